What follows belongs to an exercise in optimizing a design on an open flow for small area; a production flow would make more cautious choices.
Only simulation tests tie the RTL to the original design; equivalence was not proved.
Runs are listed by start time; runs that overlapped did not see each other's results, and the first one shown may already differ from the original design.
Some runs may be left out. An edit can pass the tests and still lose a function that they never use.
The clock cells of runs 7 to 9 and 11 to 15 come from the design's own scripts or RTL, not from TritonCTS.
The clock input has no modelled driver; a real chip could not lean on it and would need a root buffer or a full tree.
Power figures rest on the tool's default switching activity, not on a simulated workload.

===== config.mk =====
export PLATFORM = sky130hd
export DESIGN_NAME = Passthrough
export DESIGN_NICKNAME = Passthrough
export VERILOG_FILES = /design/flow/design.v
export SDC_FILE = /design/flow/constraint.sdc
export NUM_CORES = 4
export LEC_CHECK = 0
export CAP_MARGIN = 20
export CORE_MARGIN = 2
export CORE_UTILIZATION = 40
export SLEW_MARGIN = 20

===== constraint.sdc =====
create_clock -name core_clock -period 10.0 [get_ports {CLK}]
set_input_delay 2.0000 -clock core_clock [delete_from_list [all_inputs] [get_ports {CLK}]]
set_output_delay 2.0000 -clock core_clock [all_outputs]
set_load 0.01 [all_outputs]

===== design.v =====
`timescale 1ns / 1ps
module Transmitter(
	input wire clk,
	input wire rst,
	input wire en,
	input wire [7:0] data_tx,
	output reg rdy,
	output reg dout
	);
reg [2:0] index;
reg [1:0] state;
reg [8:0] counter;
always @(posedge clk)
begin
	if (rst) begin
		state <= 2'd0;
		counter <= 9'd0;
		rdy <= 1;
		dout <= 1;
	end else begin
		case (state)
			2'd0: begin
				counter <= 9'd0;
				rdy <= 1;
				dout <= 1;
				index <= 3'd0;
				if (en) begin
					state <= 2'd1;
				end else begin
					state <= 2'd0;
				end
			end
			2'd1: begin
				rdy <= 0;
				dout <= 0;
				index <= 3'd0;
				if (counter < 278) begin
					counter <= counter + 9'd1;
					state <= 2'd1;
				end else begin
					counter <= 0;
					state <= 2'd2;
				end
			end
			2'd2: begin
				rdy <= 0;
				if (counter == 0) begin
					dout <= data_tx[index];
				end else begin
					dout <= dout;
				end
				if (counter < 278) begin
					counter <= counter + 9'd1;
					index <= index;
					state <= 2'd2;
				end else begin
					if (index < 7) begin
						index <= index + 3'd1;
						counter <= 0;
						state <= 2'd2;
					end else begin
						index <= 0;
						counter <= 0;
						state <= 2'd3;
					end
				end
			end
			2'd3: begin
				rdy <= 0;
				dout <= 1;
				index <= 0;
				if (counter < 278) begin
					counter <= counter + 9'd1;
					state <= 2'd3;
				end else begin
					counter <= 0;
					state <= 2'd0;
				end
			end
		endcase
	end
end
endmodule
`timescale 1ns / 1ps
module Passthrough(
	input wire CLK,
	input wire rst,  
	output wire TX,
	output wire C4,  
	output wire C5,  
	input wire C6,  
	output wire C8,  
	output reg LED1,
	output wire C15
);
reg [7:0] bs_send_char;
reg bs_send_char_en;
reg bs_send_char_valid;
reg [7:0] usb_send_char;
reg usb_send_char_en;
reg usb_send_char_valid;
wire [7:0] data1;
wire data1_trigger;
wire [7:0] data2;
wire data2_trigger;
wire t_usb_rdy;
wire t_bs_rdy;
reg target_reset;
reg [2:0] state;  
reg [3:0] num_bytes;  
reg [12:0] resp_time;  
reg [12:0] max_resp;  
reg [7:0] max_char;  
reg [16:0] timeout;  
reg [16:0] grace_timeout;  
reg [7:0] current_char;
reg debug;
Transmitter t_usb(
	.clk(CLK),
	.rst(rst),
	.rdy(t_usb_rdy),
	.en(usb_send_char_en),
	.data_tx(usb_send_char),
	.dout(TX)
	);
Transmitter t_bs(
	.clk(CLK),
	.rst(rst),
	.rdy(t_bs_rdy),
	.en(bs_send_char_en),
	.data_tx(bs_send_char),
	.dout(C4)
	);
assign C8 = target_reset;
assign C5 = debug;
assign C15 = t_bs_rdy;
always @(posedge CLK) begin
  if (rst) begin
    state <= 3'd0;
    bs_send_char <= 8'd32;
    timeout <= 17'd0;
    num_bytes <= 4'd0;
    resp_time <= 13'd0;
    max_resp <= 13'd0;
    max_char <= 8'd0;
    grace_timeout <= 17'd0;
    usb_send_char <= 8'd0;
    LED1 <= 0;
    debug <= 0;
    current_char <= 8'd32;
    bs_send_char_en <= 0;
    usb_send_char_en <= 0;
    target_reset <= 1;
  end else begin
	bs_send_char_en <= 0;  
	usb_send_char_en <= 0;
	target_reset <= 1;
    bs_send_char <= bs_send_char;
	 current_char <= current_char;
    case (state)
        3'd0: begin
            timeout <= timeout + 17'd1;
            state <= 3'd0;
            if (timeout == 17'd110000) begin
                state <= 3'd1;
					 num_bytes <= 4'd0;
                resp_time <= 13'd0;
                if (current_char == 8'd126) begin
                    current_char <= 8'd32;
                    max_resp <= 0;
                    usb_send_char_en <=1;
                end else begin
                    current_char <= current_char +8'd1;
                end
            end
        end
        3'd1: begin
				if (num_bytes == 8'd0) begin
					bs_send_char <= 8'd72;  
				end else if (num_bytes == 8'd1) begin
					bs_send_char <= 8'd52;  
				end else if (num_bytes == 8'd2) begin
					bs_send_char <= 8'd114;  
				end else if (num_bytes == 8'd3) begin
					bs_send_char <= 8'd100;  
				end else if (num_bytes == 8'd4) begin
					bs_send_char <= 8'd99;  
				end else if (num_bytes == 8'd5) begin
					bs_send_char <= 8'd48;  
				end else if (num_bytes == 8'd6) begin
					bs_send_char <= 8'd114;  
				end else if (num_bytes == 8'd7) begin
					bs_send_char <= 8'd51;  
				end else begin
					bs_send_char <= current_char;
				end
            bs_send_char_en <= 1;
            num_bytes <= num_bytes + 5'd1;
            state <= 3'd4;
				grace_timeout <= 16'd0;
        end
		  3'd4: begin
				if (grace_timeout == 16'd1000) begin
					state <= 3'd2;
				end else begin
					grace_timeout <= grace_timeout + 16'd1;
				end
		  end
        3'd2: begin
            state <= state;
            if (t_bs_rdy && !(num_bytes == 4'd0)) begin
                state <= 3'd1;
                num_bytes <= num_bytes;
            end else if (t_bs_rdy) begin
                num_bytes <= 4'd0;
                state <= 3'd3;    
                resp_time <= 13'd0; 
					 debug <= 1;
            end
        end
        3'd3: begin
            state <= state;
            bs_send_char <= bs_send_char;
            resp_time <= resp_time +13'd1;
            if (~C6) begin
					debug <= 0;
                if (resp_time > max_resp) begin
                    LED1 <= 1;
                    max_char <= current_char;
                    max_resp <= resp_time;
                end
                resp_time <=13'd0;
                num_bytes <= 4'd0;
                timeout <= 17'd0;
					 timeout <= timeout + 64 * max_char;
                usb_send_char <= max_char;
                state <= 3'd0;
                target_reset <= 0;
            end
        end
    endcase 
  end
end
endmodule

===== run.sh =====
#!/bin/bash
# synth_recipe.tcl (not shown) runs the flow's synth.tcl, then flattens the netlist and writes it again
# the make line also repeats each setting of config.mk as NAME=value (left out here)
make -C /OpenROAD-flow-scripts/flow DESIGN_CONFIG=/design/flow/config.mk WORK_HOME=/design/flow/orfs CLKGATE_MAP_FILE= SYNTH_SCRIPT=/design/flow/synth_recipe.tcl finish

==> results.sh, run 1 <==
export IMPL_clock_fmax_mhz=278
export IMPL_cts_resized=0
export IMPL_fp_dieH_um=138
export IMPL_grt_util_all_layers_pct=16.7
export IMPL_grt_pass1_vias=5491
export IMPL_grt_max_degree=79
export IMPL_multi_input_area_mm2=0.00414
export IMPL_hold_path_startpoint="usb_send_char_en"
export IMPL_clk_pin_slew_ns=0.06
export IMPL_cts_tree="built"
export IMPL_routed_wl_um=15700
export IMPL_pwr_share_clk_pct=52.5
export IMPL_yosysWarnings=2
export IMPL_first_pass_iters=4
export IMPL_hold_depth=2
export IMPL_r2r_slack_ns=6.55
export IMPL_clock_path_buffers=2
export IMPL_tns_ns=0
export IMPL_hp_class="flip-flop to flip-flop"
export IMPL_final_max_slew_viol_count=0
export IMPL_ys_seq_area_share_pct=38.3
export IMPL_start_util_pct=40.5
export IMPL_power_density_mw_per_mm2=147
export IMPL_max_slew_worst_pin_slew_ns=0.980
export IMPL_cts_hold_buf=0
export IMPL_htreeDepth=4
export IMPL_grt_overflow=0
export IMPL_numCtsBuffers=17
export IMPL_ys_async_sr_fraction_pct=0
export IMPL_ios=9
export IMPL_synthCells=851
export IMPL_holdPathEnd="t_usb.state[0]"
export IMPL_drive_gt1_share_pct=6.18
export IMPL_rows=49
export IMPL_root_buffer="clkbuf_16"
export IMPL_post_cts_setup_buffers=0
export IMPL_portBuffers=8
export IMPL_synth_top_area_cell="dfxtp_1"
export IMPL_drv_cap=0
export IMPL_p_leak_nw=2.94
export IMPL_n_fill_cell=1738
export IMPL_peakVddDrop_v=0.000117
export IMPL_drc=0
export IMPL_synth_top_area_share_pct=35.8
export IMPL_hold_viol=0
export IMPL_clk_latency_ns=0.42
export IMPL_critPathCaptureType="flip-flop"
export IMPL_rsz0062_at_grt="false"
export IMPL_synth_cell_types=73
export IMPL_crit_arrival_ns=3.87
export IMPL_r2r_end="max_resp[1]"
export IMPL_synth_seq_cells=135
export IMPL_synth_area_mm2=0.00722
export IMPL_seqPwrFrac_pct=46.2
export IMPL_drt_iter0_drc=249
export IMPL_fin_worst_skew_ns=0.0102
export IMPL_post_route_min_period_ns=3.60
export IMPL_setup_ws_ns=6.40
export IMPL_crit_required_ns=10.27
export IMPL_synth_edf_count=6
export IMPL_start_kind="input port"
export IMPL_grt_pass1_wl_um=26600
export IMPL_path_class="input port to flip-flop"
export IMPL_combPwrFrac_pct=1.3
export IMPL_synth_net_count=901
export IMPL_num_vias=5958
export IMPL_layout_nets=896
export IMPL_internal_power_w=0.000941
export IMPL_relSlewSlack_pct=34.2
export IMPL_ff_latch_area_mm2=0.00276
export IMPL_diodes=0
export IMPL_reg2reg_from="timeout[6]"
export IMPL_p_switching_w=0.000243
export IMPL_ys_flop_type="dfxtp_1"
export IMPL_finalCritPeriodShare_pct=36.0
export IMPL_ant_nets=0
export IMPL_crit_fanout=15
export IMPL_clock_sinks=135
export IMPL_hpwl_um=10900
export IMPL_startpoint="C6"
export IMPL_setup_viol=0
export IMPL_sw_frac_of_total_pct=20.5
export IMPL_status="no timing/DRC/antenna violations"
export IMPL_wl_per_cell_um=14.4
export IMPL_place_ws_ns=5.96
export IMPL_netlist_top_cells_area="dfxtp_1 (36%), ha_1 (8.0%), nor2_1 (5.5%), a21oi_1 (4.7%), xor2_1 (4.2%)"
export IMPL_die_w_um=138
export IMPL_ff2ff_path_depth=6
export IMPL_via_per_inst=5.48
export IMPL_syn_avg_cell_area_um2=8.48
export IMPL_place_gp_congestion=0.829
export IMPL_antenna_found_initial=0
export IMPL_core_mm2=0.0178
export IMPL_syn_to_final_growth_pct=11.3
export IMPL_die_area_mm2=0.0191
-- how the worst max path moves through the flow --
stage / end / cells past startpoint
after floorplan: timeout[12] / 6
after global placement: timeout[15] / 7
after detailed placement: timeout[15] / 7
after CTS: timeout[15] / 7
after global routing: timeout[15] / 7
final: timeout[15] / 7
-- stage by stage --
step / util [%] / total power (W) / hold slack [ns] / std cells / area, um^2
4_1_cts: 45.0 / 0.00120 / 0.442 / 1087 / 8030
6_report: 45.0 / 0.00118 / 0.436 / 1087 / 8030
3_5_place_dp: 41.7 / 0.000574 / 0.430 / 1056 / 7450
5_1_grt: 45.0 / 0.00123 / 0.479 / 1087 / 8030
2_1_floorplan: - / 0.000569 / 0.410 / 851 / 7220
3_3_place_gp: 41.7 / 0.000574 / 0.426 / 1056 / 7450
-- cell usage after synthesis (all sizes together) (5+ instances only) --
master	number
dfxtp	129
nor2	107
a21oi	68
nand2	68
o21ai	50
ha	46
inv	41
xor2	35
nand3	32
clkbuf	24
nor3	23
nand4	21
and3	19
xnor2	18
o2111ai	15
buf	12
a211oi	11
mux2i	11
or3	9
nor4	8
edfxtp	6
o21a	6
a21o	5
and2	5
nand2b	5
-- power by group through the flow --
stage	registers [W]	logic [W]	clock network (W)
6_report	0.000547	0.0000155	0.000622
5_1_grt	0.000547	0.0000178	0.000663
4_1_cts	0.000546	0.0000159	0.000639
3_5_place_dp	0.000558	0.0000159	0
3_3_place_gp	0.000558	0.0000158	0
2_1_floorplan	0.000558	0.0000118	0
-- worst max-delay path, stage by stage --
cell and delay (ns):
clkdlybuf4s50_1 0.51, and3b_1 0.25, o21a_1 0.43, o311ai_0 0.24, a211oi_1 0.25, xnor2_1 0.15
nor2_1 0.05
-- cell usage in the layout, fill, tap and decap left out, types with 4 or more instances in the layout --
master,netlist,final
a211oi_1,11,11
a21o_1,5,5
a21oi_1,68,68
a41oi_1,4,4
and2_1,5,5
and3_1,19,19
buf_4,2,4
clkbuf_1,23,4
clkbuf_16,0,18
clkdlybuf4s50_1,0,7
dfxtp_1,129,129
edfxtp_1,6,6
ha_1,46,46
inv_1,41,41
mux2i_1,11,11
mux4_2,4,4
nand2_1,68,68
nand2b_1,5,5
nand3_1,32,32
nand4_1,21,21
nor2_1,106,106
nor2b_1,4,4
nor3_1,23,23
nor3b_1,4,4
nor4_1,6,6
o2111ai_1,15,15
o21a_1,6,6
o21ai_0,38,38
o21ai_1,9,9
o22ai_1,4,4
or3_1,8,8
xnor2_1,18,18
xor2_1,35,35
-- layer usage --
layer | up-vias | wire length, um | share of wire (%) | GRT usage [%]
met2 | 70 | 7020 | 45 | 26.4
met3 | 11 | 442 | 2.8 | 3.57
met4 | 0 | 131 | 0.84 | 4.73
met1 | 2818 | 8080 | 52 | 23.1
li1 | 3059 | - | - | -
met5 | - | 0 | 0 | 0
-- final cells by class --
cell class	count	share of cell area, %
tap	229	3.57
sequential	135	34.4
inverter	41	1.92
timing repair buffer	12	1.31
clock buffer	24	6.14
multi-input combinational	639	51.5
clock inverter	7	1.17
-- cell families after synthesis --
logic type | synth area share (%)
flip-flops | 38.3
AND/OR/NAND/NOR | 22.3
XOR/XNOR | 6.43
adder cells (fa/ha/maj) | 8.25
AO/OA/AOI/OAI | 17.0
buffers and inverters | 4.49
multiplexers | 3.24
-- sequential cells by signal (all words and copies together), names as in the netlist, 9 cells and up --
| name | cells |
|---|---|
| t_usb.counter | 9 |
| max_resp | 13 |
| timeout | 17 |
| grace_timeout | 17 |
| resp_time | 13 |
| t_bs.counter | 9 |
==> run 2: changes to the inputs <==
==> design.v (replaced) <==
`timescale 1ns / 1ps
module Passthrough(
	input wire CLK,
	input wire rst,  
	output wire TX,
	output wire C4,
	output wire C5,
	input wire C6,
	output wire C8,
	output wire LED1,
	output wire C15
);
localparam [1:0] P_WAIT = 2'd0, P_WAITF = 2'd1, P_SEND = 2'd2, P_RESP = 2'd3;
reg [1:0] ph;
reg [16:0] cnt;
reg [6:0] cc;      
reg [6:0] mc;      
reg u;             
reg [12:0] mr;     
reg c4_q, c15_q;
wire [8:0] tmr = cnt[8:0];
wire [3:0] bi = cnt[12:9];
wire [3:0] by = cnt[16:13];
wire [16:0] inc = cnt + 17'd1;
wire tovf = &tmr;
wire is_send = (ph == P_SEND);
wire is_gap = (bi == 4'd9);
wire [6:0] oldmax = u ? 7'd126 : mc;
wire cc_last = (cc == 7'd126);
wire gt = cnt[12:0] > mr;
reg [6:0] pre;
always @(*) begin
	case (by[2:0])
		3'd0: pre = 7'h48;  
		3'd1: pre = 7'h34;  
		3'd2: pre = 7'h72;  
		3'd3: pre = 7'h64;  
		3'd4: pre = 7'h63;  
		3'd5: pre = 7'h30;  
		3'd6: pre = 7'h72;  
		default: pre = 7'h33;  
	endcase
end
wire [7:0] bs_data = {1'b0, by[3] ? cc : pre};
wire [7:0] usb_data = {1'b0, mc};
wire bs_frame = (bi == 4'd15) ? 1'b0 : (bi[3] ? 1'b1 : bs_data[bi[2:0]]);
wire usb_low = (cc == 7'd32) & (((bi == 4'd15) & (by == 4'd15)) |
                                (~bi[3] & (by == 4'd0) & ~usb_data[bi[2:0]]));
assign TX = ~(is_send & usb_low);
assign C4 = c4_q;
assign C15 = c15_q;
assign C5 = (ph == P_RESP);
assign C8 = (ph != P_WAITF);
assign LED1 = u | mc[6] | mc[5];
always @(posedge CLK) begin
	if (rst) begin
		ph <= P_WAIT;
		cnt <= 17'd21071;
		cc <= 7'd32;
		mc <= 7'd0;
		u <= 1'b0;
		mr <= 13'd0;
		c4_q <= 1'b1;
		c15_q <= 1'b1;
	end else begin
		c4_q <= ~is_send | bs_frame;
		c15_q <= ~is_send | is_gap;
		cnt <= inc;
		case (ph)
			P_WAIT: begin
				if (&cnt) begin
					ph <= P_SEND;
					cnt <= {4'd15, 4'd9, 9'd510};
					cc <= cc_last ? 7'd32 : cc + 7'd1;
					if (cc_last)
						mr <= 13'd0;
				end
			end
			P_WAITF: begin
				ph <= P_WAIT;
			end
			P_SEND: begin
				if (is_gap & (by == 4'd15) & ~tmr[1] & tmr[0]) begin
					ph <= P_RESP;
					cnt <= 17'd0;
				end else if (tovf) begin
					cnt[8:0] <= (bi == 4'd8) ? 9'd508 : 9'd233;
					if (is_gap)
						cnt[12:9] <= 4'd15;
				end
			end
			P_RESP: begin
				if (~C6) begin
					ph <= P_WAITF;
					cnt <= {4'd0, oldmax, 6'd0};
					if (gt)
						mr <= cnt[12:0];
					mc <= (gt & ~cc_last) ? cc : oldmax;
					u <= gt & cc_last;
				end
			end
		endcase
	end
end
endmodule
==> run 2 against run 1 <==
Still clean on timing, DRC and antenna. Critical path depth fell by 2. Clock skew up 0.0049 ns. Routed wire length shrank 51%. Core utilization is 0.52 points lower. Critical endpoint is now TX. Largest cell class unchanged. Largest power group is now sequential cells.
==> results.sh, run 2 <==
export IMPL_synth_net_count=392
export IMPL_peakVddDrop_v=0.0000741
export IMPL_ys_async_sr_fraction_pct=0
export IMPL_synth_top_area_cell="dfxtp_1"
export IMPL_layout_nets=392
export IMPL_drv_cap=0
export IMPL_mostFrequentLayoutCells="dfxtp_1 (49), nor2_1 (31), inv_1 (29), nand2_1 (29), o21ai_0 (26)"
export IMPL_final_max_slew_viol_count=0
export IMPL_final_util_pct=44.5
export IMPL_post_cts_setup_buffers=0
export IMPL_portBuffers=8
export IMPL_synth_area_mm2=0.00302
export IMPL_core_mm2=0.00729
export IMPL_synth_edf_count=0
export IMPL_hp_class="flip-flop to flip-flop"
export IMPL_relSlewSlack_pct=58.1
export IMPL_grt_pass1_wl_um=12800
export IMPL_root_buffer="clkbuf_8"
export IMPL_grt_max_degree=32
export IMPL_fin_cells=468
export IMPL_grt_pass1_vias=2537
export IMPL_top_register="cnt"
export IMPL_clk_latency_ns=0.32
export IMPL_cts_resized=0
export IMPL_power_density_mw_per_mm2=112
export IMPL_tns_ns=0
export IMPL_dp_cells=461
export IMPL_use_met1_pct=27.0
export IMPL_syn_to_final_growth_pct=7.50
export IMPL_ios=9
export IMPL_p_leak_nw=1.22
export IMPL_place_ws_ns=5.83
export IMPL_grt_busiest_layer="met2"
export IMPL_start_util_pct=41.4
export IMPL_finalCritPeriodShare_pct=45.3
export IMPL_cts_tree="built"
export IMPL_hpwl_um=5610
export IMPL_layout_commonest_cell="dfxtp_1"
export IMPL_synth_common_cells="dfxtp_1 (49), nor2_1 (31), inv_1 (29), nand2_1 (29), o21ai_0 (26)"
export IMPL_ys_seq_area_share_pct=32.5
export IMPL_hold_viol=0
export IMPL_fin_worst_skew_ns=0.0151
export IMPL_routed_wl_um=7620
export IMPL_rsz0062_at_grt="false"
export IMPL_crit_fanout=16
export IMPL_rows=31
export IMPL_synth_most_common_cell="dfxtp_1"
export IMPL_fp_dieH_um=90.9
export IMPL_p_total_w=0.000364
export IMPL_r2r_slack_ns=7.21
export IMPL_critPathCaptureType="primary output"
export IMPL_clock_fmax_mhz=221
export IMPL_first_pass_iters=5
export IMPL_diodes=0
export IMPL_antenna_found_initial=0
export IMPL_drt_iter0_drc=171
export IMPL_largestRegisters="cnt x17, mr x13"
export IMPL_setup_viol=0
export IMPL_clock_path_buffers=2
export IMPL_status="no timing/DRC/antenna violations"
export IMPL_via_per_inst=5.65
export IMPL_numCtsBuffers=5
export IMPL_die_area_mm2=0.00826
export IMPL_yosysWarnings=1
export IMPL_synth_seq_cells=49
export IMPL_start_kind="flip-flop"
export IMPL_max_slew_worst_pin_slew_ns=0.623
export IMPL_crit_arrival_ns=2.53
export IMPL_wl_per_cell_um=16.3
export IMPL_drc=0
export IMPL_crit_required_ns=8.00
export IMPL_synth_cell_types=64
export IMPL_path_class="flip-flop to primary output"
export IMPL_post_route_min_period_ns=4.53
export IMPL_clock_sinks=49
export IMPL_htreeDepth=2
export IMPL_grt_use_met3_pct=3.01
export IMPL_place_gp_congestion=0.916
export IMPL_ant_nets=0
export IMPL_globalRouteMet2Util_pct=30.3
export IMPL_grt_util_all_layers_pct=19.3
export IMPL_synth_top_area_share_pct=32.5
export IMPL_setup_ws_ns=5.47
export IMPL_syn_avg_cell_area_um2=8.18
export IMPL_clk_pin_slew_ns=0.10
export IMPL_largest_register_ffs=17
export IMPL_cts_hold_buf=0
export IMPL_num_vias=2643
export IMPL_drive_gt1_share_pct=6.50
export IMPL_grt_overflow=0
export IMPL_netlist_top_cells_area="dfxtp_1 (32%), ha_1 (8.3%), o21ai_0 (4.3%), nor2_1 (3.9%), a22o_1 (3.8%)"
export IMPL_die_w_um=90.9
export IMPL_synthCells=369
export IMPL_ys_flop_type="dfxtp_1"
==> run 2: per-stage QoR <==
step | cell area (um^2) | hold WS [ns]
after floorplan | 3020 | 0.449
after global placement | 3160 | 0.462
after detailed placement | 3160 | 0.465
after CTS | 3250 | 0.493
after global routing | 3250 | 0.503
final | 3250 | 0.486
==> run 2: cell type report <==
cell class / count / area, um^2
well taps: 99 / 124
inverters: 29 / 109
fillers: 780 / 4050
repair buffers: 10 / 95.1
clock buffers: 6 / 82.6
multi-input cells: 274 / 1850
flip-flops and latches: 49 / 981
clock inverters: 1 / 7.51
==> run 2: critical path: stages, from the launching register on <==
cell	delay, ns
dfxtp_1	0.74
mux4_2	0.57
o21ai_0	0.16
nand3_1	0.09
a21o_1	0.19
clkdlybuf4s50_1	0.47
==> run 2: where the power goes <==
group	internal, W	switching, W	total [W]
registers	0.000199	0.00000838	0.000208
clock network	0.0000549	0.0000712	0.000126
logic	0.0000138	0.0000166	0.0000305
total	0.000268	0.0000962	0.000364
==> run 2: worst paths after layout <==
kind	from	to	depth (start not counted)
max	cnt[9]	TX	5
min	mr[6]	mr[6]	1
max reg2reg	cnt[9]	mr[11]	10
min reg2reg	mr[6]	mr[6]	1
==> run 2: layer usage <==
layer / routed length (um) / vias up
li1: - / 1331
met1: 3750 / 1253
met2: 3440 / 48
met3: 292 / 11
met4: 140 / 0
met5: 0 / -
==> run 2: logic make-up (layout without fill, tap and decap cells) <==
family | Yosys count | after routing | synth area share [%]
flip-flops | 49 | 49 | 32.5
XOR/XNOR | 13 | 13 | 3.77
AND/OR/NAND/NOR | 133 | 133 | 23.3
AO/OA/AOI/OAI | 103 | 103 | 23.7
multiplexers | 5 | 5 | 2.11
adder cells (fa/ha/maj) | 20 | 20 | 8.29
buffers and inverters | 46 | 46 | 6.34
==> run 3: changes to the inputs <==
==> flow/run.sh (new file) <==
#!/bin/bash
# Own flow: the standard layout, except that synthesis maps the logic with
# an area-oriented ABC script (flow/abc_area.script). Everything else in
# synthesis (flip-flop mapping, flattening, renaming) is the standard script's.
set -euo pipefail
here=$(pwd)
script=$here/flow/abc_area.script
# ORFS's synth.tcl with only the ABC call changed
sed "s#log_cmd abc {\*}\$abc_args#log_cmd abc -script $script {*}[lrange \$abc_args 2 end]#" \
  "$FLOW_HOME/scripts/synth.tcl" > "$here/synth_area.tcl"
grep -q "abc -script $script" "$here/synth_area.tcl"
# The standard flow's synthesis script, sourcing the changed synth.tcl
sed "s#\$::env(SCRIPTS_DIR)/synth.tcl#$here/synth_area.tcl#" synth_recipe.tcl > "$here/synth_recipe_area.tcl"
grep -q "synth_area.tcl" "$here/synth_recipe_area.tcl"
bash standard.sh SYNTH_SCRIPT="$here/synth_recipe_area.tcl" finish > "$here/flow.log" 2>&1
==> flow/abc_area.script (new file) <==
strash
&get -n
&deepsyn -T 20
&dch
&nf -a
&put
==> standard.sh (new file) <==
#!/bin/bash
# synth_recipe.tcl (not shown) runs the flow's synth.tcl, then flattens the netlist and writes it again
# the make line also repeats each setting of config.mk as NAME=value (left out here)
make -C /OpenROAD-flow-scripts/flow DESIGN_CONFIG=/design/flow/config.mk WORK_HOME=/design/flow/orfs CLKGATE_MAP_FILE= SYNTH_SCRIPT=/design/flow/synth_recipe.tcl "${@:-finish}"
removed: run.sh
==> run 3 against run 2 <==
Synthesized cell count is 13% lower. Synthesized area decreased by 13%. Non-clock buffer count shrank 2. Sequential share of layout area up 3.7 points. Global-route usage up 0.59 points. Critical path type unchanged. Flip-flop and latch count stayed put. Maximum frequency rose by 3.3%.
==> results.sh, run 3 <==
export IMPL_synth_seq_cells=49
export IMPL_dp_cells=406
export IMPL_combPwrFrac_pct=6.8
export IMPL_hpwl_um=5240
export IMPL_rsz0062_at_grt="false"
export IMPL_setup_ws_ns=5.61
export IMPL_hold_viol=0
export IMPL_die_area_mm2=0.00725
export IMPL_synth_top_family_by_area="compound AO/OA/AOI/OAI gates"
export IMPL_ys_async_sr_fraction_pct=0
export IMPL_clock_fmax_mhz=228
export IMPL_synth_net_count=344
export IMPL_muxShareOfSynthArea_pct=0.380
export IMPL_yosysWarnings=1
export IMPL_grt_max_degree=16
export IMPL_layout_nets=359
export IMPL_post_route_min_period_ns=4.39
export IMPL_internal_power_w=0.000257
export IMPL_wl_met3_um=279
export IMPL_wl_met1_um=3320
export IMPL_synthAdderAreaFrac_pct=9.51
export IMPL_grt_pass1_wl_um=11500
export IMPL_tns_ns=0
export IMPL_synth_cell_types=38
export IMPL_netlist_top_cells_area="dfxtp_1 (37%), ha_1 (9.5%), nand2_1 (5.0%), a22o_1 (4.7%), nor2_1 (4.3%)"
export IMPL_syn_to_final_growth_pct=9.93
export IMPL_core_mm2=0.00635
export IMPL_ys_seq_area_share_pct=37.3
export IMPL_relSlewSlack_pct=32.1
export IMPL_wl_met2_um=3190
export IMPL_place_gp_congestion=0.977
export IMPL_path_class="flip-flop to primary output"
export IMPL_ys_flop_type="dfxtp_1"
export IMPL_grt_pass1_vias=2267
export IMPL_rows=29
export IMPL_synth_edf_count=0
export IMPL_start_kind="flip-flop"
export IMPL_p_leak_nw=1.05
export IMPL_drc=0
export IMPL_fin_worst_skew_ns=0.0129
export IMPL_die_w_um=85.1
export IMPL_synth_most_common_cell="dfxtp_1"
export IMPL_cts_hold_buf=0
export IMPL_ant_nets=0
export IMPL_hp_class="flip-flop to flip-flop"
export IMPL_drive_gt1_share_pct=2.08
export IMPL_synth_top_area_share_pct=37.3
export IMPL_max_slew_worst_pin_slew_ns=1.00
export IMPL_num_vias=2416
export IMPL_ff2ff_path_depth=12
export IMPL_via_per_inst=5.85
export IMPL_cts_tree="built"
export IMPL_startpoint="cnt[9]"
export IMPL_pwr_share_clk_pct=33.7
export IMPL_cts_resized=0
export IMPL_r2r_slack_ns=6.53
export IMPL_numCtsBuffers=5
export IMPL_synthCells=321
export IMPL_portBuffers=8
export IMPL_grt_util_all_layers_pct=19.9
export IMPL_mostFrequentLayoutCells="dfxtp_1 (49), nand2_1 (35), nor2_1 (30)"
export IMPL_largest_register_ffs=17
export IMPL_largestRegisters="cnt x17, mr x13"
export IMPL_clock_path_buffers=2
export IMPL_root_buffer="clkbuf_8"
export IMPL_grt_overflow=0
export IMPL_r2r_end="mr[4]"
export IMPL_finalCritPeriodShare_pct=43.9
export IMPL_sw_frac_of_total_pct=25.4
export IMPL_ios=9
export IMPL_clk_latency_ns=0.31
export IMPL_peakVddDrop_v=0.0000808
export IMPL_crit_required_ns=8.00
export IMPL_top_register="cnt"
export IMPL_post_cts_setup_buffers=0
export IMPL_critPathCaptureType="primary output"
export IMPL_diodes=0
export IMPL_start_util_pct=41.5
export IMPL_wl_per_cell_um=16.8
export IMPL_synth_top_area_cell="dfxtp_1"
export IMPL_crit_fanout=14
export IMPL_synth_area_mm2=0.00263
export IMPL_syn_avg_cell_area_um2=8.20
export IMPL_highest_layer="met4"
export IMPL_synth_common_cells="dfxtp_1 (49), nand2_1 (35), nor2_1 (30), clkinv_1 (28), o21ai_0 (22)"
export IMPL_setup_viol=0
export IMPL_drv_cap=0
export IMPL_crit_arrival_ns=2.39
export IMPL_synthXorXnorAreaFrac_pct=2.33
export IMPL_antenna_found_initial=0
export IMPL_fp_dieH_um=85.1
export IMPL_clock_sinks=49
export IMPL_synth_compound_area_share_pct=24.0
export IMPL_reg2reg_from="cnt[1]"
export IMPL_fin_cells=413
export IMPL_drt_iter0_drc=138
export IMPL_clk_pin_slew_ns=0.08
export IMPL_power_density_mw_per_mm2=119
export IMPL_first_pass_iters=4
export IMPL_synthSimpleGateAreaFrac_pct=22.5
export IMPL_htreeDepth=2
export IMPL_p_switching_w=0.0000875
export IMPL_crit_path_end="TX"
export IMPL_routed_wl_um=6920
export IMPL_seqPwrFrac_pct=59.6
export IMPL_final_max_slew_viol_count=0
export IMPL_place_ws_ns=5.35
export IMPL_status="no timing/DRC/antenna violations"
export IMPL_layout_commonest_cell="dfxtp_1"
[run 3: cell count changes after synthesis, moves of 5 or more]
| cell | delta |
|---|---|
| xnor2_1 | -8 |
| clkinv_1 | +28 |
| a21oi_1 | +5 |
| a211oi_1 | -5 |
| inv_1 | -29 |
| o221a_1 | +5 |
| nand2b_1 | -5 |
| nand2_1 | +6 |
| nand4_1 | +8 |
| buf_2 | -6 |
| and2_1 | -8 |
| clkbuf_1 | -8 |
[run 3: cell families (layout without fill, tap and decap cells)]
kind of cell               after synthesis  in the layout
muxes                                    1              1
AOI/OAI and AO/OA                       93             93
buffers and inverters                   28             43
DFF                                     49             49
adders and majority gates               20             20
xor gates and xnor gates                 7              7
and+or+nand+nor                        123            123
[run 3: metal layers]
| layer | vias to the layer above | track usage (%) |
|---|---|---|
| met5 | - | 0 |
| met1 | 1124 | 27.1 |
| met3 | 13 | 4.28 |
| met4 | 0 | 5.05 |
| met2 | 68 | 32.2 |
| li1 | 1211 | - |
[run 3: layout make-up]
class	instances	area, um^2
Clock buffer	5	68.8
Tap cell	77	96.3
Timing Repair Buffer	8	80.1
Clock inverter	2	16.3
Inverter	28	105
Multi-Input combinational cell	244	1550
Fill cell	619	3460
Sequential cell	49	981
[run 3: worst min-delay path by stage]
stage	slack (ns)	endpoint	startpoint	cells after the start
CTS	0.50	mr[12]	mr[12]	1
global placement	0.47	mr[12]	mr[12]	1
detailed placement	0.47	mr[8]	mr[8]	1
floorplan	0.45	mr[0]	mr[0]	1
global route	0.51	mr[12]	mr[12]	1
finish	0.50	mr[7]	mr[7]	1
[run 3: critical path, cell delays in order, from the launching register on]
cell and delay [ns]:
dfxtp_1 0.60, nor2b_1 0.39, a22oi_1 0.15, nand2_1 0.10, a211oi_1 0.07, o211ai_1 0.21
clkdlybuf4s50_1 0.57
[run 3: power groups by stage]
stage          Sequential [W]  Combinational, W  Clock, W
2_1_floorplan        0.000207         0.0000173         0
3_3_place_gp         0.000210         0.0000222         0
3_5_place_dp         0.000210         0.0000231         0
4_1_cts              0.000205         0.0000233  0.000118
5_1_grt              0.000206         0.0000265  0.000127
6_report             0.000205         0.0000233  0.000116
[run 3: metrics by stage]
stage / utilization, % / cell area [um^2] / power (W) / hold WS, ns
detailed placement: 44.2 / 2810 / 0.000233 / 0.474
finish: 45.6 / 2890 / 0.000345 / 0.496
global route: 45.6 / 2890 / 0.000360 / 0.512
floorplan: - / 2630 / 0.000224 / 0.454
global placement: 44.2 / 2810 / 0.000232 / 0.471
CTS: 45.6 / 2890 / 0.000347 / 0.499
==> run 4: changes to the inputs <==
--- a/flow/run.sh
+++ b/flow/run.sh
@@ -12,4 +12,4 @@
 # The standard flow's synthesis script, sourcing the changed synth.tcl
 sed "s#\$::env(SCRIPTS_DIR)/synth.tcl#$here/synth_area.tcl#" synth_recipe.tcl > "$here/synth_recipe_area.tcl"
 grep -q "synth_area.tcl" "$here/synth_recipe_area.tcl"
-bash standard.sh SYNTH_SCRIPT="$here/synth_recipe_area.tcl" finish > "$here/flow.log" 2>&1
+bash standard.sh SYNTH_SCRIPT="$here/synth_recipe_area.tcl" ADDER_MAP_FILE= finish > "$here/flow.log" 2>&1
==> flow/abc_area.script (replaced) <==
strash
&get -n
&deepsyn -T 20
&dch -f
&nf -a -R 1000
&put
--- a/config.mk
+++ b/config.mk
@@ -7,5 +7,8 @@
 export LEC_CHECK = 0
 export CAP_MARGIN = 20
 export CORE_MARGIN = 2
-export CORE_UTILIZATION = 40
+export CORE_UTILIZATION = 60
+export CTS_BUF_LIST = sky130_fd_sc_hd__clkbuf_8
+export CTS_CLUSTER_DIAMETER = 300
+export CTS_CLUSTER_SIZE = 60
 export SLEW_MARGIN = 20
==> run 4 against run 3 <==
Clock skew down 0.0079 ns. Critical path type unchanged. Setup slack worse by 0.24 ns. Via count down 9.4%. Sequential power about the same. Global-route usage up 10 points. Die area down 41%. Non-clock buffer count up 2. Core utilization up 23 points. Still clean on timing, DRC and antenna. Combinational power down 7%. Clock power down 6%. First-iteration DRC count unchanged. Highest routed layer unchanged. Routed wire length down 15%.
==> results.sh, run 4 <==
export IMPL_peakVddDrop_v=0.0000805
export IMPL_mostFrequentLayoutCells="dfxtp_1 (49), nor2_1 (37), nor3_1 (25)"
export IMPL_fp_dieH_um=65.2
export IMPL_grt_max_degree=21
export IMPL_clock_path_buffers=2
export IMPL_yosysWarnings=1
export IMPL_synth_area_mm2=0.00224
export IMPL_top_register="cnt"
export IMPL_path_cells="clkinv_1 -> or3_1 -> o221ai_1 -> nor3_1 -> a21oi_1 -> o2111ai_1 -> clkdlybuf4s50_1"
export IMPL_power_density_mw_per_mm2=135
export IMPL_critPathCaptureType="primary output"
export IMPL_tns_ns=0
export IMPL_synthCells=279
export IMPL_design_area_mm2=0.00248
export IMPL_clock_sinks=49
export IMPL_syn_avg_cell_area_um2=8.05
export IMPL_clock_fmax_mhz=216
export IMPL_clk_pin_slew_ns=0.08
export IMPL_cp_slowest_stage_delay_ns=0.62
export IMPL_post_cts_setup_buffers=0
export IMPL_netlist_top_cells_area="dfxtp_1 (44%), nor2_1 (6.2%), nor3_1 (5.6%), a22o_1 (5.5%), o21ai_0 (4.0%)"
export IMPL_die_w_um=65.2
export IMPL_grt_busiest_layer="met2"
export IMPL_grt_use_met3_pct=5.65
export IMPL_synth_cell_types=38
export IMPL_cts_resized=0
export IMPL_grt_pass1_vias=2055
export IMPL_cts_tree="built"
export IMPL_hold_viol=0
export IMPL_use_met1_pct=40.2
export IMPL_rows=22
export IMPL_ant_nets=0
export IMPL_drt_iter0_drc=138
export IMPL_ys_flop_type="dfxtp_1"
export IMPL_p_leak_nw=0.881
export IMPL_grt_pass1_wl_um=9860
export IMPL_fin_cells=345
export IMPL_ff2ff_path_depth=13
export IMPL_cts_hold_buf=0
export IMPL_synth_edf_count=0
export IMPL_hp_class="flip-flop to flip-flop"
export IMPL_slowest_stage="dfxtp_1"
export IMPL_synth_most_common_cell="dfxtp_1"
export IMPL_post_route_min_period_ns=4.63
export IMPL_layout_nets=299
export IMPL_n_fill_cell=320
export IMPL_syn_to_final_growth_pct=10.6
export IMPL_hold_path_startpoint="mr[6]"
export IMPL_numCtsBuffers=5
export IMPL_crit_arrival_ns=2.63
export IMPL_placed_area_mm2=0.00240
export IMPL_setup_viol=0
export IMPL_antenna_found_initial=0
export IMPL_start_kind="flip-flop"
export IMPL_die_area_mm2=0.00425
export IMPL_htreeDepth=2
export IMPL_final_max_slew_viol_count=0
export IMPL_ys_async_sr_fraction_pct=0
export IMPL_grt_util_all_layers_pct=30.1
export IMPL_largest_register_ffs=17
export IMPL_grt_overflow=0
export IMPL_portBuffers=8
export IMPL_diodes=0
export IMPL_crit_family="buffers and inverters"
export IMPL_crit_fanout=11
export IMPL_drc=0
export IMPL_status="no timing/DRC/antenna violations"
export IMPL_root_buffer="clkbuf_8"
export IMPL_hold_depth=1
export IMPL_start_util_pct=61.8
export IMPL_holdPathEnd="mr[6]"
export IMPL_reg2reg_from="cnt[1]"
export IMPL_drv_cap=0
export IMPL_largestRegisters="cnt x17, mr x13"
export IMPL_ys_seq_area_share_pct=43.7
export IMPL_globalRouteMet2Util_pct=49.0
export IMPL_wl_per_cell_um=17.0
export IMPL_ios=9
export IMPL_synth_top_area_cell="dfxtp_1"
export IMPL_num_vias=2188
export IMPL_synth_top_area_share_pct=43.7
export IMPL_core_mm2=0.00363
export IMPL_synth_net_count=282
export IMPL_p_total_w=0.000334
export IMPL_dp_cells=337
export IMPL_routed_wl_um=5850
export IMPL_hpwl_um=4290
export IMPL_rsz0062_at_grt="false"
export IMPL_place_gp_congestion=0.948
export IMPL_relSlewSlack_pct=28.9
export IMPL_via_per_inst=6.34
export IMPL_synth_common_cells="dfxtp_1 (49), nor2_1 (37), nor3_1 (25), nand2_1 (23), clkinv_1 (19)"
export IMPL_clk_latency_ns=0.30
export IMPL_max_slew_worst_pin_slew_ns=1.06
export IMPL_drive_gt1_share_pct=3.03
export IMPL_r2r_end="u"
export IMPL_place_ws_ns=5.45
export IMPL_crit_required_ns=8.00
export IMPL_layout_commonest_cell="dfxtp_1"
export IMPL_critPathBufInv=2
export IMPL_setup_ws_ns=5.37
export IMPL_finalCritPeriodShare_pct=46.3
export IMPL_first_pass_iters=5
export IMPL_fin_worst_skew_ns=0.00503
export IMPL_synth_seq_cells=49
export IMPL_path_class="flip-flop to primary output"
export IMPL_r2r_slack_ns=6.17
run 4: cell types whose count changed in the layout (fill, tap and decap cells not counted), sizes merged, moves of 5 or more:
cell	previous run	this run
a21oi	21	14
nand2	35	23
nor2	30	37
o22ai	0	9
xor2	5	0
clkinv	29	21
ha	20	0
nand4	12	3
nor3	7	25
run 4: final cells by class:
class,count,area [um^2],share of cell area [%]
multi-input cells,211,1190,48.0
repair buffers,10,95.1,3.83
flip-flops and latches,49,981,39.5
well taps,48,60.1,2.42
clock inverters,3,13.8,0.554
inverters,19,71.3,2.87
clock buffers,5,68.8,2.77
run 4: worst max path at each step:
| stage | start | to | slack [ns] | cells past startpoint |
|---|---|---|---|---|
| after floorplan | cnt[10] | TX | 6.59 | 6 |
| after global placement | rst | mr[0] | 5.57 | 5 |
| after detailed placement | rst | mr[0] | 5.45 | 5 |
| after CTS | cnt[10] | TX | 5.41 | 7 |
| after global routing | cnt[10] | TX | 5.28 | 7 |
| final | cnt[10] | TX | 5.37 | 7 |
run 4: cell families after synthesis:
kind of cell	after synthesis	share of synthesized area, %
and+or+nand+nor	121	25.5
AOI/OAI and AO/OA	83	24.9
DFF	49	43.7
buffers and inverters	19	3.18
xor gates and xnor gates	6	2.34
adders and majority gates	1	0.446
run 4: metal layers:
metal  part of all wire [%]  vias to the layer above
li1                       -                     1071
met1                     46                     1034
met2                     46                       70
met3                    5.7                       13
met4                    2.3                        0
met5                      0                        -
run 4: where the power goes:
group / internal [W] / leakage [nW] / switching (W) / total [W]
clock: 0.0000475 / 0.0491 / 0.0000610 / 0.000109
sequential: 0.000199 / 0.397 / 0.00000493 / 0.000204
combinational: 0.00000808 / 0.434 / 0.0000135 / 0.0000216
run 4: stage by stage:
step	utilization [%]	hold WS, ns
floorplan	-	0.450
global placement	66.0	0.458
detailed placement	66.0	0.472
CTS	68.3	0.494
global route	68.3	0.510
finish	68.3	0.489
==> run 5: changes to the inputs <==
--- a/flow/run.sh
+++ b/flow/run.sh
@@ -12,4 +12,4 @@
 # The standard flow's synthesis script, sourcing the changed synth.tcl
 sed "s#\$::env(SCRIPTS_DIR)/synth.tcl#$here/synth_area.tcl#" synth_recipe.tcl > "$here/synth_recipe_area.tcl"
 grep -q "synth_area.tcl" "$here/synth_recipe_area.tcl"
-bash standard.sh SYNTH_SCRIPT="$here/synth_recipe_area.tcl" ADDER_MAP_FILE= finish > "$here/flow.log" 2>&1
+bash standard.sh SYNTH_SCRIPT="$here/synth_recipe_area.tcl" ADDER_MAP_FILE= BUFFER_PORTS_ARGS="-inputs -outputs -buffer_cell sky130_fd_sc_hd__buf_1" CTS_ARGS="-repair_clock_nets -buf_list sky130_fd_sc_hd__clkbuf_8 -root_buf sky130_fd_sc_hd__clkbuf_8 -dont_use_dummy_load" finish > "$here/flow.log" 2>&1
==> run 5 against run 4 <==
Maximum frequency grew 13%. Global-route usage shrank 0.90 points. Cell count shrank 0.87%. Synthesized cell count is the same. Synthesized area is the same. Still clean. Core utilization shrank 1.8 points. Sequential share of layout area grew 1.0 points. Via count shrank 0.87%. Design area shrank 2.6%.
==> results.sh, run 5 <==
export IMPL_path_class="flip-flop to primary output"
export IMPL_final_util_pct=66.6
export IMPL_die_w_um=65.2
export IMPL_finalCritPeriodShare_pct=41.0
export IMPL_placed_area_mm2=0.00235
export IMPL_hpwl_um=4380
export IMPL_grt_pass1_vias=1915
export IMPL_antenna_found_initial=0
export IMPL_crit_fanout=11
export IMPL_wl_per_cell_um=17.1
export IMPL_holdPathEnd="mr[0]"
export IMPL_crit_arrival_ns=2.10
export IMPL_drive_gt1_share_pct=2.38
export IMPL_grt_pass1_wl_um=9520
export IMPL_crit_required_ns=8.00
export IMPL_cts_tree="built"
export IMPL_rows=22
export IMPL_fin_worst_skew_ns=0.0102
export IMPL_synth_seq_cells=49
export IMPL_ys_seq_area_share_pct=43.7
export IMPL_p_leak_nw=0.844
export IMPL_critPathCaptureType="primary output"
export IMPL_relSlewSlack_pct=26.1
export IMPL_synth_edf_count=0
export IMPL_final_max_slew_viol_count=0
export IMPL_tns_ns=0
export IMPL_fin_cells=342
export IMPL_status="no timing/DRC/antenna violations"
export IMPL_post_route_min_period_ns=4.10
export IMPL_start_kind="flip-flop"
export IMPL_r2r_slack_ns=6.20
export IMPL_drv_cap=0
export IMPL_cts_hold_buf=0
export IMPL_ant_nets=0
export IMPL_first_pass_iters=5
export IMPL_syn_to_final_growth_pct=7.75
export IMPL_die_area_mm2=0.00425
export IMPL_rsz0062_at_grt="false"
export IMPL_place_gp_congestion=0.926
export IMPL_synthCells=279
export IMPL_drc=0
export IMPL_max_slew_worst_pin_slew_ns=1.11
export IMPL_ios=9
export IMPL_ys_async_sr_fraction_pct=0
export IMPL_cts_resized=0
export IMPL_synth_cell_types=38
export IMPL_htreeDepth=2
export IMPL_startpoint="cnt[10]"
export IMPL_synth_top_area_share_pct=43.7
export IMPL_root_buffer="clkbuf_8"
export IMPL_hp_class="flip-flop to flip-flop"
export IMPL_dp_cells=337
export IMPL_yosysWarnings=1
export IMPL_grt_max_degree=21
export IMPL_top_register="cnt"
export IMPL_r2r_end="u"
export IMPL_netlist_top_cells_area="dfxtp_1 (44%), nor2_1 (6.2%), nor3_1 (5.6%), a22o_1 (5.5%), o21ai_0 (4.0%)"
export IMPL_clk_pin_slew_ns=0.09
export IMPL_post_cts_setup_buffers=0
export IMPL_hold_depth=1
export IMPL_peakVddDrop_v=0.0000993
export IMPL_clk_latency_ns=0.30
export IMPL_layout_commonest_cell="dfxtp_1"
export IMPL_grt_util_all_layers_pct=29.2
export IMPL_numCtsBuffers=5
export IMPL_syn_avg_cell_area_um2=8.05
export IMPL_diodes=0
export IMPL_reg2reg_from="cnt[1]"
export IMPL_ff2ff_path_depth=13
export IMPL_synth_top_area_cell="dfxtp_1"
export IMPL_fp_dieH_um=65.2
export IMPL_synth_net_count=282
export IMPL_clock_fmax_mhz=244
export IMPL_grt_overflow=0
export IMPL_ys_flop_type="dfxtp_1"
export IMPL_synth_area_mm2=0.00224
export IMPL_design_area_mm2=0.00242
export IMPL_clock_path_buffers=2
export IMPL_layout_nets=299
export IMPL_drt_iter0_drc=192
export IMPL_clock_sinks=49
export IMPL_power_density_mw_per_mm2=136
export IMPL_via_per_inst=6.34
export IMPL_largest_register_ffs=17
export IMPL_fin_hold_ws_ns=0.491
export IMPL_hold_path_startpoint="mr[0]"
export IMPL_core_mm2=0.00363
export IMPL_routed_wl_um=5840
export IMPL_start_util_pct=61.8
export IMPL_synth_common_cells="dfxtp_1 (49), nor2_1 (37), nor3_1 (25), nand2_1 (23), clkinv_1 (19)"
export IMPL_largestRegisters="cnt x17, mr x13"
export IMPL_hold_viol=0
export IMPL_mostFrequentLayoutCells="dfxtp_1 (49), nor2_1 (37), nor3_1 (25)"
export IMPL_num_vias=2169
export IMPL_setup_viol=0
export IMPL_synth_most_common_cell="dfxtp_1"
export IMPL_portBuffers=8
## run 5: cell counts after synthesis
Identical to the previous run, type by type.
## run 5: through the flow
stage	worst slack (ns)	total power (W)
after floorplan	6.59	0.000222
after global placement	5.82	0.000229
final	5.90	0.000330
after global routing	5.75	0.000342
after detailed placement	5.84	0.000229
after CTS	5.94	0.000331
## run 5: worst max-delay path by stage
stage,end
after floorplan,TX
after global placement,mr[4]
after detailed placement,mr[4]
after CTS,TX
after global routing,TX
final,TX
## run 5: cell type report
class / instances / area [um^2]
inverters: 19 / 71.3
multi-input cells: 211 / 1190
fillers: 341 / 1210
repair buffers: 10 / 45.0
clock buffers: 5 / 68.8
flip-flops and latches: 49 / 981
well taps: 48 / 60.1
## run 5: layer usage
layer  GRT usage [%]  wire (um)
met5               0          0
met2            46.8       2650
met3            5.65        472
met1            41.5       2630
met4            5.47         89
## run 5: where the power goes
part           internal [W]  switching [W]  leakage (nW)  total [W]
combinational    0.00000755      0.0000132         0.412  0.0000208
clock             0.0000452      0.0000599        0.0359   0.000105
sequential         0.000199     0.00000509         0.397   0.000204
## run 5: critical path: stages, from the launching register on
cell	delay, ns
dfxtp_1	0.55
clkinv_1	0.29
or3_1	0.40
o221ai_1	0.08
nor3_1	0.06
a21oi_1	0.14
o2111ai_1	0.14
buf_1	0.16
## run 5: kinds of logic after synthesis
kind of cell             synth area share, %
flip-flops                              43.7
AND/OR/NAND/NOR                         25.5
adder cells (fa/ha/maj)                0.446
AO/OA/AOI/OAI                           24.9
buffers and inverters                   3.18
XOR/XNOR                                2.34
==> run 6: changes to the inputs <==
--- a/flow/run.sh
+++ b/flow/run.sh
@@ -12,4 +12,4 @@
 # The standard flow's synthesis script, sourcing the changed synth.tcl
 sed "s#\$::env(SCRIPTS_DIR)/synth.tcl#$here/synth_area.tcl#" synth_recipe.tcl > "$here/synth_recipe_area.tcl"
 grep -q "synth_area.tcl" "$here/synth_recipe_area.tcl"
-bash standard.sh SYNTH_SCRIPT="$here/synth_recipe_area.tcl" ADDER_MAP_FILE= BUFFER_PORTS_ARGS="-inputs -outputs -buffer_cell sky130_fd_sc_hd__buf_1" CTS_ARGS="-repair_clock_nets -buf_list sky130_fd_sc_hd__clkbuf_8 -root_buf sky130_fd_sc_hd__clkbuf_8 -dont_use_dummy_load" finish > "$here/flow.log" 2>&1
+bash standard.sh SYNTH_SCRIPT="$here/synth_recipe_area.tcl" ADDER_MAP_FILE= BUFFER_PORTS_ARGS="-inputs -outputs -buffer_cell sky130_fd_sc_hd__buf_1" CTS_ARGS="-sink_clustering_enable -repair_clock_nets -sink_clustering_size 60 -sink_clustering_max_diameter 300 -buf_list sky130_fd_sc_hd__clkbuf_16 -root_buf sky130_fd_sc_hd__clkbuf_16 -dont_use_dummy_load" finish > "$here/flow.log" 2>&1
==> run 6 against run 5 <==
Die area unchanged. Count of clock-buffer cells in the layout unchanged. Via count up 0.41%.
==> results.sh, run 6 <==
export IMPL_netlist_top_cells_area="dfxtp_1 (44%), nor2_1 (6.2%), nor3_1 (5.6%), a22o_1 (5.5%), o21ai_0 (4.0%)"
export IMPL_combPwrFrac_pct=5.5
export IMPL_max_slew_worst_pin_slew_ns=1.09
export IMPL_path_cells="clkinv_1 -> or3_1 -> o221ai_1 -> nor3_1 -> a21oi_1 -> o2111ai_1 -> buf_1"
export IMPL_synth_area_mm2=0.00224
export IMPL_start_kind="flip-flop"
export IMPL_die_area_mm2=0.00425
export IMPL_post_route_min_period_ns=4.06
export IMPL_ys_flop_type="dfxtp_1"
export IMPL_crit_required_ns=8.00
export IMPL_tns_ns=0
export IMPL_rows=22
export IMPL_cts_tree="built"
export IMPL_antenna_found_initial=0
export IMPL_grt_max_degree=21
export IMPL_ys_seq_area_share_pct=43.7
export IMPL_portBuffers=8
export IMPL_grt_util_all_layers_pct=29.3
export IMPL_ys_async_sr_fraction_pct=0
export IMPL_fp_dieH_um=65.2
export IMPL_die_w_um=65.2
export IMPL_diodes=0
export IMPL_rsz0062_at_grt="false"
export IMPL_fin_cells=342
export IMPL_synth_top_area_share_pct=43.7
export IMPL_hpwl_um=4380
export IMPL_clock_path_buffers=2
export IMPL_seqPwrFrac_pct=53.9
export IMPL_cp_slowest_stage_delay_ns=0.53
export IMPL_synth_top_area_cell="dfxtp_1"
export IMPL_synth_cell_types=38
export IMPL_yosysWarnings=1
export IMPL_drt_iter0_drc=209
export IMPL_htreeDepth=2
export IMPL_internal_power_w=0.000295
export IMPL_routed_wl_um=5830
export IMPL_final_util_pct=68.1
export IMPL_post_cts_setup_buffers=0
export IMPL_synth_edf_count=0
export IMPL_crit_fanout=11
export IMPL_status="no timing/DRC/antenna violations"
export IMPL_syn_avg_cell_area_um2=8.05
export IMPL_critPathCaptureType="primary output"
export IMPL_grt_pass1_wl_um=9540
export IMPL_ios=9
export IMPL_critPathBufInv=2
export IMPL_reg2reg_from="cnt[1]"
export IMPL_clk_pin_slew_ns=0.06
export IMPL_top_register="cnt"
export IMPL_drive_gt1_share_pct=2.38
export IMPL_hold_viol=0
export IMPL_startpoint="cnt[10]"
export IMPL_place_gp_congestion=0.926
export IMPL_hold_path_startpoint="mr[0]"
export IMPL_relSlewSlack_pct=26.8
export IMPL_first_pass_iters=5
export IMPL_setup_viol=0
export IMPL_ant_nets=0
export IMPL_synth_common_cells="dfxtp_1 (49), nor2_1 (37), nor3_1 (25), nand2_1 (23), clkinv_1 (19)"
export IMPL_largest_register_ffs=17
export IMPL_largestRegisters="cnt x17, mr x13"
export IMPL_layout_nets=299
export IMPL_crit_arrival_ns=2.06
export IMPL_hold_depth=1
export IMPL_crit_cells=7
export IMPL_mostFrequentLayoutCells="dfxtp_1 (49), nor2_1 (37), nor3_1 (25)"
export IMPL_p_switching_w=0.0000835
export IMPL_layout_commonest_cell="dfxtp_1"
export IMPL_core_mm2=0.00363
export IMPL_grt_pass1_vias=1969
export IMPL_cts_resized=0
export IMPL_sw_frac_of_total_pct=22.1
export IMPL_cts_hold_buf=0
export IMPL_numCtsBuffers=5
export IMPL_clock_fmax_mhz=247
export IMPL_hp_class="flip-flop to flip-flop"
export IMPL_fin_worst_skew_ns=0.00711
export IMPL_power_density_mw_per_mm2=153
export IMPL_placed_area_mm2=0.00235
export IMPL_root_buffer="clkbuf_16"
export IMPL_path_class="flip-flop to primary output"
export IMPL_n_fill_cell=333
export IMPL_pwr_share_clk_pct=40.6
export IMPL_design_area_mm2=0.00247
export IMPL_clk_latency_ns=0.29
export IMPL_crit_family="flip-flops"
export IMPL_slowest_stage="dfxtp_1"
export IMPL_clock_sinks=49
export IMPL_setup_ws_ns=5.94
export IMPL_num_vias=2178
export IMPL_synth_most_common_cell="dfxtp_1"
export IMPL_grt_overflow=0
export IMPL_drc=0
export IMPL_synth_seq_cells=49
export IMPL_syn_to_final_growth_pct=10.3
export IMPL_dp_cells=337
export IMPL_synth_net_count=282
export IMPL_drv_cap=0
export IMPL_peakVddDrop_v=0.0000995
export IMPL_synthCells=279
export IMPL_start_util_pct=61.8
export IMPL_finalCritPeriodShare_pct=40.6
export IMPL_ff2ff_path_depth=13
export IMPL_place_ws_ns=5.84
export IMPL_wl_per_cell_um=17.0
export IMPL_via_per_inst=6.37
export IMPL_final_max_slew_viol_count=0
export IMPL_p_leak_nw=0.870
## run 6: cell counts after synthesis
Identical to the previous run, type by type.
## run 6: per-layer routing
metal,up-vias,track usage (%),routed length [um]
li1,1060,-,-
met3,5,6.16,447
met1,1012,41.0,2680
met2,101,47.3,2650
met5,-,0,0
met4,0,5.47,42
## run 6: layout make-up
| type | instances | area (um^2) | share of cell area (%) |
|---|---|---|---|
| clock buffers | 5 | 125 | 5.06 |
| multi-input cells | 211 | 1190 | 48.2 |
| flip-flops and latches | 49 | 981 | 39.6 |
| repair buffers | 10 | 45.0 | 1.82 |
| well taps | 48 | 60.1 | 2.43 |
| inverters | 19 | 71.3 | 2.88 |
## run 6: final timing paths
check / slack, ns / to
max: 5.94 / TX
min: 0.48 / mr[0]
max reg2reg: 6.22 / u
min reg2reg: 0.48 / mr[0]
## run 6: power by group through the flow
stage | combinational [W] | sequential (W) | clock [W]
finish | 0.0000208 | 0.000204 | 0.000154
global route | 0.0000239 | 0.000205 | 0.000162
CTS | 0.0000205 | 0.000204 | 0.000155
detailed placement | 0.0000204 | 0.000208 | 0
global placement | 0.0000203 | 0.000208 | 0
floorplan | 0.0000151 | 0.000207 | 0
## run 6: cell families (layout without fill, tap and decap cells)
logic type	after synthesis	after routing	share of synthesized area (%)
adders and majority gates	1	1	0.446
xor gates and xnor gates	6	6	2.34
buffers and inverters	19	34	3.18
AOI/OAI and AO/OA	83	83	24.9
and+or+nand+nor	121	121	25.5
DFF	49	49	43.7
## run 6: metrics by stage
stage          total power [W]  hold WS, ns
5_1_grt               0.000390        0.522
6_report              0.000379        0.485
4_1_cts               0.000379        0.495
3_5_place_dp          0.000229        0.481
2_1_floorplan         0.000222        0.450
3_3_place_gp          0.000229        0.467
==> run 7: changes to the inputs <==
--- a/flow/run.sh
+++ b/flow/run.sh
@@ -12,4 +12,4 @@
 # The standard flow's synthesis script, sourcing the changed synth.tcl
 sed "s#\$::env(SCRIPTS_DIR)/synth.tcl#$here/synth_area.tcl#" synth_recipe.tcl > "$here/synth_recipe_area.tcl"
 grep -q "synth_area.tcl" "$here/synth_recipe_area.tcl"
-bash standard.sh SYNTH_SCRIPT="$here/synth_recipe_area.tcl" ADDER_MAP_FILE= BUFFER_PORTS_ARGS="-inputs -outputs -buffer_cell sky130_fd_sc_hd__buf_1" CTS_ARGS="-sink_clustering_enable -repair_clock_nets -sink_clustering_size 60 -sink_clustering_max_diameter 300 -buf_list sky130_fd_sc_hd__clkbuf_16 -root_buf sky130_fd_sc_hd__clkbuf_16 -dont_use_dummy_load" finish > "$here/flow.log" 2>&1
+bash standard.sh SYNTH_SCRIPT="$here/synth_recipe_area.tcl" ADDER_MAP_FILE= BUFFER_PORTS_ARGS="-inputs -outputs -buffer_cell sky130_fd_sc_hd__buf_1" PRE_CTS_TCL="$here/flow/cts_single.tcl" CLKBUF_CELL=sky130_fd_sc_hd__clkbuf_8 CLKBUF_N=3 finish > "$here/flow.log" 2>&1
==> flow/cts_single.tcl (new file) <==
rename clock_tree_synthesis _tritoncts_unused
proc clock_tree_synthesis {args} {
  set cell sky130_fd_sc_hd__clkbuf_8
  if { [info exists ::env(CLKBUF_CELL)] } { set cell $::env(CLKBUF_CELL) }
  set k 3
  if { [info exists ::env(CLKBUF_N)] } { set k $::env(CLKBUF_N) }
  set block [ord::get_db_block]
  set clk [$block findNet CLK]
  set master [[ord::get_db] findMaster $cell]
  set sinks {}
  foreach it [$clk getITerms] {
    set bb [[$it getInst] getBBox]
    lappend sinks [list $it [expr {([$bb xMin] + [$bb xMax]) / 2.0}] [expr {([$bb yMin] + [$bb yMax]) / 2.0}]]
  }
  # k-means on the clock pins' positions, started from bands along x
  set sinks [lsort -real -index 1 $sinks]
  set n [llength $sinks]
  set cx {}
  set cy {}
  for {set c 0} {$c < $k} {incr c} {
    set s [lindex $sinks [expr {int(($c + 0.5) * $n / $k)}]]
    lappend cx [lindex $s 1]
    lappend cy [lindex $s 2]
  }
  for {set iter 0} {$iter < 30} {incr iter} {
    # greedy assignment by distance, at most ceil(n/k) pins per buffer
    set cap [expr {($n + $k - 1) / $k}]
    set pairs {}
    set i 0
    foreach s $sinks {
      for {set c 0} {$c < $k} {incr c} {
        lappend pairs [list $i $c [expr {abs([lindex $s 1] - [lindex $cx $c]) + abs([lindex $s 2] - [lindex $cy $c])}]]
      }
      incr i
    }
    set pairs [lsort -real -index 2 $pairs]
    set assign [lrepeat $n -1]
    set used [lrepeat $k 0]
    foreach p $pairs {
      lassign $p i c d
      if {[lindex $assign $i] < 0 && [lindex $used $c] < $cap} {
        lset assign $i $c
        lset used $c [expr {[lindex $used $c] + 1}]
      }
    }
    set nx {}
    set ny {}
    for {set c 0} {$c < $k} {incr c} {
      set sx 0.0; set sy 0.0; set m 0
      foreach s $sinks a $assign {
        if {$a == $c} { set sx [expr {$sx + [lindex $s 1]}]; set sy [expr {$sy + [lindex $s 2]}]; incr m }
      }
      if {$m > 0} { lappend nx [expr {$sx / $m}]; lappend ny [expr {$sy / $m}] } else { lappend nx [lindex $cx $c]; lappend ny [lindex $cy $c] }
    }
    set cx $nx
    set cy $ny
  }
  for {set c 0} {$c < $k} {incr c} {
    set buf [odb::dbInst_create $block $master clkbuf_leaf_${c}_CLK]
    set net [odb::dbNet_create $block clknet_leaf_${c}_CLK]
    $net setSigType CLOCK
    set m 0
    foreach s $sinks a $assign {
      if {$a == $c} {
        set it [lindex $s 0]
        $it disconnect
        $it connect $net
        incr m
      }
    }
    [$buf findITerm A] connect $clk
    [$buf findITerm X] connect $net
    $buf setLocation [expr {int([lindex $cx $c])}] [expr {int([lindex $cy $c])}]
    $buf setPlacementStatus PLACED
    puts "clock buffer $c: $cell driving $m clock pins"
  }
  set_propagated_clock [all_clocks]
}
==> run 7 against run 6 <==
Still clean on timing, DRC and antenna. Sequential power about the same. Cell count decreased by 0.58%. Flip-flop and latch count stayed put. Global-route usage down 1.1 points. Sequential share of layout area is 1.4 points higher. Via count fell by 1.2%. Register-to-register slack worse by 0.04 ns. Clock skew grew 0.00079 ns. Critical path depth shrank 2. Synthesized area unchanged. Critical path type is now input port to flip-flop. Largest cell class unchanged. Largest power group unchanged.
==> results.sh, run 7 <==
export IMPL_crit_required_ns=10.11
export IMPL_tns_ns=0
export IMPL_synthCells=279
export IMPL_slowest_stage="nor2b_1"
export IMPL_top_register="cnt"
export IMPL_hold_viol=0
export IMPL_num_vias=2152
export IMPL_clock_fmax_mhz=246
export IMPL_grt_util_all_layers_pct=28.2
export IMPL_r2r_end="u"
export IMPL_grt_pass1_vias=1929
export IMPL_ys_async_sr_fraction_pct=0
export IMPL_post_route_min_period_ns=4.06
export IMPL_mostFrequentLayoutCells="dfxtp_1 (49), nor2_1 (37), nor3_1 (25)"
export IMPL_hp_class="flip-flop to flip-flop"
export IMPL_syn_avg_cell_area_um2=8.05
export IMPL_grt_max_degree=21
export IMPL_power_density_mw_per_mm2=126
export IMPL_grt_overflow=0
export IMPL_drt_iter0_drc=163
export IMPL_critPathCaptureType="flip-flop"
export IMPL_fp_dieH_um=65.2
export IMPL_cpMostUsedCell="nor2_1"
export IMPL_place_gp_congestion=0.926
export IMPL_synth_edf_count=0
export IMPL_antenna_found_initial=0
export IMPL_holdPathEnd="mr[0]"
export IMPL_largest_register_ffs=17
export IMPL_rows=22
export IMPL_relSlewSlack_pct=28.9
export IMPL_path_cells="buf_1 -> nor2_1 -> nor2_1 -> nor2b_1 -> a22o_1"
export IMPL_cp_slowest_stage_delay_ns=0.77
export IMPL_die_area_mm2=0.00425
export IMPL_largestRegisters="cnt x17, mr x13"
export IMPL_final_max_slew_viol_count=0
export IMPL_drv_cap=0
export IMPL_post_cts_setup_buffers=0
export IMPL_layout_commonest_cell="dfxtp_1"
export IMPL_p_leak_nw=0.830
export IMPL_core_mm2=0.00363
export IMPL_cts_hold_buf=0
export IMPL_synth_top_area_cell="dfxtp_1"
export IMPL_synth_common_cells="dfxtp_1 (49), nor2_1 (37), nor3_1 (25), nand2_1 (23), clkinv_1 (19)"
export IMPL_routed_wl_um=5770
export IMPL_path_class="input port to flip-flop"
export IMPL_grt_pass1_wl_um=9530
export IMPL_synth_cell_types=38
export IMPL_synth_seq_cells=49
export IMPL_start_kind="input port"
export IMPL_layout_nets=297
export IMPL_hpwl_um=4380
export IMPL_crit_arrival_ns=4.16
export IMPL_ios=9
export IMPL_portBuffers=8
export IMPL_status="no timing/DRC/antenna violations"
export IMPL_finalCritPeriodShare_pct=40.6
export IMPL_drive_gt1_share_pct=1.71
export IMPL_clk_latency_ns=0.16
export IMPL_fin_worst_skew_ns=0.00790
export IMPL_ant_nets=0
export IMPL_drc=0
export IMPL_synth_top_area_share_pct=43.7
export IMPL_synth_most_common_cell="dfxtp_1"
export IMPL_rsz0062_at_grt="false"
export IMPL_syn_to_final_growth_pct=6.52
export IMPL_via_per_inst=6.33
export IMPL_r2r_slack_ns=6.18
export IMPL_n_fill_cell=344
export IMPL_synth_net_count=282
export IMPL_dp_cells=337
export IMPL_start_util_pct=61.8
export IMPL_peakVddDrop_v=0.000104
export IMPL_cts_resized=0
export IMPL_fin_cells=340
export IMPL_hold_path_startpoint="mr[0]"
export IMPL_die_w_um=65.2
export IMPL_setup_viol=0
export IMPL_hold_depth=1
export IMPL_synth_area_mm2=0.00224
export IMPL_max_slew_worst_pin_slew_ns=1.06
export IMPL_clk_pin_slew_ns=0.10
export IMPL_wl_per_cell_um=17.0
export IMPL_reg2reg_from="cnt[1]"
export IMPL_first_pass_iters=5
export IMPL_yosysWarnings=1
export IMPL_ys_flop_type="dfxtp_1"
export IMPL_netlist_top_cells_area="dfxtp_1 (44%), nor2_1 (6.2%), nor3_1 (5.6%), a22o_1 (5.5%), o21ai_0 (4.0%)"
export IMPL_ff2ff_path_depth=13
export IMPL_diodes=0
export IMPL_ys_seq_area_share_pct=43.7
export IMPL_crit_fanout=20
export IMPL_crit_family="simple AND/OR/NAND/NOR gates"
export IMPL_critPathBufInv=1
[run 7: cells by family (layout without fill, tap and decap cells)]
| kind of cell | count (synthesis) | count (layout) | synth area share [%] |
|---|---|---|---|
| AO/OA/AOI/OAI | 83 | 83 | 24.9 |
| XOR/XNOR | 6 | 6 | 2.34 |
| adder cells (fa/ha/maj) | 1 | 1 | 0.446 |
| buffers and inverters | 19 | 32 | 3.18 |
| flip-flops | 49 | 49 | 43.7 |
| AND/OR/NAND/NOR | 121 | 121 | 25.5 |
[run 7: worst max-delay path by stage]
stage                       start  endpoint  cells after the start
after floorplan           cnt[10]        TX                      6
after CTS                     rst     mr[4]                      5
after global placement        rst     mr[4]                      5
after detailed placement      rst     mr[4]                      5
after global routing          rst     mr[4]                      5
final                         rst     mr[4]                      5
[run 7: where the power goes]
group	switching, W	internal (W)
combinational	0.0000133	0.00000755
clock	0.0000496	0.0000279
sequential	0.00000510	0.000199
total	0.0000680	0.000234
[run 7: worst register-to-register path, stage by stage (launching register included)]
cell and delay (ns):
dfxtp_1 0.49, clkinv_1 0.14, a22oi_1 0.20, a21oi_1 0.09, a221oi_1 0.26, o2bb2ai_1 0.14
maj3_1 0.36, a21oi_1 0.11, or2_0 0.12, a21oi_1 0.06, a221oi_1 0.21, o21ai_0 0.39
nor2_1 0.94, a22o_1 0.28
[run 7: metrics by stage]
step | total power, W | area [um^2] | setup WS (ns) | utilization [%] | hold WS [ns]
after floorplan | 0.000222 | 2240 | 6.59 | - | 0.450
after global placement | 0.000229 | 2350 | 5.82 | 64.7 | 0.467
after detailed placement | 0.000229 | 2350 | 5.84 | 64.7 | 0.481
after CTS | 0.000305 | 2390 | 6.01 | 65.8 | 0.506
after global routing | 0.000316 | 2390 | 5.80 | 65.8 | 0.535
final | 0.000302 | 2390 | 5.94 | 65.8 | 0.496
[run 7: metal layers]
| metal | vias up | share of wire [%] | track usage (%) |
|---|---|---|---|
| met3 | 4 | 7.3 | 2.57 |
| met2 | 74 | 46 | 46.9 |
| met5 | - | 0 | 0 |
| met1 | 1019 | 46 | 41.6 |
| li1 | 1055 | - | - |
| met4 | 0 | 0.66 | 2.34 |
[run 7: cell type report]
type / instances / area [um^2] / share of cell area (%)
inverter: 19 / 71.3 / 2.98
multi-input combinational: 211 / 1190 / 49.9
buffer: 3 / 41.3 / 1.73
sequential: 49 / 981 / 41.0
tap: 48 / 60.1 / 2.51
timing repair buffer: 10 / 45.0 / 1.88
==> run 8: changes to the inputs <==
==> config.mk (replaced) <==
export PLATFORM = sky130hd
export DESIGN_NAME = Passthrough
export DESIGN_NICKNAME = Passthrough
export VERILOG_FILES = /design/flow/design.v
export SDC_FILE = /design/flow/constraint.sdc
export NUM_CORES = 4
export LEC_CHECK = 0
export CAP_MARGIN = 0
export CORE_MARGIN = 2
export CORE_UTILIZATION = 60
export GPL_TIMING_DRIVEN = 0
export SLEW_MARGIN = 0
==> run 8 against run 7 <==
Clock skew about the same. Sequential power barely moved. Clock power rose by 0.8%.
==> results.sh, run 8 <==
export IMPL_start_util_pct=61.8
export IMPL_crit_fanout=20
export IMPL_drv_cap=0
export IMPL_layout_nets=295
export IMPL_ys_async_sr_fraction_pct=0
export IMPL_finalCritPeriodShare_pct=41.8
export IMPL_drive_gt1_share_pct=1.38
export IMPL_top_register="cnt"
export IMPL_yosysWarnings=1
export IMPL_grt_max_degree=21
export IMPL_synth_seq_cells=49
export IMPL_fp_dieH_um=65.2
export IMPL_core_mm2=0.00363
export IMPL_grt_pass1_wl_um=9170
export IMPL_num_vias=2135
export IMPL_ant_nets=0
export IMPL_largest_register_ffs=17
export IMPL_peakVddDrop_v=0.000117
export IMPL_p_switching_w=0.0000680
export IMPL_ios=9
export IMPL_power_density_mw_per_mm2=127
export IMPL_dp_cells=335
export IMPL_fin_hold_ws_ns=0.493
export IMPL_pwr_share_clk_pct=25.8
export IMPL_cts_hold_buf=0
export IMPL_synthAdderAreaFrac_pct=0.446
export IMPL_grt_pass1_vias=1829
export IMPL_synth_common_cells="dfxtp_1 (49), nor2_1 (37), nor3_1 (25), nand2_1 (23), clkinv_1 (19)"
export IMPL_drc=0
export IMPL_setup_viol=0
export IMPL_combPwrFrac_pct=6.8
export IMPL_synth_most_common_cell="dfxtp_1"
export IMPL_synthSimpleGateAreaFrac_pct=25.5
export IMPL_rows=22
export IMPL_synth_area_mm2=0.00224
export IMPL_ys_seq_area_share_pct=43.7
export IMPL_ys_flop_type="dfxtp_1"
export IMPL_synthXorXnorAreaFrac_pct=2.34
export IMPL_synth_top_area_share_pct=43.7
export IMPL_sw_frac_of_total_pct=22.5
export IMPL_hpwl_um=3990
export IMPL_drt_iter0_drc=210
export IMPL_synth_cell_types=38
export IMPL_p_leak_nw=0.819
export IMPL_critPathCaptureType="flip-flop"
export IMPL_via_per_inst=6.32
export IMPL_rsz0062_at_grt="false"
export IMPL_synth_top_area_cell="dfxtp_1"
export IMPL_clk_latency_ns=0.16
export IMPL_synth_edf_count=0
export IMPL_synth_top_family_by_area="simple AND/OR/NAND/NOR gates"
export IMPL_layout_commonest_cell="dfxtp_1"
export IMPL_post_cts_setup_buffers=0
export IMPL_routed_wl_um=5530
export IMPL_place_gp_congestion=0.937
export IMPL_tns_ns=0
export IMPL_grt_util_all_layers_pct=26.9
export IMPL_crit_required_ns=10.10
export IMPL_wl_per_cell_um=16.4
export IMPL_relSlewSlack_pct=23.7
export IMPL_mostFrequentLayoutCells="dfxtp_1 (49), nor2_1 (37), nor3_1 (25)"
export IMPL_post_route_min_period_ns=4.18
export IMPL_clk_pin_slew_ns=0.10
export IMPL_diodes=0
export IMPL_max_slew_worst_pin_slew_ns=1.14
export IMPL_final_max_slew_viol_count=0
export IMPL_synth_net_count=282
export IMPL_seqPwrFrac_pct=67.4
export IMPL_internal_power_w=0.000234
export IMPL_fin_cells=338
export IMPL_path_class="input port to flip-flop"
export IMPL_first_pass_iters=5
export IMPL_status="no timing/DRC/antenna violations"
export IMPL_largestRegisters="cnt x17, mr x13"
export IMPL_final_util_pct=65.6
export IMPL_clock_fmax_mhz=239
export IMPL_crit_arrival_ns=4.28
export IMPL_syn_avg_cell_area_um2=8.05
export IMPL_synthCells=279
export IMPL_start_kind="input port"
export IMPL_netlist_top_cells_area="dfxtp_1 (44%), nor2_1 (6.2%), nor3_1 (5.6%), a22o_1 (5.5%), o21ai_0 (4.0%)"
export IMPL_fin_worst_skew_ns=0.00771
export IMPL_portBuffers=8
export IMPL_syn_to_final_growth_pct=6.13
export IMPL_cts_resized=0
export IMPL_hp_class="flip-flop to flip-flop"
export IMPL_muxShareOfSynthArea_pct=0
export IMPL_die_w_um=65.2
export IMPL_grt_overflow=0
export IMPL_synth_compound_area_share_pct=24.9
export IMPL_hold_viol=0
export IMPL_die_area_mm2=0.00425
export IMPL_antenna_found_initial=0
[run 8: worst paths after layout]
path	cells after the start	endpoint	start	slack, ns
worst max-delay path	5	mr[5]	rst	5.82
worst min-delay path	1	mr[0]	mr[0]	0.49
worst max register to register	13	u	cnt[1]	6.17
worst min register to register	1	mr[0]	mr[0]	0.49
[run 8: final cells by class]
type / instances / area (um^2)
plain buffers: 3 / 41.3
fillers: 347 / 1250
well taps: 48 / 60.1
multi-input cells: 211 / 1200
repair buffers: 8 / 30.0
inverters: 19 / 71.3
flip-flops and latches: 49 / 981
[run 8: power by group through the flow]
stage	Combinational (W)	Clock, W	Sequential (W)
after CTS	0.0000202	0.0000793	0.000204
after global placement	0.0000199	0	0.000208
final	0.0000206	0.0000781	0.000204
after detailed placement	0.0000201	0	0.000208
after global routing	0.0000234	0.0000855	0.000204
after floorplan	0.0000151	0	0.000207
[run 8: critical path, cell delays in order]
cell	delay, ns
buf_1	0.37
nor2_1	0.54
nor2_1	0.18
nor2b_1	0.88
a22o_1	0.28
[run 8: stage by stage]
stage                     cell area (um^2)  setup slack, ns  total power (W)
after floorplan                       2240             6.59         0.000222
after global placement                2330             5.70         0.000228
after detailed placement              2330             5.72         0.000228
after CTS                             2380             5.90         0.000303
after global routing                  2380             5.58         0.000313
final                                 2380             5.82         0.000302
[run 8: per-layer routing]
metal / GRT usage, % / wire (um) / vias up
met2: 39.5 / 2350 / 91
met3: 1.71 / 362 / 5
met1: 44.2 / 2770 / 981
met5: 0 / 0 / -
met4: 3.13 / 57 / 0
li1: - / - / 1058
[run 8: logic make-up after synthesis]
kind of cell,after synthesis
and+or+nand+nor,121
xor gates and xnor gates,6
AOI/OAI and AO/OA,83
buffers and inverters,19
DFF,49
adders and majority gates,1
==> run 9: changes to the inputs <==
--- a/design.v
+++ b/design.v
@@ -16,7 +16,7 @@
 reg [6:0] cc;      
 reg [6:0] mc;      
 reg u;             
-reg [12:0] mr;     
+reg [12:0] mrn;    
 reg c4_q, c15_q;
 wire [8:0] tmr = cnt[8:0];
 wire [3:0] bi = cnt[12:9];
@@ -27,7 +27,7 @@
 wire is_gap = (bi == 4'd9);
 wire [6:0] oldmax = u ? 7'd126 : mc;
 wire cc_last = (cc == 7'd126);
-wire gt = cnt[12:0] > mr;
+wire gt = cnt[12:0] > ~mrn;
 reg [6:0] pre;
 always @(*) begin
 	case (by[2:0])
@@ -59,7 +59,7 @@
 		cc <= 7'd32;
 		mc <= 7'd0;
 		u <= 1'b0;
-		mr <= 13'd0;
+		mrn <= 13'h1fff;
 		c4_q <= 1'b1;
 		c15_q <= 1'b1;
 	end else begin
@@ -73,7 +73,7 @@
 					cnt <= {4'd15, 4'd9, 9'd510};
 					cc <= cc_last ? 7'd32 : cc + 7'd1;
 					if (cc_last)
-						mr <= 13'd0;
+						mrn <= 13'h1fff;
 				end
 			end
 			P_WAITF: begin
@@ -94,7 +94,7 @@
 					ph <= P_WAITF;
 					cnt <= {4'd0, oldmax, 6'd0};
 					if (gt)
-						mr <= cnt[12:0];
+						mrn <= ~cnt[12:0];
 					mc <= (gt & ~cc_last) ? cc : oldmax;
 					u <= gt & cc_last;
 				end
==> flow/abc_area.script (replaced) <==
strash
&get -n
&deepsyn -T 60
&dch -f
&nf -a -p -R 1000
&put
==> run 9 against run 8 <==
Routed wire length decreased by 6.9%. Die area decreased by 2.3%. Sequential power about the same. Critical path depth increased by 2. Setup slack got worse by 0.0055 ns. Cell count decreased by 0.30%. Sequential share of layout area increased by 1.0 points. Clock power decreased by 3%. Register-to-register slack improved by 0.04 ns. Flip-flop and latch count unchanged. Critical path type is now flip-flop to primary output. Largest cell class unchanged.
==> results.sh, run 9 <==
export IMPL_r2r_slack_ns=6.21
export IMPL_ys_async_sr_fraction_pct=0
export IMPL_core_mm2=0.00342
export IMPL_reg2reg_from="cnt[1]"
export IMPL_ant_nets=0
export IMPL_power_density_mw_per_mm2=128
export IMPL_fp_dieH_um=64.4
export IMPL_holdPathEnd="mrn[5]"
export IMPL_mostFrequentLayoutCells="nor2_1 (57), dfxtp_1 (49), a21oi_1 (33)"
export IMPL_grt_pass1_vias=1956
export IMPL_cpMostUsedCell="nor2_1"
export IMPL_rows=21
export IMPL_drv_cap=0
export IMPL_p_leak_nw=0.798
export IMPL_peakVddDrop_v=0.000122
export IMPL_clk_latency_ns=0.16
export IMPL_crit_required_ns=8.00
export IMPL_syn_avg_cell_area_um2=7.85
export IMPL_clk_pin_slew_ns=0.10
export IMPL_synth_net_count=282
export IMPL_hp_class="flip-flop to flip-flop"
export IMPL_status="no timing/DRC/antenna violations"
export IMPL_synth_area_mm2=0.00219
export IMPL_globalRouteMet2Util_pct=44.1
export IMPL_place_gp_congestion=0.876
export IMPL_wl_per_cell_um=15.3
export IMPL_largest_register_ffs=17
export IMPL_synth_top_area_cell="dfxtp_1"
export IMPL_synth_edf_count=0
export IMPL_post_cts_setup_buffers=0
export IMPL_syn_to_final_growth_pct=6.11
export IMPL_relSlewSlack_pct=33.4
export IMPL_tns_ns=0
export IMPL_drc=0
export IMPL_ios=9
export IMPL_portBuffers=8
export IMPL_layout_nets=296
export IMPL_grt_use_met3_pct=4.34
export IMPL_grt_pass1_wl_um=9080
export IMPL_diodes=0
export IMPL_r2r_end="mrn[1]"
export IMPL_routed_wl_um=5150
export IMPL_largestRegisters="cnt x17, mrn x13"
export IMPL_hpwl_um=3760
export IMPL_fin_worst_skew_ns=0.00919
export IMPL_grt_max_degree=20
export IMPL_synth_most_common_cell="nor2_1"
export IMPL_post_route_min_period_ns=4.18
export IMPL_ff2ff_path_depth=12
export IMPL_rsz0062_at_grt="false"
export IMPL_finalCritPeriodShare_pct=41.8
export IMPL_grt_overflow=0
export IMPL_cts_resized=0
export IMPL_synth_seq_cells=49
export IMPL_synth_cell_types=40
export IMPL_crit_arrival_ns=2.18
export IMPL_yosysWarnings=1
export IMPL_final_max_slew_viol_count=0
export IMPL_synthCells=279
export IMPL_cp_slowest_stage_delay_ns=0.63
export IMPL_start_util_pct=64.1
export IMPL_hold_viol=0
export IMPL_critPathCaptureType="primary output"
export IMPL_grt_util_all_layers_pct=26.6
export IMPL_cts_hold_buf=0
export IMPL_antenna_found_initial=0
export IMPL_use_met1_pct=37.7
export IMPL_ys_seq_area_share_pct=44.8
export IMPL_path_cells="clkinv_1 -> nand2_1 -> nor2_1 -> nor2_1 -> o21ai_0 -> o311ai_0 -> buf_1"
export IMPL_first_pass_iters=5
export IMPL_hold_path_startpoint="cnt[5]"
export IMPL_slowest_stage="dfxtp_1"
export IMPL_via_per_inst=6.21
export IMPL_top_register="cnt"
export IMPL_layout_commonest_cell="nor2_1"
export IMPL_clock_fmax_mhz=239
export IMPL_grt_busiest_layer="met2"
export IMPL_setup_viol=0
export IMPL_synth_common_cells="nor2_1 (57), dfxtp_1 (49), a21oi_1 (33), nor3_1 (22), o21ai_0 (20)"
export IMPL_path_class="flip-flop to primary output"
export IMPL_num_vias=2092
export IMPL_hold_depth=1
export IMPL_synth_top_area_share_pct=44.8
export IMPL_start_kind="flip-flop"
export IMPL_p_total_w=0.000297
export IMPL_drt_iter0_drc=156
export IMPL_crit_fanout=13
export IMPL_ys_flop_type="dfxtp_1"
export IMPL_netlist_top_cells_area="dfxtp_1 (45%), nor2_1 (9.8%), a21oi_1 (7.5%), nor3_1 (5.0%), o21ai_0 (4.6%)"
export IMPL_die_area_mm2=0.00415
export IMPL_max_slew_worst_pin_slew_ns=0.989
export IMPL_drive_gt1_share_pct=1.37
export IMPL_die_w_um=64.4
export IMPL_n_fill_cell=325
==> run 9: cell types whose count changed after synthesis, sizes merged, moves of 3 or more <==
| cell | before | now |
|---|---|---|
| a22o | 14 | 1 |
| nor2 | 37 | 57 |
| nor3 | 25 | 22 |
| o22ai | 9 | 6 |
| clkinv | 19 | 5 |
| nand2 | 23 | 19 |
| or2 | 4 | 1 |
| a21oi | 14 | 33 |
==> run 9: area by class of cell <==
cell class                      count  area (um^2)  share of cell area, %
Sequential cell                    49          981                   42.2
Tap cell                           46         57.6                   2.48
Buffer                              3         41.3                   1.78
Inverter                            5         18.8                  0.807
Multi-Input combinational cell    225         1190                   51.2
Timing Repair Buffer                9         35.0                   1.51
==> run 9: cell families after synthesis <==
logic type | count (synthesis) | share of synthesized area (%)
compound gates | 93 | 26.0
buf+inv | 5 | 0.857
xor+xnor | 5 | 2.00
flops | 49 | 44.8
simple gates | 127 | 26.3
==> run 9: routing by layer <==
layer  share of wire [%]  vias to the layer above
li1                    -                     1067
met1                  48                      965
met2                  44                       55
met3                 6.7                        5
met4                 1.0                        0
met5                   0                        -
==> run 9: per-stage QoR <==
| step | hold WS (ns) | std cells | cell area (um^2) | setup slack, ns | utilization, % |
|---|---|---|---|---|---|
| 2_1_floorplan | 0.454 | 279 | 2190 | 6.50 | - |
| 3_3_place_gp | 0.473 | 333 | 2280 | 5.58 | 66.7 |
| 3_5_place_dp | 0.484 | 334 | 2280 | 5.88 | 66.8 |
| 4_1_cts | 0.506 | 337 | 2320 | 5.90 | 68.1 |
| 5_1_grt | 0.533 | 337 | 2320 | 5.66 | 68.1 |
| 6_report | 0.503 | 337 | 2320 | 5.82 | 68.1 |
==> run 9: critical path: cells and delay by family, from the launching register on <==
family,cells,cell delay [ns]
buf+inv,2,0.51
flops,1,0.63
compound gates,2,0.49
simple gates,3,0.39
==> run 9: how the worst max path moves through the flow <==
stage | from | endpoint | slack, ns | cells past startpoint
after global routing | cnt[1] | mrn[2] | 5.66 | 12
after detailed placement | rst | mrn[1] | 5.88 | 6
after global placement | rst | mrn[10] | 5.58 | 5
final | cnt[10] | TX | 5.82 | 7
after CTS | cnt[10] | TX | 5.90 | 7
after floorplan | cnt[10] | TX | 6.50 | 6
==> run 9: where the power goes <==
part / switching (W) / internal, W / leakage [nW]
combinational: 0.00000879 / 0.00000689 / 0.378
sequential: 0.00000606 / 0.000199 / 0.398
clock: 0.0000483 / 0.0000278 / 0.0216
total: 0.0000631 / 0.000234 / 0.798
==> run 10: changes to the inputs <==
--- a/config.mk
+++ b/config.mk
@@ -7,6 +7,7 @@
 export LEC_CHECK = 0
 export CAP_MARGIN = 0
 export CORE_MARGIN = 2
-export CORE_UTILIZATION = 60
+export CORE_UTILIZATION = 80
 export GPL_TIMING_DRIVEN = 0
+export PLACE_DENSITY = 0.85
 export SLEW_MARGIN = 0
==> run 10 against run 9 <==
The run now fails in global placement without I/O. Synthesized area is the same. Synthesized cell count is the same.
==> results.sh, run 10 <==
export IMPL_status="aborted with a tool error"
export IMPL_stop_stage="global placement without I/O"
export IMPL_error="[ERROR GPL-0301] Utilization 101.519 % exceeds 100%."
export IMPL_synth_edf_count=0
export IMPL_synthCells=279
export IMPL_synth_net_count=282
export IMPL_fp_dieH_um=56.3
export IMPL_ys_seq_area_share_pct=44.8
export IMPL_synth_top_area_share_pct=44.8
export IMPL_netlist_top_cells_area="dfxtp_1 (45%), nor2_1 (9.8%), a21oi_1 (7.5%), nor3_1 (5.0%), o21ai_0 (4.6%)"
export IMPL_ys_flop_type="dfxtp_1"
export IMPL_synth_common_cells="nor2_1 (57), dfxtp_1 (49), a21oi_1 (33), nor3_1 (22), o21ai_0 (20)"
export IMPL_synth_seq_cells=49
export IMPL_ys_async_sr_fraction_pct=0
export IMPL_yosysWarnings=1
export IMPL_synth_area_mm2=0.00219
export IMPL_start_util_pct=86.1
export IMPL_synth_most_common_cell="nor2_1"
export IMPL_die_w_um=56.3
export IMPL_synth_cell_types=40
export IMPL_syn_avg_cell_area_um2=7.85
export IMPL_synth_top_area_cell="dfxtp_1"
export IMPL_rows=18
run 10: cell families after synthesis:
family                 Yosys count  synth area share (%)
AND/OR/NAND/NOR                127                  26.3
AO/OA/AOI/OAI                   93                  26.0
XOR/XNOR                         5                  2.00
buffers and inverters            5                 0.857
flip-flops                      49                  44.8
==> run 11: changes to the inputs <==
--- a/config.mk
+++ b/config.mk
@@ -7,7 +7,7 @@
 export LEC_CHECK = 0
 export CAP_MARGIN = 0
 export CORE_MARGIN = 2
-export CORE_UTILIZATION = 80
+export CORE_UTILIZATION = 70
 export GPL_TIMING_DRIVEN = 0
-export PLACE_DENSITY = 0.85
+export PLACE_DENSITY = 0.8
 export SLEW_MARGIN = 0
==> run 11 against run 10 <==
The run now finishes clean. Synthesized area did not move. Synthesized cell count did not move.
==> results.sh, run 11 <==
export IMPL_status="no timing/DRC/antenna violations"
export IMPL_via_per_inst=6.49
export IMPL_layout_commonest_cell="nor2_1"
export IMPL_p_total_w=0.000298
export IMPL_start_kind="input port"
export IMPL_crit_fanout=15
export IMPL_hold_depth=2
export IMPL_holdPathEnd="mrn[0]"
export IMPL_cts_hold_buf=0
export IMPL_mostFrequentLayoutCells="nor2_1 (57), dfxtp_1 (49), a21oi_1 (33)"
export IMPL_peakVddDrop_v=0.0000727
export IMPL_synth_cell_types=40
export IMPL_largestRegisters="cnt x17, mrn x13"
export IMPL_grt_pass1_vias=1878
export IMPL_core_mm2=0.00300
export IMPL_grt_overflow=0
export IMPL_tns_ns=0
export IMPL_clk_latency_ns=0.16
export IMPL_p_switching_w=0.0000643
export IMPL_cpMostUsedCell="nor2_1"
export IMPL_wl_per_cell_um=16.6
export IMPL_drive_gt1_share_pct=1.03
export IMPL_rows=20
export IMPL_die_area_mm2=0.00359
export IMPL_synthCells=279
export IMPL_portBuffers=8
export IMPL_synth_seq_cells=49
export IMPL_synth_net_count=282
export IMPL_pwr_share_clk_pct=25.8
export IMPL_drc=0
export IMPL_ios=9
export IMPL_p_leak_nw=0.793
export IMPL_reg2reg_from="cnt[1]"
export IMPL_synth_common_cells="nor2_1 (57), dfxtp_1 (49), a21oi_1 (33), nor3_1 (22), o21ai_0 (20)"
export IMPL_ys_async_sr_fraction_pct=0
export IMPL_synth_edf_count=0
export IMPL_path_cells="buf_1 -> nor2_1 -> o211ai_1 -> nor2_1 -> a22o_1"
export IMPL_setup_viol=0
export IMPL_netlist_top_cells_area="dfxtp_1 (45%), nor2_1 (9.8%), a21oi_1 (7.5%), nor3_1 (5.0%), o21ai_0 (4.6%)"
export IMPL_r2r_slack_ns=6.29
export IMPL_crit_arrival_ns=4.29
export IMPL_hold_viol=0
export IMPL_num_vias=2096
export IMPL_ant_nets=0
export IMPL_dp_cells=320
export IMPL_largest_register_ffs=17
export IMPL_syn_avg_cell_area_um2=7.85
export IMPL_die_w_um=59.9
export IMPL_cts_resized=0
export IMPL_fin_cells=323
export IMPL_ys_seq_area_share_pct=44.8
export IMPL_drv_cap=0
export IMPL_synth_area_mm2=0.00219
export IMPL_synth_top_area_cell="dfxtp_1"
export IMPL_hp_class="flip-flop to flip-flop"
export IMPL_antenna_found_initial=0
export IMPL_place_ws_ns=5.57
export IMPL_sw_frac_of_total_pct=21.6
export IMPL_fin_worst_skew_ns=0.00929
export IMPL_internal_power_w=0.000234
export IMPL_start_util_pct=73.0
export IMPL_routed_wl_um=5380
export IMPL_yosysWarnings=1
export IMPL_crit_required_ns=10.11
export IMPL_hpwl_um=3920
export IMPL_relSlewSlack_pct=28.9
export IMPL_grt_pass1_wl_um=8630
export IMPL_hold_path_startpoint="mrn[0]"
export IMPL_first_pass_iters=4
export IMPL_ys_flop_type="dfxtp_1"
export IMPL_top_register="cnt"
export IMPL_synth_most_common_cell="nor2_1"
export IMPL_cp_slowest_stage_delay_ns=0.94
export IMPL_place_gp_congestion=0.901
export IMPL_finalCritPeriodShare_pct=41.9
export IMPL_n_fill_cell=250
export IMPL_layout_nets=295
export IMPL_post_cts_setup_buffers=0
export IMPL_clock_fmax_mhz=239
export IMPL_grt_util_all_layers_pct=30.5
export IMPL_critPathCaptureType="flip-flop"
export IMPL_final_max_slew_viol_count=0
export IMPL_r2r_end="mrn[2]"
export IMPL_drt_iter0_drc=188
export IMPL_combPwrFrac_pct=5.3
export IMPL_setup_ws_ns=5.81
export IMPL_power_density_mw_per_mm2=129
export IMPL_post_route_min_period_ns=4.19
export IMPL_fp_dieH_um=59.9
export IMPL_syn_to_final_growth_pct=5.14
export IMPL_slowest_stage="nor2_1"
export IMPL_ff2ff_path_depth=11
export IMPL_grt_max_degree=20
export IMPL_synth_top_area_share_pct=44.8
export IMPL_max_slew_worst_pin_slew_ns=1.06
export IMPL_path_class="input port to flip-flop"
export IMPL_seqPwrFrac_pct=68.9
export IMPL_diodes=0
export IMPL_clk_pin_slew_ns=0.10
export IMPL_rsz0062_at_grt="false"
run 11: how the worst max path moves through the flow:
| stage | startpoint | end | cells past startpoint |
|---|---|---|---|
| finish | C6 | u | 5 |
| global route | C6 | mrn[2] | 5 |
| CTS | rst | mrn[2] | 5 |
| detailed placement | rst | mrn[2] | 5 |
| global placement | rst | mrn[7] | 5 |
| floorplan | cnt[10] | TX | 6 |
run 11: cells by family (layout without fill, tap and decap cells):
| kind of cell | after synthesis | after routing | share of synthesized area (%) |
|---|---|---|---|
| and+or+nand+nor | 127 | 127 | 26.3 |
| AOI/OAI and AO/OA | 93 | 93 | 26.0 |
| DFF | 49 | 49 | 44.8 |
| xor gates and xnor gates | 5 | 5 | 2.00 |
| buffers and inverters | 5 | 16 | 0.857 |
run 11: critical path, delay by kind of cell:
family / cells / cell delay [ns]
buf+inv: 1 / 0.09
simple gates: 2 / 1.43
compound gates: 2 / 0.76
run 11: layer usage:
layer  part of all wire (%)  GRT usage, %  wire [um]  vias up
met1                     45          39.1       2410      967
met3                    4.4          1.73        239        9
met5                      0             0          0        -
met2                     49          56.8       2660       61
met4                    1.3          4.76         71        0
li1                       -             -          -     1059
run 11: cell type report:
type | count | area, um^2 | share of cell area, %
repair buffers | 8 | 30.0 | 1.30
plain buffers | 3 | 41.3 | 1.79
inverters | 5 | 18.8 | 0.815
multi-input cells | 225 | 1190 | 51.7
well taps | 33 | 41.3 | 1.79
flip-flops and latches | 49 | 981 | 42.6
run 11: power groups by stage:
stage | Clock [W] | Sequential (W) | Combinational, W
after floorplan | 0 | 0.000208 | 0.0000116
after global placement | 0 | 0.000209 | 0.0000147
after detailed placement | 0 | 0.000209 | 0.0000156
after CTS | 0.0000771 | 0.000205 | 0.0000157
after global routing | 0.0000848 | 0.000206 | 0.0000172
final | 0.0000770 | 0.000205 | 0.0000157
run 11: through the flow:
step	utilization, %	instance area, um^2	hold WS, ns
floorplan	-	2190	0.454
global placement	75.3	2260	0.468
detailed placement	75.3	2260	0.484
CTS	76.7	2300	0.503
global route	76.7	2300	0.519
finish	76.7	2300	0.504
==> run 12: changes to the inputs <==
--- a/flow/run.sh
+++ b/flow/run.sh
@@ -12,4 +12,4 @@
 # The standard flow's synthesis script, sourcing the changed synth.tcl
 sed "s#\$::env(SCRIPTS_DIR)/synth.tcl#$here/synth_area.tcl#" synth_recipe.tcl > "$here/synth_recipe_area.tcl"
 grep -q "synth_area.tcl" "$here/synth_recipe_area.tcl"
-bash standard.sh SYNTH_SCRIPT="$here/synth_recipe_area.tcl" ADDER_MAP_FILE= BUFFER_PORTS_ARGS="-inputs -outputs -buffer_cell sky130_fd_sc_hd__buf_1" PRE_CTS_TCL="$here/flow/cts_single.tcl" CLKBUF_CELL=sky130_fd_sc_hd__clkbuf_8 CLKBUF_N=3 finish > "$here/flow.log" 2>&1
+bash standard.sh SYNTH_SCRIPT="$here/synth_recipe_area.tcl" ADDER_MAP_FILE= BUFFER_PORTS_ARGS="-inputs -outputs -buffer_cell sky130_fd_sc_hd__buf_1" PRE_CTS_TCL="$here/flow/cts_single.tcl" CLKROOT_CELL=sky130_fd_sc_hd__inv_2 CLKBUF_CELL=sky130_fd_sc_hd__inv_6 CLKBUF_N=3 finish > "$here/flow.log" 2>&1
--- a/flow/cts_single.tcl
+++ b/flow/cts_single.tcl
@@ -6,6 +6,7 @@
   if { [info exists ::env(CLKBUF_N)] } { set k $::env(CLKBUF_N) }
   set block [ord::get_db_block]
   set clk [$block findNet CLK]
+  set src $clk
   set master [[ord::get_db] findMaster $cell]
   set sinks {}
   foreach it [$clk getITerms] {
@@ -55,6 +56,20 @@
     set cx $nx
     set cy $ny
   }
+  # with inverting leaf cells, one inverter between the port and the leaves
+  # keeps the clock's polarity
+  if { [info exists ::env(CLKROOT_CELL)] } {
+    set root [odb::dbInst_create $block [[ord::get_db] findMaster $::env(CLKROOT_CELL)] clkbuf_root_CLK]
+    set src [odb::dbNet_create $block clknet_root_CLK]
+    $src setSigType CLOCK
+    [$root findITerm A] connect $clk
+    [$root findITerm Y] connect $src
+    set rx 0.0; set ry 0.0
+    for {set c 0} {$c < $k} {incr c} { set rx [expr {$rx + [lindex $cx $c]}]; set ry [expr {$ry + [lindex $cy $c]}] }
+    $root setLocation [expr {int($rx / $k)}] [expr {int($ry / $k)}]
+    $root setPlacementStatus PLACED
+    puts "clock root: $::env(CLKROOT_CELL)"
+  }
   for {set c 0} {$c < $k} {incr c} {
     set buf [odb::dbInst_create $block $master clkbuf_leaf_${c}_CLK]
     set net [odb::dbNet_create $block clknet_leaf_${c}_CLK]
@@ -68,8 +83,10 @@
         incr m
       }
     }
-    [$buf findITerm A] connect $clk
-    [$buf findITerm X] connect $net
+    [$buf findITerm A] connect $src
+    set out [$buf findITerm X]
+    if { $out == "NULL" || $out == "" } { set out [$buf findITerm Y] }
+    $out connect $net
     $buf setLocation [expr {int([lindex $cx $c])}] [expr {int([lindex $cy $c])}]
     $buf setPlacementStatus PLACED
     puts "clock buffer $c: $cell driving $m clock pins"
==> run 12 against run 11 <==
Still clean on timing, DRC and antenna. Core utilization decreased by 0.37 points. Via count is 0.86% higher. Register-to-register slack about the same. Sequential power hardly changed. First-iteration DRC count up 11%.
==> results.sh, run 12 <==
export IMPL_synth_top_area_share_pct=44.8
export IMPL_yosysWarnings=1
export IMPL_hold_depth=2
export IMPL_hp_class="flip-flop to flip-flop"
export IMPL_path_cells="clkinv_1 -> and3_1 -> a221o_1 -> a21oi_1 -> o311ai_0 -> buf_1"
export IMPL_via_per_inst=6.52
export IMPL_relSlewSlack_pct=28.0
export IMPL_p_leak_nw=0.789
export IMPL_crit_arrival_ns=2.16
export IMPL_diodes=0
export IMPL_grt_pass1_wl_um=8650
export IMPL_power_density_mw_per_mm2=129
export IMPL_r2r_slack_ns=6.29
export IMPL_fp_dieH_um=59.9
export IMPL_finalCritPeriodShare_pct=41.6
export IMPL_die_area_mm2=0.00359
export IMPL_cp_slowest_stage_delay_ns=0.72
export IMPL_tns_ns=0
export IMPL_fin_worst_skew_ns=0.0104
export IMPL_fin_hold_ws_ns=0.505
export IMPL_synth_cell_types=40
export IMPL_hold_viol=0
export IMPL_synth_seq_cells=49
export IMPL_core_mm2=0.00300
export IMPL_layout_nets=296
export IMPL_ff2ff_path_depth=11
export IMPL_synth_most_common_cell="nor2_1"
export IMPL_syn_to_final_growth_pct=4.63
export IMPL_drive_gt1_share_pct=1.37
export IMPL_routed_wl_um=5410
export IMPL_max_slew_worst_pin_slew_ns=1.08
export IMPL_cts_hold_buf=0
export IMPL_drt_iter0_drc=209
export IMPL_synth_common_cells="nor2_1 (57), dfxtp_1 (49), a21oi_1 (33), nor3_1 (22), o21ai_0 (20)"
export IMPL_hpwl_um=3920
export IMPL_num_vias=2114
export IMPL_rows=20
export IMPL_grt_max_degree=20
export IMPL_final_max_slew_viol_count=0
export IMPL_crit_fanout=18
export IMPL_post_route_min_period_ns=4.16
export IMPL_portBuffers=8
export IMPL_start_kind="flip-flop"
export IMPL_setup_viol=0
export IMPL_rsz0062_at_grt="false"
export IMPL_ios=9
export IMPL_n_fill_cell=250
export IMPL_crit_required_ns=8.00
export IMPL_clock_fmax_mhz=240
export IMPL_ys_flop_type="dfxtp_1"
export IMPL_clk_pin_slew_ns=0.11
export IMPL_status="no timing/DRC/antenna violations"
export IMPL_grt_util_all_layers_pct=30.7
export IMPL_place_gp_congestion=0.901
export IMPL_syn_avg_cell_area_um2=7.85
export IMPL_r2r_end="mrn[2]"
export IMPL_multi_input_area_mm2=0.00119
export IMPL_ys_seq_area_share_pct=44.8
export IMPL_ff_latch_area_um2=981
export IMPL_peakVddDrop_v=0.0000626
export IMPL_synth_edf_count=0
export IMPL_clk_latency_ns=0.23
export IMPL_layout_commonest_cell="nor2_1"
export IMPL_synth_area_mm2=0.00219
export IMPL_startpoint="cnt[9]"
export IMPL_synth_top_area_cell="dfxtp_1"
export IMPL_largest_register_ffs=17
export IMPL_slowest_stage="dfxtp_1"
export IMPL_holdPathEnd="mrn[0]"
export IMPL_reg2reg_from="cnt[1]"
export IMPL_cts_resized=0
export IMPL_netlist_top_cells_area="dfxtp_1 (45%), nor2_1 (9.8%), a21oi_1 (7.5%), nor3_1 (5.0%), o21ai_0 (4.6%)"
export IMPL_drv_cap=0
export IMPL_ys_async_sr_fraction_pct=0
export IMPL_grt_pass1_vias=1885
export IMPL_top_register="cnt"
export IMPL_start_util_pct=73.0
export IMPL_grt_overflow=0
export IMPL_synthCells=279
export IMPL_synth_net_count=282
export IMPL_antenna_found_initial=0
export IMPL_wl_per_cell_um=16.7
export IMPL_die_w_um=59.9
export IMPL_largestRegisters="cnt x17, mrn x13"
export IMPL_crit_family="flip-flops"
export IMPL_drc=0
export IMPL_path_class="flip-flop to primary output"
export IMPL_critPathBufInv=2
export IMPL_mostFrequentLayoutCells="nor2_1 (57), dfxtp_1 (49), a21oi_1 (33)"
export IMPL_critPathCaptureType="primary output"
export IMPL_first_pass_iters=5
export IMPL_post_cts_setup_buffers=0
export IMPL_ant_nets=0
export IMPL_hold_path_startpoint="mrn[0]"
run 12: cell counts after synthesis:
Identical to the previous run, type by type.
run 12: layout make-up:
class | instances | share of cell area [%]
Tap cell | 33 | 1.80
Inverter | 9 | 2.13
Timing Repair Buffer | 8 | 1.31
Sequential cell | 49 | 42.8
Multi-Input combinational cell | 225 | 52.0
run 12: metal layers:
| metal | global-route usage (%) | up-vias | routed length, um |
|---|---|---|---|
| met4 | 5.71 | 0 | 96 |
| met3 | 2.38 | 14 | 270 |
| met2 | 56.8 | 58 | 2660 |
| met5 | 0 | - | 0 |
| li1 | - | 1065 | - |
| met1 | 38.9 | 977 | 2380 |
run 12: per-stage QoR:
step / instances / util [%] / setup slack (ns) / total power [W] / instance area [um^2]
floorplan: 279 / - / 6.50 / 0.000219 / 2190
global placement: 320 / 75.3 / 5.61 / 0.000224 / 2260
detailed placement: 320 / 75.3 / 5.57 / 0.000225 / 2260
CTS: 324 / 76.3 / 5.81 / 0.000297 / 2290
global route: 324 / 76.3 / 5.69 / 0.000305 / 2290
finish: 324 / 76.3 / 5.84 / 0.000296 / 2290
run 12: worst max path at each step:
stage	end	slack [ns]	depth (start not counted)
after floorplan	TX	6.50	6
final	TX	5.84	6
after detailed placement	mrn[2]	5.57	5
after global placement	mrn[7]	5.61	5
after CTS	mrn[2]	5.81	5
after global routing	TX	5.69	7
run 12: report_power, final:
| part | switching, W | internal, W |
|---|---|---|
| clock network | 0.0000665 | 0.00000850 |
| logic | 0.00000902 | 0.00000677 |
| registers | 0.00000638 | 0.000199 |
| total | 0.0000819 | 0.000214 |
run 12: cells by family after synthesis:
family | synth area share [%]
AO/OA/AOI/OAI | 26.0
XOR/XNOR | 2.00
buffers and inverters | 0.857
flip-flops | 44.8
AND/OR/NAND/NOR | 26.3
run 12: worst reg2reg max path: cells and delay by family, from the launching register on:
kind	cells	cell delay, ns
flip-flops	1	0.50
AND/OR/NAND/NOR	9	2.19
AO/OA/AOI/OAI	2	0.97
==> run 13: changes to the inputs <==
--- a/design.v
+++ b/design.v
@@ -17,7 +17,6 @@
 reg [6:0] mc;      
 reg u;             
 reg [12:0] mrn;    
-reg c4_q, c15_q;
 wire [8:0] tmr = cnt[8:0];
 wire [3:0] bi = cnt[12:9];
 wire [3:0] by = cnt[16:13];
@@ -44,11 +43,13 @@
 wire [7:0] bs_data = {1'b0, by[3] ? cc : pre};
 wire [7:0] usb_data = {1'b0, mc};
 wire bs_frame = (bi == 4'd15) ? 1'b0 : (bi[3] ? 1'b1 : bs_data[bi[2:0]]);
-wire usb_low = (cc == 7'd32) & (((bi == 4'd15) & (by == 4'd15)) |
-                                (~bi[3] & (by == 4'd0) & ~usb_data[bi[2:0]]));
+wire [3:0] nbi = (is_gap & tovf) ? 4'd15 : inc[12:9];
+wire [3:0] nby = inc[16:13];
+wire usb_low = (cc == 7'd32) & (((nbi == 4'd15) & (nby == 4'd15)) |
+                                (~nbi[3] & (nby == 4'd0) & ~usb_data[nbi[2:0]]));
 assign TX = ~(is_send & usb_low);
-assign C4 = c4_q;
-assign C15 = c15_q;
+assign C4 = ~is_send | bs_frame;
+assign C15 = ~is_send | is_gap;
 assign C5 = (ph == P_RESP);
 assign C8 = (ph != P_WAITF);
 assign LED1 = u | mc[6] | mc[5];
@@ -60,17 +61,13 @@
 		mc <= 7'd0;
 		u <= 1'b0;
 		mrn <= 13'h1fff;
-		c4_q <= 1'b1;
-		c15_q <= 1'b1;
 	end else begin
-		c4_q <= ~is_send | bs_frame;
-		c15_q <= ~is_send | is_gap;
 		cnt <= inc;
 		case (ph)
 			P_WAIT: begin
 				if (&cnt) begin
 					ph <= P_SEND;
-					cnt <= {4'd15, 4'd9, 9'd510};
+					cnt <= {4'd15, 4'd9, 9'd509};
 					cc <= cc_last ? 7'd32 : cc + 7'd1;
 					if (cc_last)
 						mrn <= 13'h1fff;
@@ -80,7 +77,7 @@
 				ph <= P_WAIT;
 			end
 			P_SEND: begin
-				if (is_gap & (by == 4'd15) & ~tmr[1] & tmr[0]) begin
+				if (is_gap & (by == 4'd15) & ~tmr[1] & ~tmr[0]) begin
 					ph <= P_RESP;
 					cnt <= 17'd0;
 				end else if (tovf) begin
==> run 13 against run 12 <==
Synthesized area is 0.34% lower. Setup slack got worse by 0.92 ns. Clock power fell by 2%. Design area shrank 0.33%. Flip-flop and latch count decreased by 2. First-iteration DRC count fell by 7.2%. Global-route usage down 1.1 points. Via count up 0.90%. Sequential share of layout area shrank 1.6 points. Cell count shrank 0.62%. Critical endpoint unchanged.
==> results.sh, run 13 <==
export IMPL_ff2ff_path_depth=12
export IMPL_crit_required_ns=8.00
export IMPL_synth_common_cells="nor2_1 (51), dfxtp_1 (47), a21oi_1 (31), nand2_1 (29), o21ai_0 (19)"
export IMPL_ys_flop_type="dfxtp_1"
export IMPL_die_area_mm2=0.00358
export IMPL_yosysWarnings=1
export IMPL_layout_commonest_cell="nor2_1"
export IMPL_dp_cells=318
export IMPL_mostFrequentLayoutCells="nor2_1 (51), dfxtp_1 (47), a21oi_1 (31)"
export IMPL_clk_pin_slew_ns=0.12
export IMPL_start_util_pct=72.7
export IMPL_synthCells=277
export IMPL_synth_edf_count=0
export IMPL_finalCritPeriodShare_pct=50.8
export IMPL_ios=9
export IMPL_path_class="flip-flop to primary output"
export IMPL_num_vias=2133
export IMPL_relSlewSlack_pct=33.0
export IMPL_design_area_mm2=0.00228
export IMPL_post_cts_setup_buffers=0
export IMPL_grt_pass1_wl_um=8380
export IMPL_die_w_um=59.9
export IMPL_ys_async_sr_fraction_pct=0
export IMPL_rsz0062_at_grt="false"
export IMPL_startpoint="cnt[0]"
export IMPL_grt_overflow=0
export IMPL_portBuffers=8
export IMPL_grt_pass1_vias=1755
export IMPL_reg2reg_from="cnt[0]"
export IMPL_cts_hold_buf=0
export IMPL_cpMostUsedCell="and3_1"
export IMPL_ys_seq_area_share_pct=43.1
export IMPL_crit_fanout=7
export IMPL_hp_class="flip-flop to flip-flop"
export IMPL_fin_worst_skew_ns=0.0169
export IMPL_sw_frac_of_total_pct=28.3
export IMPL_largestRegisters="cnt x17, mrn x13"
export IMPL_r2r_slack_ns=5.87
export IMPL_final_max_slew_viol_count=0
export IMPL_post_route_min_period_ns=5.08
export IMPL_clk_latency_ns=0.23
export IMPL_status="no timing/DRC/antenna violations"
export IMPL_power_density_mw_per_mm2=127
export IMPL_r2r_end="mrn[5]"
export IMPL_synth_area_mm2=0.00218
export IMPL_syn_avg_cell_area_um2=7.88
export IMPL_final_util_pct=76.1
export IMPL_cp_slowest_stage_delay_ns=0.48
export IMPL_top_register="cnt"
export IMPL_ant_nets=0
export IMPL_clock_fmax_mhz=197
export IMPL_wl_per_cell_um=16.0
export IMPL_routed_wl_um=5140
export IMPL_crit_arrival_ns=3.08
export IMPL_place_ws_ns=5.26
export IMPL_max_slew_worst_pin_slew_ns=1.00
export IMPL_setup_viol=0
export IMPL_synth_most_common_cell="nor2_1"
export IMPL_path_cells="and3_1 -> and2_0 -> and3_1 -> and3_1 -> and2_0 -> nor2_1 -> nor2b_1 -> nand4b_1 -> nand4_1 -> nor2_1 -> o221ai_1 -> buf_1"
export IMPL_synth_seq_cells=47
export IMPL_grt_max_degree=19
export IMPL_syn_to_final_growth_pct=4.64
export IMPL_core_mm2=0.00300
export IMPL_pwr_share_clk_pct=25.5
export IMPL_seqPwrFrac_pct=68.8
export IMPL_drc=0
export IMPL_via_per_inst=6.62
export IMPL_grt_util_all_layers_pct=29.6
export IMPL_tns_ns=0
export IMPL_antenna_found_initial=0
export IMPL_synth_cell_types=40
export IMPL_internal_power_w=0.000207
export IMPL_drv_cap=0
export IMPL_p_leak_nw=0.831
export IMPL_n_fill_cell=247
export IMPL_peakVddDrop_v=0.000109
export IMPL_setup_ws_ns=4.92
export IMPL_critPathCaptureType="primary output"
export IMPL_cts_resized=0
export IMPL_fin_cells=322
export IMPL_slowest_stage="dfxtp_1"
export IMPL_synth_net_count=280
export IMPL_diodes=0
export IMPL_hpwl_um=3730
export IMPL_rows=20
export IMPL_start_kind="flip-flop"
export IMPL_synth_top_area_cell="dfxtp_1"
export IMPL_crit_path_end="TX"
export IMPL_combPwrFrac_pct=5.7
export IMPL_drive_gt1_share_pct=1.38
export IMPL_largest_register_ffs=17
export IMPL_netlist_top_cells_area="dfxtp_1 (43%), nor2_1 (8.8%), a21oi_1 (7.1%), nand2_1 (5.0%), o21ai_0 (4.4%)"
export IMPL_p_switching_w=0.0000818
export IMPL_drt_iter0_drc=194
export IMPL_layout_nets=294
export IMPL_fp_dieH_um=59.9
export IMPL_synth_top_area_share_pct=43.1
export IMPL_place_gp_congestion=0.983
export IMPL_placed_area_mm2=0.00225
export IMPL_hold_viol=0
export IMPL_first_pass_iters=4
[run 13: cell types whose count changed after synthesis, moves of 3 or more]
cell | previous run | this run
nand2_1 | 19 | 29
nor3_1 | 22 | 15
nor2_1 | 57 | 51
a31oi_1 | 4 | 0
o21a_1 | 2 | 6
a21o_1 | 0 | 3
and2_0 | 1 | 4
clkinv_1 | 5 | 2
nand4_1 | 2 | 5
o221ai_1 | 1 | 4
[run 13: worst min path at each step]
stage,startpoint,endpoint,slack [ns],depth (start not counted)
2_1_floorplan,mrn[0],mrn[0],0.44,2
3_3_place_gp,mrn[0],mrn[0],0.46,2
3_5_place_dp,mrn[0],mrn[0],0.46,2
4_1_cts,mrn[0],mrn[0],0.49,2
5_1_grt,cnt[5],mrn[5],0.53,1
6_report,mrn[0],mrn[0],0.48,2
[run 13: logic make-up (layout without fill, tap and decap cells)]
family | count (synthesis) | count (layout) | share of synthesized area (%)
simple gates | 135 | 135 | 29.2
compound gates | 86 | 86 | 24.4
flops | 47 | 47 | 43.1
xor+xnor | 5 | 5 | 2.01
mux | 2 | 2 | 0.974
buf+inv | 2 | 14 | 0.344
[run 13: worst max-delay path, delay by kind of cell (launching register included)]
family	cells	cell delay, ns
flops	1	0.48
buf+inv	1	0.18
simple gates	10	2.00
compound gates	1	0.21
[run 13: metal layers]
metal / up-vias / wire length [um] / GRT usage, %
li1: 1058 / - / -
met3: 10 / 371 / 3.03
met4: 0 / 87 / 4.13
met5: - / 0 / 0
met2: 80 / 2270 / 47.0
met1: 985 / 2420 / 44.3
[run 13: area by class of cell]
type | instances | area [um^2] | area share, %
timing repair buffer | 8 | 30.0 | 1.31
inverter | 6 | 37.5 | 1.64
sequential | 47 | 941 | 41.2
multi-input combinational | 228 | 1230 | 54.1
tap | 33 | 41.3 | 1.81
[run 13: stage by stage]
| stage | hold WS [ns] | total power (W) |
|---|---|---|
| final | 0.483 | 0.000289 |
| after floorplan | 0.439 | 0.000213 |
| after CTS | 0.488 | 0.000289 |
| after global placement | 0.462 | 0.000218 |
| after global routing | 0.527 | 0.000298 |
| after detailed placement | 0.464 | 0.000219 |
[run 13: power by group through the flow]
stage | Clock, W | Sequential [W] | Combinational, W
floorplan | 0 | 0.000201 | 0.0000125
global placement | 0 | 0.000202 | 0.0000158
detailed placement | 0 | 0.000203 | 0.0000163
CTS | 0.0000741 | 0.000199 | 0.0000164
global route | 0.0000798 | 0.000200 | 0.0000182
finish | 0.0000737 | 0.000199 | 0.0000166
==> run 14: changes to the inputs <==
==> flow/run.sh (replaced) <==
#!/bin/bash
# Own flow: the standard layout (standard.sh), with these changes for area:
# - synthesis maps the logic with an area-oriented ABC script
#   (flow/abc_area.script) and without the half/full adder cell step
#   (ADDER_MAP_FILE empty); everything else in synthesis (flip-flop mapping,
#   flattening, renaming) is the standard script's;
# - the port buffers are buf_1 cells;
# - clock tree synthesis builds a flat tree (flow/cts_single.tcl).
# Each tool's output is in orfs/logs/ and all of make's output in flow.log.
set -euo pipefail
here=$(pwd)
script=$here/flow/abc_area.script
# ORFS's synth.tcl with only the ABC call changed
sed "s#log_cmd abc {\*}\$abc_args#log_cmd abc -script $script {*}[lrange \$abc_args 2 end]#" \
  "$FLOW_HOME/scripts/synth.tcl" > "$here/synth_area.tcl"
grep -q "abc -script $script" "$here/synth_area.tcl"
# The standard flow's synthesis script, sourcing the changed synth.tcl
sed "s#\$::env(SCRIPTS_DIR)/synth.tcl#$here/synth_area.tcl#" synth_recipe.tcl > "$here/synth_recipe_area.tcl"
grep -q "synth_area.tcl" "$here/synth_recipe_area.tcl"
bash standard.sh SYNTH_SCRIPT="$here/synth_recipe_area.tcl" ADDER_MAP_FILE= BUFFER_PORTS_ARGS="-inputs -outputs -buffer_cell sky130_fd_sc_hd__buf_1" PRE_CTS_TCL="$here/flow/cts_single.tcl" CLKROOT_CELL=sky130_fd_sc_hd__inv_2 CLKBUF_CELL=sky130_fd_sc_hd__inv_8 CLKBUF_N=3 finish > "$here/flow.log" 2>&1
==> run 14 against run 13 <==
Register-to-register slack better by 0.05 ns. Routed wire length down 0.14%. Via count down 2.2%. Die area unchanged. Critical endpoint unchanged. Design area up 0.33%. Largest cell class unchanged. Core utilization up 0.25 points. Flip-flop and latch count unchanged. Sequential share of layout area down 0.13 points. Critical path depth unchanged. Synthesized area unchanged. Combinational power about the same. Total power up 2.1%.
==> results.sh, run 14 <==
export IMPL_ys_flop_type="dfxtp_1"
export IMPL_clock_fmax_mhz=197
export IMPL_critPathCaptureType="primary output"
export IMPL_grt_pass1_vias=1777
export IMPL_grt_overflow=0
export IMPL_largestRegisters="cnt x17, mrn x13"
export IMPL_crit_arrival_ns=3.09
export IMPL_drv_cap=0
export IMPL_crit_path_end="TX"
export IMPL_startpoint="cnt[0]"
export IMPL_ant_nets=0
export IMPL_top_register="cnt"
export IMPL_ys_async_sr_fraction_pct=0
export IMPL_routed_wl_um=5140
export IMPL_max_slew_worst_pin_slew_ns=0.993
export IMPL_drc=0
export IMPL_status="no timing/DRC/antenna violations"
export IMPL_synth_top_area_cell="dfxtp_1"
export IMPL_grt_max_degree=19
export IMPL_ff2ff_path_depth=12
export IMPL_drive_gt1_share_pct=1.38
export IMPL_p_leak_nw=0.836
export IMPL_layout_nets=294
export IMPL_synth_seq_cells=47
export IMPL_diodes=0
export IMPL_crit_fanout=7
export IMPL_syn_to_final_growth_pct=4.99
export IMPL_r2r_slack_ns=5.92
export IMPL_path_class="flip-flop to primary output"
export IMPL_netlist_top_cells_area="dfxtp_1 (43%), nor2_1 (8.8%), a21oi_1 (7.1%), nand2_1 (5.0%), o21ai_0 (4.4%)"
export IMPL_drt_iter0_drc=237
export IMPL_place_gp_congestion=0.983
export IMPL_ios=9
export IMPL_start_util_pct=72.7
export IMPL_ys_seq_area_share_pct=43.1
export IMPL_finalCritPeriodShare_pct=50.9
export IMPL_die_w_um=59.9
export IMPL_syn_avg_cell_area_um2=7.88
export IMPL_r2r_end="mrn[5]"
export IMPL_grt_pass1_wl_um=8400
export IMPL_via_per_inst=6.48
export IMPL_fp_dieH_um=59.9
export IMPL_yosysWarnings=1
export IMPL_core_mm2=0.00300
export IMPL_mostFrequentLayoutCells="nor2_1 (51), dfxtp_1 (47), a21oi_1 (31)"
export IMPL_n_fill_cell=244
export IMPL_antenna_found_initial=0
export IMPL_layout_commonest_cell="nor2_1"
export IMPL_grt_util_all_layers_pct=29.6
export IMPL_post_route_min_period_ns=5.09
export IMPL_relSlewSlack_pct=33.6
export IMPL_die_area_mm2=0.00358
export IMPL_clk_pin_slew_ns=0.09
export IMPL_synthCells=277
export IMPL_cts_hold_buf=0
export IMPL_crit_required_ns=8.00
export IMPL_fin_worst_skew_ns=0.0102
export IMPL_synth_net_count=280
export IMPL_tns_ns=0
export IMPL_post_cts_setup_buffers=0
export IMPL_synth_top_area_share_pct=43.1
export IMPL_final_max_slew_viol_count=0
export IMPL_start_kind="flip-flop"
export IMPL_num_vias=2086
export IMPL_portBuffers=8
export IMPL_setup_viol=0
export IMPL_wl_per_cell_um=15.9
export IMPL_largest_register_ffs=17
export IMPL_hpwl_um=3730
export IMPL_clk_latency_ns=0.24
export IMPL_power_density_mw_per_mm2=129
export IMPL_peakVddDrop_v=0.000124
export IMPL_hp_class="flip-flop to flip-flop"
export IMPL_synth_edf_count=0
export IMPL_cts_resized=0
export IMPL_fin_cells=322
export IMPL_synth_cell_types=40
export IMPL_reg2reg_from="cnt[0]"
export IMPL_rows=20
export IMPL_first_pass_iters=4
export IMPL_synth_common_cells="nor2_1 (51), dfxtp_1 (47), a21oi_1 (31), nand2_1 (29), o21ai_0 (19)"
export IMPL_hold_viol=0
export IMPL_dp_cells=318
export IMPL_synth_area_mm2=0.00218
export IMPL_rsz0062_at_grt="false"
export IMPL_synth_most_common_cell="nor2_1"
run 14: changes by cell type in the layout (fill, tap and decap cells not counted):
| cell | change |
|---|---|
| inv_6 | -3 |
| inv_8 | +3 |
run 14: cells by family after synthesis:
| group | after synthesis | share of synthesized area (%) |
|---|---|---|
| and+or+nand+nor | 135 | 29.2 |
| DFF | 47 | 43.1 |
| muxes | 2 | 0.974 |
| AOI/OAI and AO/OA | 86 | 24.4 |
| buffers and inverters | 2 | 0.344 |
| xor gates and xnor gates | 5 | 2.01 |
run 14: critical path, cell delays in order, from the launching register on:
cell,delay (ns)
dfxtp_1,0.48
and3_1,0.23
and2_0,0.25
and3_1,0.26
and3_1,0.24
and2_0,0.32
nor2_1,0.11
nor2b_1,0.28
nand4b_1,0.13
nand4_1,0.09
nor2_1,0.04
o221ai_1,0.22
buf_1,0.18
run 14: routing by layer:
metal / share of wire, % / wire length [um] / global-route usage [%] / up-vias
met4: 0.66 / 34 / 3.81 / 0
met3: 7.7 / 394 / 2.81 / 4
met2: 46 / 2350 / 47.7 / 70
met1: 46 / 2360 / 44.2 / 957
li1: - / - / - / 1055
met5: 0 / 0 / 0 / -
run 14: layout make-up:
class                   count  area, um^2  share of cell area, %
multi-input cells         228        1230                   53.9
flip-flops and latches     47         941                   41.0
well taps                  33        41.3                   1.80
repair buffers              8        30.0                   1.31
inverters                   6        45.0                   1.97
run 14: how the worst min path moves through the flow:
stage | cells after the start | startpoint | end
floorplan | 2 | mrn[0] | mrn[0]
global placement | 2 | mrn[0] | mrn[0]
detailed placement | 2 | mrn[0] | mrn[0]
CTS | 2 | mrn[0] | mrn[0]
global route | 1 | cnt[5] | mrn[5]
finish | 2 | mrn[0] | mrn[0]
run 14: metrics by stage:
step / util [%] / hold slack [ns] / power [W] / setup WS (ns) / instance area, um^2
after floorplan: - / 0.439 / 0.000213 / 5.75 / 2180
after global placement: 75.1 / 0.462 / 0.000218 / 5.32 / 2250
after detailed placement: 75.1 / 0.464 / 0.000219 / 5.26 / 2250
after CTS: 76.3 / 0.484 / 0.000295 / 4.98 / 2290
after global routing: 76.3 / 0.523 / 0.000304 / 4.69 / 2290
final: 76.3 / 0.480 / 0.000295 / 4.91 / 2290
run 14: report_power, final:
part / switching, W / total (W) / internal, W
Combinational: 0.00000935 / 0.0000165 / 0.00000720
Sequential: 0.00000710 / 0.000199 / 0.000192
Clock: 0.0000689 / 0.0000800 / 0.0000111
==> run 15: changes to the inputs <==
--- a/design.v
+++ b/design.v
@@ -23,9 +23,10 @@
 wire [16:0] inc = cnt + 17'd1;
 wire tovf = &tmr;
 wire is_send = (ph == P_SEND);
-wire is_gap = (bi == 4'd9);
+wire is_gap = bi[3] & ~bi[1] & bi[0];    
+wire is_stop = bi[3] & ~bi[0];           
 wire [6:0] oldmax = u ? 7'd126 : mc;
-wire cc_last = (cc == 7'd126);
+wire cc_last = &cc[6:1];               
 wire gt = cnt[12:0] > ~mrn;
 reg [6:0] pre;
 always @(*) begin
@@ -42,10 +43,10 @@
 end
 wire [7:0] bs_data = {1'b0, by[3] ? cc : pre};
 wire [7:0] usb_data = {1'b0, mc};
-wire bs_frame = (bi == 4'd15) ? 1'b0 : (bi[3] ? 1'b1 : bs_data[bi[2:0]]);
+wire bs_frame = (bi[3] & bi[1]) ? 1'b0 : (bi[3] ? 1'b1 : bs_data[bi[2:0]]);
 wire [3:0] nbi = (is_gap & tovf) ? 4'd15 : inc[12:9];
 wire [3:0] nby = inc[16:13];
-wire usb_low = (cc == 7'd32) & (((nbi == 4'd15) & (nby == 4'd15)) |
+wire usb_low = (~cc[6] & ~|cc[4:0]) & (((nbi == 4'd15) & (nby == 4'd15)) |
                                 (~nbi[3] & (nby == 4'd0) & ~usb_data[nbi[2:0]]));
 assign TX = ~(is_send & usb_low);
 assign C4 = ~is_send | bs_frame;
@@ -81,7 +82,7 @@
 					ph <= P_RESP;
 					cnt <= 17'd0;
 				end else if (tovf) begin
-					cnt[8:0] <= (bi == 4'd8) ? 9'd508 : 9'd233;
+					cnt[8:0] <= is_stop ? 9'd508 : 9'd233;
 					if (is_gap)
 						cnt[12:9] <= 4'd15;
 				end
==> flow/run.sh (replaced) <==
#!/bin/bash
# Own flow: the standard layout (standard.sh), with these changes for area:
# - synthesis maps the logic with area-oriented ABC runs (flow/abc_multi.tcl:
#   &deepsyn from several seeds, the smallest result kept) and without the
#   half/full adder cell step (ADDER_MAP_FILE empty); everything else in
#   synthesis (flip-flop mapping, flattening, renaming) is the standard
#   script's;
# - the port buffers are buf_1 cells;
# - clock tree synthesis builds a flat tree (flow/cts_single.tcl).
# Each tool's output is in orfs/logs/ and all of make's output in flow.log.
set -euo pipefail
here=$(pwd)
multi=$here/flow/abc_multi.tcl
# ORFS's synth.tcl with only the ABC call changed
sed "s#log_cmd abc {\*}\$abc_args#source $multi#" \
  "$FLOW_HOME/scripts/synth.tcl" > "$here/synth_area.tcl"
grep -q "source $multi" "$here/synth_area.tcl"
# The standard flow's synthesis script, sourcing the changed synth.tcl
sed "s#\$::env(SCRIPTS_DIR)/synth.tcl#$here/synth_area.tcl#" synth_recipe.tcl > "$here/synth_recipe_area.tcl"
grep -q "synth_area.tcl" "$here/synth_recipe_area.tcl"
bash standard.sh SYNTH_SCRIPT="$here/synth_recipe_area.tcl" ADDER_MAP_FILE= BUFFER_PORTS_ARGS="-inputs -outputs -buffer_cell sky130_fd_sc_hd__buf_1" PRE_CTS_TCL="$here/flow/cts_single.tcl" CLKROOT_CELL=sky130_fd_sc_hd__inv_2 CLKBUF_CELL=sky130_fd_sc_hd__inv_8 CLKBUF_N=3 finish > "$here/flow.log" 2>&1
==> flow/abc_multi.tcl (new file) <==
# ABC with several random seeds of &deepsyn; keeps the smallest netlist.
# Sourced by synth_area.tcl (written by run.sh) in place of ORFS's single abc
# call; uses its
# abc_args and lib_args.
design -save my_pre_abc
set best_area 1e18
set best_seed -1
foreach seed {0 1 2 3 4 5 6 7} {
  design -load my_pre_abc
  set f [open "$::env(OBJECTS_DIR)/abc_area_$seed.script" w]
  puts $f "strash\n&get -n\n&deepsyn -T 60 -S $seed\n&dch -f\n&nf -a -p -R 1000\n&put"
  close $f
  log_cmd abc -script $::env(OBJECTS_DIR)/abc_area_$seed.script {*}[lrange $abc_args 2 end]
  opt_clean
  set st [tee -q -s result.string stat {*}$lib_args]
  if { ![regexp {Chip area for module[^:]*: ([0-9.]+)} $st -> area] } { error "no area from stat" }
  puts "abc seed $seed: area $area"
  if { $area < $best_area } {
    set best_area $area
    set best_seed $seed
    design -save my_best_abc
  }
}
design -load my_best_abc
puts "abc: kept seed $best_seed, area $best_area"
removed: flow/abc_area.script
==> run 15 against run 14 <==
First-iteration DRC count down 21%. Critical path depth up 1. Core utilization down 0.58 points. Synthesized area down 1.7%. Clock skew down 0.0015 ns. Synthesized cell count down 1.1%. Hold slack better by 0.017 ns. Flip-flop and latch count unchanged. Total power up 0.88%. Design area down 1.6%. Clock power about the same. Critical path type unchanged. Highest routed layer unchanged.
==> results.sh, run 15 <==
export IMPL_r2r_slack_ns=5.81
export IMPL_wl_per_cell_um=15.4
export IMPL_crit_path_end="TX"
export IMPL_grt_pass1_vias=1736
export IMPL_place_gp_congestion=0.874
export IMPL_clk_latency_ns=0.24
export IMPL_rows=20
export IMPL_status="no timing/DRC/antenna violations"
export IMPL_via_per_inst=6.51
export IMPL_drt_iter0_drc=187
export IMPL_layout_nets=291
export IMPL_hold_viol=0
export IMPL_final_max_slew_viol_count=0
export IMPL_slowest_stage="o21ai_0"
export IMPL_cts_hold_buf=0
export IMPL_diodes=0
export IMPL_crit_fanout=7
export IMPL_critPathCaptureType="primary output"
export IMPL_crit_family="simple AND/OR/NAND/NOR gates"
export IMPL_synth_edf_count=0
export IMPL_clock_fmax_mhz=196
export IMPL_finalCritPeriodShare_pct=51.0
export IMPL_post_route_min_period_ns=5.10
export IMPL_rsz0062_at_grt="false"
export IMPL_path_cells="nand4_1 -> nor2b_1 -> nand3_1 -> nor2b_1 -> and2_0 -> nor2_1 -> o21ai_0 -> a21oi_1 -> a31oi_1 -> nor2_1 -> nor3_1 -> o21ai_0 -> buf_1"
export IMPL_portBuffers=8
export IMPL_path_class="flip-flop to primary output"
export IMPL_top_register="cnt"
export IMPL_ys_flop_type="dfxtp_1"
export IMPL_max_slew_worst_pin_slew_ns=1.09
export IMPL_placed_area_mm2=0.00222
export IMPL_synthCells=274
export IMPL_crit_cells=13
export IMPL_grt_overflow=0
export IMPL_yosysWarnings=1
export IMPL_ff2ff_path_depth=11
export IMPL_grt_util_all_layers_pct=28.7
export IMPL_drc=0
export IMPL_first_pass_iters=5
export IMPL_crit_arrival_ns=3.10
export IMPL_start_kind="flip-flop"
export IMPL_netlist_top_cells_area="dfxtp_1 (44%), nor2_1 (10%), a21oi_1 (7.2%), o21ai_0 (5.1%), nor3_1 (3.7%)"
export IMPL_n_fill_cell=243
export IMPL_setup_viol=0
export IMPL_synth_most_common_cell="nor2_1"
export IMPL_fin_worst_skew_ns=0.00872
export IMPL_tns_ns=0
export IMPL_layout_commonest_cell="nor2_1"
export IMPL_setup_ws_ns=4.90
export IMPL_core_mm2=0.00298
export IMPL_num_vias=2076
export IMPL_relSlewSlack_pct=26.8
export IMPL_post_cts_setup_buffers=0
export IMPL_cp_slowest_stage_delay_ns=0.47
export IMPL_clk_pin_slew_ns=0.08
export IMPL_startpoint="cnt[1]"
export IMPL_start_util_pct=72.1
export IMPL_die_w_um=59.4
export IMPL_largest_register_ffs=17
export IMPL_p_leak_nw=0.833
export IMPL_synth_seq_cells=47
export IMPL_r2r_end="mrn[2]"
export IMPL_drv_cap=0
export IMPL_synth_net_count=277
export IMPL_ys_seq_area_share_pct=43.8
export IMPL_syn_avg_cell_area_um2=7.84
export IMPL_ant_nets=0
export IMPL_synth_common_cells="nor2_1 (58), dfxtp_1 (47), a21oi_1 (31), o21ai_0 (22), nand2_1 (21)"
export IMPL_routed_wl_um=4910
export IMPL_design_area_mm2=0.00226
export IMPL_grt_max_degree=17
export IMPL_die_area_mm2=0.00353
export IMPL_drive_gt1_share_pct=1.75
export IMPL_largestRegisters="cnt x17, mrn x13"
export IMPL_hp_class="flip-flop to flip-flop"
export IMPL_ys_async_sr_fraction_pct=0
export IMPL_reg2reg_from="cnt[1]"
export IMPL_antenna_found_initial=0
export IMPL_hpwl_um=3520
export IMPL_synth_top_area_cell="dfxtp_1"
export IMPL_place_ws_ns=5.21
export IMPL_synth_cell_types=36
export IMPL_fp_dieH_um=59.4
export IMPL_peakVddDrop_v=0.000116
export IMPL_critPathBufInv=1
export IMPL_cts_resized=0
export IMPL_power_density_mw_per_mm2=132
export IMPL_ios=9
export IMPL_synth_area_mm2=0.00215
export IMPL_grt_pass1_wl_um=7990
export IMPL_mostFrequentLayoutCells="nor2_1 (58), dfxtp_1 (47), a21oi_1 (31)"
export IMPL_crit_required_ns=8.00
export IMPL_syn_to_final_growth_pct=5.07
export IMPL_synth_top_area_share_pct=43.8
## run 15: per-stage QoR
stage | power [W] | util, % | std cells | hold WS (ns)
global route | 0.000307 | 75.8 | 319 | 0.519
detailed placement | 0.000222 | 74.5 | 315 | 0.486
finish | 0.000298 | 75.8 | 319 | 0.497
global placement | 0.000221 | 74.5 | 315 | 0.477
CTS | 0.000298 | 75.8 | 319 | 0.497
floorplan | 0.000216 | - | 274 | 0.457
## run 15: cells by family after synthesis
group / synth area share (%)
buffers and inverters: 0.350
AND/OR/NAND/NOR: 28.3
AO/OA/AOI/OAI: 22.6
XOR/XNOR: 2.45
flip-flops: 43.8
multiplexers: 2.56
## run 15: how the worst min path moves through the flow
stage | cells after the start | end | start
2_1_floorplan | 2 | mc[0] | mc[0]
3_3_place_gp | 2 | mrn[0] | mrn[0]
3_5_place_dp | 1 | mrn[3] | cnt[3]
4_1_cts | 2 | mrn[0] | mrn[0]
5_1_grt | 2 | mrn[0] | mrn[0]
6_report | 2 | mrn[0] | mrn[0]
## run 15: power by group
group,switching (W),internal [W]
combinational,0.0000105,0.00000734
clock,0.0000686,0.0000111
sequential,0.00000787,0.000192
total,0.0000870,0.000211
## run 15: layer usage
| layer | vias up | global-route usage (%) | part of all wire, % |
|---|---|---|---|
| li1 | 1025 | - | - |
| met1 | 972 | 44.0 | 48 |
| met4 | 0 | 5.52 | 1.0 |
| met2 | 72 | 44.3 | 44 |
| met3 | 7 | 2.62 | 6.7 |
| met5 | - | 0 | 0 |
## run 15: area by class of cell
cell class                      instances  area, um^2  area share [%]
Tap cell                               33        41.3            1.83
Timing Repair Buffer                    8        30.0            1.33
Sequential cell                        47         941            41.7
Inverter                                6        45.0            2.00
Multi-Input combinational cell        225        1200            53.1
## run 15: worst min-delay path: stages, from the launching register on
cell,delay [ns]
dfxtp_1,0.32
nor2_1,0.10
a21oi_1,0.04

separate check: timing with driven ports:
The flow's constraints put no driver on any port. The routed layouts listed below were extracted and timed again, unchanged, in two steps. Step 1 assumes that a clkbuf_16 drives the clock port and a buf_2 every other input. Step 2 also shifts input and output timing later by t, the mid clock arrival at the registers, as if the neighbouring blocks saw the same clock. a / b / c = no drivers / after step 1 / after step 2; a / b = the first two.
| run | t, ns | setup slack, ns | clock arrival spread, ns | worst register clock-pin slew, ns |
|---|---|---|---|---|
| run 1 | 0.459 | 6.400 / 6.408 / 5.949 | 0.013 / 0.013 | 0.06 / 0.06 |
| run 2 | 0.342 | 5.466 / 5.436 / 5.778 | 0.016 / 0.015 | 0.10 / 0.10 |
| run 3 | 0.330 | 5.612 / 5.581 / 5.469 | 0.013 / 0.013 | 0.10 / 0.10 |
| run 4 | 0.323 | 5.367 / 5.337 / 5.420 | 0.005 / 0.005 | 0.08 / 0.08 |
| run 5 | 0.320 | 5.896 / 5.870 / 5.764 | 0.010 / 0.011 | 0.09 / 0.09 |
| run 6 | 0.310 | 5.944 / 5.916 / 5.763 | 0.008 / 0.007 | 0.06 / 0.06 |
| run 7 | 0.205 | 5.943 / 5.973 / 5.768 | 0.008 / 0.008 | 0.10 / 0.10 |
| run 8 | 0.202 | 5.822 / 5.850 / 5.648 | 0.008 / 0.008 | 0.10 / 0.10 |
| run 9 | 0.204 | 5.816 / 5.766 / 5.854 | 0.010 / 0.010 | 0.10 / 0.10 |
| run 11 | 0.201 | 5.815 / 5.840 / 5.642 | 0.010 / 0.009 | 0.10 / 0.10 |
| run 12 | 0.251 | 5.836 / 5.808 / 5.624 | 0.010 / 0.010 | 0.11 / 0.11 |
| run 13 | 0.252 | 4.917 / 4.889 / 5.140 | 0.017 / 0.017 | 0.12 / 0.12 |
| run 14 | 0.258 | 4.911 / 4.884 / 5.142 | 0.010 / 0.010 | 0.09 / 0.09 |
| run 15 | 0.263 | 4.896 / 4.867 / 5.129 | 0.009 / 0.009 | 0.09 / 0.09 |
After both steps every run listed still meets setup and hold. For run 1, which loses most, drivers alone change the setup slack by +0.008 ns; drivers and shift together by -0.451 ns.
